This is an optimization exercise on Yosys and OpenROAD, whose aim is small area and few clock cycles, not a production implementation. Where RTL was checked, it was by simulation tests only, not by an equivalence proof against the original. Order is by start time. A run may have started before the one above it ended, and the first run may already hold edits. Some runs may be left out. An edit can pass the tests and still lose a function that they never use. No functional check of the RTL was part of run 3.

**design.v**
```verilog
module  mcolrow  ( a1,a2,a3, y ) ; 
input   [4:0]  a1 ;   
input   [4:0]  a2 ;   
input   [4:0]  a3 ;   
output  [4:0]  y ;   
assign y=a1^a2^a3;
endmodule
module  mcol  ( a1, a2, a3, a4, y1, y2, y3, y4 ) ;
input   [4:0]  a1 ;   
input   [4:0]  a2 ;   
input   [4:0]  a3 ;   
input   [4:0]  a4 ;   
output  [4:0]  y1 ;   
output  [4:0]  y2 ;   
output  [4:0]  y3 ;   
output  [4:0]  y4 ;   
mcolrow m1(.a1(a2), .a2(a3), .a3(a4), .y(y1));
mcolrow m2(.a1(a1), .a2(a3), .a3(a4), .y(y2));
mcolrow m3(.a1(a1), .a2(a2), .a3(a4), .y(y3));
mcolrow m4(.a1(a1), .a2(a2), .a3(a3), .y(y4));
endmodule
module  mcol_state  ( a, y ) ;
input   [159:0]  a ;   
output  [159:0]  y ;   
wire [4:0] a00 = a[159:155];
wire [4:0] a01 = a[154:150];
wire [4:0] a02 = a[149:145];
wire [4:0] a03 = a[144:140];
wire [4:0] a10 = a[139:135];
wire [4:0] a11 = a[134:130];
wire [4:0] a12 = a[129:125];
wire [4:0] a13 = a[124:120];
wire [4:0] a20 = a[119:115];
wire [4:0] a21 = a[114:110];
wire [4:0] a22 = a[109:105];
wire [4:0] a23 = a[104:100];
wire [4:0] a30 = a[99:95];
wire [4:0] a31 = a[94:90];
wire [4:0] a32 = a[89:85];
wire [4:0] a33 = a[84:80];
wire [4:0] a40 = a[79:75];
wire [4:0] a41 = a[74:70];
wire [4:0] a42 = a[69:65];
wire [4:0] a43 = a[64:60];
wire [4:0] a50 = a[59:55];
wire [4:0] a51 = a[54:50];
wire [4:0] a52 = a[49:45];
wire [4:0] a53 = a[44:40];
wire [4:0] a60 = a[39:35];
wire [4:0] a61 = a[34:30];
wire [4:0] a62 = a[29:25];
wire [4:0] a63 = a[24:20];
wire [4:0] a70 = a[19:15];
wire [4:0] a71 = a[14:10];
wire [4:0] a72 = a[9:5];
wire [4:0] a73 = a[4:0];
mcol m1(.a1(a[159:155]), .a2(a[154:150]), .a3(a[149:145]), .a4(a[144:140]), .y1(y[159:155]), .y2(y[154:150]), .y3(y[149:145]), .y4(y[144:140]) );
mcol m2(.a1(a[139:135]), .a2(a[134:130]), .a3(a[129:125]), .a4(a[124:120]), .y1(y[139:135]), .y2(y[134:130]), .y3(y[129:125]), .y4(y[124:120]) );
mcol m3(.a1(a[119:115]), .a2(a[114:110]), .a3(a[109:105]), .a4(a[104:100]), .y1(y[119:115]), .y2(y[114:110]), .y3(y[109:105]), .y4(y[104:100]) );
mcol m4(.a1(a[99:95]), .a2(a[94:90]), .a3(a[89:85]), .a4(a[84:80]), .y1(y[99:95]), .y2(y[94:90]), .y3(y[89:85]), .y4(y[84:80]) );
mcol m5(.a1(a[79:75]), .a2(a[74:70]), .a3(a[69:65]), .a4(a[64:60]), .y1(y[79:75]), .y2(y[74:70]), .y3(y[69:65]), .y4(y[64:60]) );
mcol m6(.a1(a[59:55]), .a2(a[54:50]), .a3(a[49:45]), .a4(a[44:40]), .y1(y[59:55]), .y2(y[54:50]), .y3(y[49:45]), .y4(y[44:40]) );
mcol m7(.a1(a[39:35]), .a2(a[34:30]), .a3(a[29:25]), .a4(a[24:20]), .y1(y[39:35]), .y2(y[34:30]), .y3(y[29:25]), .y4(y[24:20]) );
mcol m8(.a1(a[19:15]), .a2(a[14:10]), .a3(a[9:5]), .a4(a[4:0]), .y1(y[19:15]), .y2(y[14:10]), .y3(y[9:5]), .y4(y[4:0]) );
endmodule
 module sbox_1 ( a2, a3, a4, y); 
input [0:4] a2; 
input [0:4] a3; 
input [0:4] a4; 
output [0:4] y; 
 assign y={a2[3]^a2[2]^((a2[3]^a3[3]^a4[3])&(a2[2]^a3[2]^a4[2]))^a2[1]^((a2[4]^a3[4]^a4[4])&(a2[1]^a3[1]^a4[1]))^((a2[3]^a3[3]^a4[3])&(a2[0]^a3[0]^a4[0]))^((a2[2]^a3[2]^a4[2])&(a2[0]^a3[0]^a4[0])),a2[3]^((a2[4]^a3[4]^a4[4])&(a2[2]^a3[2]^a4[2]))^((a2[3]^a3[3]^a4[3])&(a2[2]^a3[2]^a4[2]))^((a2[3]^a3[3]^a4[3])&(a2[1]^a3[1]^a4[1]))^((a2[2]^a3[2]^a4[2])&(a2[1]^a3[1]^a4[1]))^a2[0],((a2[4]^a3[4]^a4[4])&(a2[2]^a3[2]^a4[2]))^((a2[3]^a3[3]^a4[3])&(a2[2]^a3[2]^a4[2]))^a2[1]^a2[0]^((a2[4]^a3[4]^a4[4])&(a2[0]^a3[0]^a4[0]))^((a2[1]^a3[1]^a4[1])&(a2[0]^a3[0]^a4[0])),((a2[4]^a3[4]^a4[4])&(a2[3]^a3[3]^a4[3]))^((a2[2]^a3[2]^a4[2])&(a2[1]^a3[1]^a4[1]))^a2[0]^((a2[4]^a3[4]^a4[4])&(a2[0]^a3[0]^a4[0]))^((a2[2]^a3[2]^a4[2])&(a2[0]^a3[0]^a4[0])),1'b1^a2[4]^((a2[4]^a3[4]^a4[4])&(a2[2]^a3[2]^a4[2]))^a2[1]^((a2[3]^a3[3]^a4[3])&(a2[0]^a3[0]^a4[0]))}; 
 endmodule 
 module sbox_2 ( a1, a3, a4, y); 
input [0:4] a1; 
input [0:4] a3; 
input [0:4] a4; 
output [0:4] y; 
 assign y={a3[3]^a3[2]^((a1[3]&(a3[2]^a4[2]))^(a1[2]&(a3[3]^a4[3]))^(a1[3]&a1[2]))^a3[1]^((a1[4]&(a3[1]^a4[1]))^(a1[1]&(a3[4]^a4[4]))^(a1[4]&a1[1]))^((a1[3]&(a3[0]^a4[0]))^(a1[0]&(a3[3]^a4[3]))^(a1[3]&a1[0]))^((a1[2]&(a3[0]^a4[0]))^(a1[0]&(a3[2]^a4[2]))^(a1[2]&a1[0])),a3[3]^((a1[4]&(a3[2]^a4[2]))^(a1[2]&(a3[4]^a4[4]))^(a1[4]&a1[2]))^((a1[3]&(a3[2]^a4[2]))^(a1[2]&(a3[3]^a4[3]))^(a1[3]&a1[2]))^((a1[3]&(a3[1]^a4[1]))^(a1[1]&(a3[3]^a4[3]))^(a1[3]&a1[1]))^((a1[2]&(a3[1]^a4[1]))^(a1[1]&(a3[2]^a4[2]))^(a1[2]&a1[1]))^a3[0],((a1[4]&(a3[2]^a4[2]))^(a1[2]&(a3[4]^a4[4]))^(a1[4]&a1[2]))^((a1[3]&(a3[2]^a4[2]))^(a1[2]&(a3[3]^a4[3]))^(a1[3]&a1[2]))^a3[1]^a3[0]^((a1[4]&(a3[0]^a4[0]))^(a1[0]&(a3[4]^a4[4]))^(a1[4]&a1[0]))^((a1[1]&(a3[0]^a4[0]))^(a1[0]&(a3[1]^a4[1]))^(a1[1]&a1[0])),((a1[4]&(a3[3]^a4[3]))^(a1[3]&(a3[4]^a4[4]))^(a1[4]&a1[3]))^((a1[2]&(a3[1]^a4[1]))^(a1[1]&(a3[2]^a4[2]))^(a1[2]&a1[1]))^a3[0]^((a1[4]&(a3[0]^a4[0]))^(a1[0]&(a3[4]^a4[4]))^(a1[4]&a1[0]))^((a1[2]&(a3[0]^a4[0]))^(a1[0]&(a3[2]^a4[2]))^(a1[2]&a1[0])),a3[4]^((a1[4]&(a3[2]^a4[2]))^(a1[2]&(a3[4]^a4[4]))^(a1[4]&a1[2]))^a3[1]^((a1[3]&(a3[0]^a4[0]))^(a1[0]&(a3[3]^a4[3]))^(a1[3]&a1[0]))}; 
 endmodule 
 module sbox_3 ( a1, a2, a4, y); 
input [0:4] a1; 
input [0:4] a2; 
input [0:4] a4; 
output [0:4] y; 
 assign y={a4[3]^a4[2]^(a1[3]&a2[2])^(a2[3]&a1[2])^a4[1]^(a1[4]&a2[1])^(a2[4]&a1[1])^(a1[3]&a2[0])^(a2[3]&a1[0])^(a1[2]&a2[0])^(a2[2]&a1[0]),a4[3]^(a1[4]&a2[2])^(a2[4]&a1[2])^(a1[3]&a2[2])^(a2[3]&a1[2])^(a1[3]&a2[1])^(a2[3]&a1[1])^(a1[2]&a2[1])^(a2[2]&a1[1])^a4[0],(a1[4]&a2[2])^(a2[4]&a1[2])^(a1[3]&a2[2])^(a2[3]&a1[2])^a4[1]^a4[0]^(a1[4]&a2[0])^(a2[4]&a1[0])^(a1[1]&a2[0])^(a2[1]&a1[0]),(a1[4]&a2[3])^(a2[4]&a1[3])^(a1[2]&a2[1])^(a2[2]&a1[1])^a4[0]^(a1[4]&a2[0])^(a2[4]&a1[0])^(a1[2]&a2[0])^(a2[2]&a1[0]),a4[4]^(a1[4]&a2[2])^(a2[4]&a1[2])^a4[1]^(a1[3]&a2[0])^(a2[3]&a1[0])}; 
 endmodule 
 module sbox_4 ( a1, a2, a3, y); 
input [0:4] a1; 
input [0:4] a2; 
input [0:4] a3; 
output [0:4] y; 
 assign y={a1[3]^a1[2]^a1[1],a1[3]^a1[0],a1[1]^a1[0],a1[0],a1[4]^a1[1]}; 
 endmodule 
 module sbox_state (a1,a2,a3,a4,y1,y2,y3,y4) ;
 input [159:0] a1;
 input [159:0] a2;
 input [159:0] a3;
 input [159:0] a4;
 output [159:0] y1;
 output [159:0] y2;
 output [159:0] y3;
 output [159:0] y4;
	sbox_1 sb01(.a2(a2[4:0]), .a3(a3[4:0]), .a4(a4[4:0]), .y(y1[4:0]));
	sbox_2 sb02(.a1(a1[4:0]), .a3(a3[4:0]), .a4(a4[4:0]), .y(y2[4:0]));
	sbox_3 sb03(.a1(a1[4:0]), .a2(a2[4:0]), .a4(a4[4:0]), .y(y3[4:0]));
	sbox_4 sb04(.a1(a1[4:0]), .a2(a2[4:0]), .a3(a3[4:0]), .y(y4[4:0]));
	sbox_1 sb11(.a2(a2[9:5]), .a3(a3[9:5]), .a4(a4[9:5]), .y(y1[9:5]));
	sbox_2 sb12(.a1(a1[9:5]), .a3(a3[9:5]), .a4(a4[9:5]), .y(y2[9:5]));
	sbox_3 sb13(.a1(a1[9:5]), .a2(a2[9:5]), .a4(a4[9:5]), .y(y3[9:5]));
	sbox_4 sb14(.a1(a1[9:5]), .a2(a2[9:5]), .a3(a3[9:5]), .y(y4[9:5]));
	sbox_1 sb21(.a2(a2[14:10]), .a3(a3[14:10]), .a4(a4[14:10]), .y(y1[14:10]));
	sbox_2 sb22(.a1(a1[14:10]), .a3(a3[14:10]), .a4(a4[14:10]), .y(y2[14:10]));
	sbox_3 sb23(.a1(a1[14:10]), .a2(a2[14:10]), .a4(a4[14:10]), .y(y3[14:10]));
	sbox_4 sb24(.a1(a1[14:10]), .a2(a2[14:10]), .a3(a3[14:10]), .y(y4[14:10]));
	sbox_1 sb31(.a2(a2[19:15]), .a3(a3[19:15]), .a4(a4[19:15]), .y(y1[19:15]));
	sbox_2 sb32(.a1(a1[19:15]), .a3(a3[19:15]), .a4(a4[19:15]), .y(y2[19:15]));
	sbox_3 sb33(.a1(a1[19:15]), .a2(a2[19:15]), .a4(a4[19:15]), .y(y3[19:15]));
	sbox_4 sb34(.a1(a1[19:15]), .a2(a2[19:15]), .a3(a3[19:15]), .y(y4[19:15]));
	sbox_1 sb41(.a2(a2[24:20]), .a3(a3[24:20]), .a4(a4[24:20]), .y(y1[24:20]));
	sbox_2 sb42(.a1(a1[24:20]), .a3(a3[24:20]), .a4(a4[24:20]), .y(y2[24:20]));
	sbox_3 sb43(.a1(a1[24:20]), .a2(a2[24:20]), .a4(a4[24:20]), .y(y3[24:20]));
	sbox_4 sb44(.a1(a1[24:20]), .a2(a2[24:20]), .a3(a3[24:20]), .y(y4[24:20]));
	sbox_1 sb51(.a2(a2[29:25]), .a3(a3[29:25]), .a4(a4[29:25]), .y(y1[29:25]));
	sbox_2 sb52(.a1(a1[29:25]), .a3(a3[29:25]), .a4(a4[29:25]), .y(y2[29:25]));
	sbox_3 sb53(.a1(a1[29:25]), .a2(a2[29:25]), .a4(a4[29:25]), .y(y3[29:25]));
	sbox_4 sb54(.a1(a1[29:25]), .a2(a2[29:25]), .a3(a3[29:25]), .y(y4[29:25]));
	sbox_1 sb61(.a2(a2[34:30]), .a3(a3[34:30]), .a4(a4[34:30]), .y(y1[34:30]));
	sbox_2 sb62(.a1(a1[34:30]), .a3(a3[34:30]), .a4(a4[34:30]), .y(y2[34:30]));
	sbox_3 sb63(.a1(a1[34:30]), .a2(a2[34:30]), .a4(a4[34:30]), .y(y3[34:30]));
	sbox_4 sb64(.a1(a1[34:30]), .a2(a2[34:30]), .a3(a3[34:30]), .y(y4[34:30]));
	sbox_1 sb71(.a2(a2[39:35]), .a3(a3[39:35]), .a4(a4[39:35]), .y(y1[39:35]));
	sbox_2 sb72(.a1(a1[39:35]), .a3(a3[39:35]), .a4(a4[39:35]), .y(y2[39:35]));
	sbox_3 sb73(.a1(a1[39:35]), .a2(a2[39:35]), .a4(a4[39:35]), .y(y3[39:35]));
	sbox_4 sb74(.a1(a1[39:35]), .a2(a2[39:35]), .a3(a3[39:35]), .y(y4[39:35]));
	sbox_1 sb81(.a2(a2[44:40]), .a3(a3[44:40]), .a4(a4[44:40]), .y(y1[44:40]));
	sbox_2 sb82(.a1(a1[44:40]), .a3(a3[44:40]), .a4(a4[44:40]), .y(y2[44:40]));
	sbox_3 sb83(.a1(a1[44:40]), .a2(a2[44:40]), .a4(a4[44:40]), .y(y3[44:40]));
	sbox_4 sb84(.a1(a1[44:40]), .a2(a2[44:40]), .a3(a3[44:40]), .y(y4[44:40]));
	sbox_1 sb91(.a2(a2[49:45]), .a3(a3[49:45]), .a4(a4[49:45]), .y(y1[49:45]));
	sbox_2 sb92(.a1(a1[49:45]), .a3(a3[49:45]), .a4(a4[49:45]), .y(y2[49:45]));
	sbox_3 sb93(.a1(a1[49:45]), .a2(a2[49:45]), .a4(a4[49:45]), .y(y3[49:45]));
	sbox_4 sb94(.a1(a1[49:45]), .a2(a2[49:45]), .a3(a3[49:45]), .y(y4[49:45]));
	sbox_1 sb101(.a2(a2[54:50]), .a3(a3[54:50]), .a4(a4[54:50]), .y(y1[54:50]));
	sbox_2 sb102(.a1(a1[54:50]), .a3(a3[54:50]), .a4(a4[54:50]), .y(y2[54:50]));
	sbox_3 sb103(.a1(a1[54:50]), .a2(a2[54:50]), .a4(a4[54:50]), .y(y3[54:50]));
	sbox_4 sb104(.a1(a1[54:50]), .a2(a2[54:50]), .a3(a3[54:50]), .y(y4[54:50]));
	sbox_1 sb111(.a2(a2[59:55]), .a3(a3[59:55]), .a4(a4[59:55]), .y(y1[59:55]));
	sbox_2 sb112(.a1(a1[59:55]), .a3(a3[59:55]), .a4(a4[59:55]), .y(y2[59:55]));
	sbox_3 sb113(.a1(a1[59:55]), .a2(a2[59:55]), .a4(a4[59:55]), .y(y3[59:55]));
	sbox_4 sb114(.a1(a1[59:55]), .a2(a2[59:55]), .a3(a3[59:55]), .y(y4[59:55]));
	sbox_1 sb121(.a2(a2[64:60]), .a3(a3[64:60]), .a4(a4[64:60]), .y(y1[64:60]));
	sbox_2 sb122(.a1(a1[64:60]), .a3(a3[64:60]), .a4(a4[64:60]), .y(y2[64:60]));
	sbox_3 sb123(.a1(a1[64:60]), .a2(a2[64:60]), .a4(a4[64:60]), .y(y3[64:60]));
	sbox_4 sb124(.a1(a1[64:60]), .a2(a2[64:60]), .a3(a3[64:60]), .y(y4[64:60]));
	sbox_1 sb131(.a2(a2[69:65]), .a3(a3[69:65]), .a4(a4[69:65]), .y(y1[69:65]));
	sbox_2 sb132(.a1(a1[69:65]), .a3(a3[69:65]), .a4(a4[69:65]), .y(y2[69:65]));
	sbox_3 sb133(.a1(a1[69:65]), .a2(a2[69:65]), .a4(a4[69:65]), .y(y3[69:65]));
	sbox_4 sb134(.a1(a1[69:65]), .a2(a2[69:65]), .a3(a3[69:65]), .y(y4[69:65]));
	sbox_1 sb141(.a2(a2[74:70]), .a3(a3[74:70]), .a4(a4[74:70]), .y(y1[74:70]));
	sbox_2 sb142(.a1(a1[74:70]), .a3(a3[74:70]), .a4(a4[74:70]), .y(y2[74:70]));
	sbox_3 sb143(.a1(a1[74:70]), .a2(a2[74:70]), .a4(a4[74:70]), .y(y3[74:70]));
	sbox_4 sb144(.a1(a1[74:70]), .a2(a2[74:70]), .a3(a3[74:70]), .y(y4[74:70]));
	sbox_1 sb151(.a2(a2[79:75]), .a3(a3[79:75]), .a4(a4[79:75]), .y(y1[79:75]));
	sbox_2 sb152(.a1(a1[79:75]), .a3(a3[79:75]), .a4(a4[79:75]), .y(y2[79:75]));
	sbox_3 sb153(.a1(a1[79:75]), .a2(a2[79:75]), .a4(a4[79:75]), .y(y3[79:75]));
	sbox_4 sb154(.a1(a1[79:75]), .a2(a2[79:75]), .a3(a3[79:75]), .y(y4[79:75]));
	sbox_1 sb161(.a2(a2[84:80]), .a3(a3[84:80]), .a4(a4[84:80]), .y(y1[84:80]));
	sbox_2 sb162(.a1(a1[84:80]), .a3(a3[84:80]), .a4(a4[84:80]), .y(y2[84:80]));
	sbox_3 sb163(.a1(a1[84:80]), .a2(a2[84:80]), .a4(a4[84:80]), .y(y3[84:80]));
	sbox_4 sb164(.a1(a1[84:80]), .a2(a2[84:80]), .a3(a3[84:80]), .y(y4[84:80]));
	sbox_1 sb171(.a2(a2[89:85]), .a3(a3[89:85]), .a4(a4[89:85]), .y(y1[89:85]));
	sbox_2 sb172(.a1(a1[89:85]), .a3(a3[89:85]), .a4(a4[89:85]), .y(y2[89:85]));
	sbox_3 sb173(.a1(a1[89:85]), .a2(a2[89:85]), .a4(a4[89:85]), .y(y3[89:85]));
	sbox_4 sb174(.a1(a1[89:85]), .a2(a2[89:85]), .a3(a3[89:85]), .y(y4[89:85]));
	sbox_1 sb181(.a2(a2[94:90]), .a3(a3[94:90]), .a4(a4[94:90]), .y(y1[94:90]));
	sbox_2 sb182(.a1(a1[94:90]), .a3(a3[94:90]), .a4(a4[94:90]), .y(y2[94:90]));
	sbox_3 sb183(.a1(a1[94:90]), .a2(a2[94:90]), .a4(a4[94:90]), .y(y3[94:90]));
	sbox_4 sb184(.a1(a1[94:90]), .a2(a2[94:90]), .a3(a3[94:90]), .y(y4[94:90]));
	sbox_1 sb191(.a2(a2[99:95]), .a3(a3[99:95]), .a4(a4[99:95]), .y(y1[99:95]));
	sbox_2 sb192(.a1(a1[99:95]), .a3(a3[99:95]), .a4(a4[99:95]), .y(y2[99:95]));
	sbox_3 sb193(.a1(a1[99:95]), .a2(a2[99:95]), .a4(a4[99:95]), .y(y3[99:95]));
	sbox_4 sb194(.a1(a1[99:95]), .a2(a2[99:95]), .a3(a3[99:95]), .y(y4[99:95]));
	sbox_1 sb201(.a2(a2[104:100]), .a3(a3[104:100]), .a4(a4[104:100]), .y(y1[104:100]));
	sbox_2 sb202(.a1(a1[104:100]), .a3(a3[104:100]), .a4(a4[104:100]), .y(y2[104:100]));
	sbox_3 sb203(.a1(a1[104:100]), .a2(a2[104:100]), .a4(a4[104:100]), .y(y3[104:100]));
	sbox_4 sb204(.a1(a1[104:100]), .a2(a2[104:100]), .a3(a3[104:100]), .y(y4[104:100]));
	sbox_1 sb211(.a2(a2[109:105]), .a3(a3[109:105]), .a4(a4[109:105]), .y(y1[109:105]));
	sbox_2 sb212(.a1(a1[109:105]), .a3(a3[109:105]), .a4(a4[109:105]), .y(y2[109:105]));
	sbox_3 sb213(.a1(a1[109:105]), .a2(a2[109:105]), .a4(a4[109:105]), .y(y3[109:105]));
	sbox_4 sb214(.a1(a1[109:105]), .a2(a2[109:105]), .a3(a3[109:105]), .y(y4[109:105]));
	sbox_1 sb221(.a2(a2[114:110]), .a3(a3[114:110]), .a4(a4[114:110]), .y(y1[114:110]));
	sbox_2 sb222(.a1(a1[114:110]), .a3(a3[114:110]), .a4(a4[114:110]), .y(y2[114:110]));
	sbox_3 sb223(.a1(a1[114:110]), .a2(a2[114:110]), .a4(a4[114:110]), .y(y3[114:110]));
	sbox_4 sb224(.a1(a1[114:110]), .a2(a2[114:110]), .a3(a3[114:110]), .y(y4[114:110]));
	sbox_1 sb231(.a2(a2[119:115]), .a3(a3[119:115]), .a4(a4[119:115]), .y(y1[119:115]));
	sbox_2 sb232(.a1(a1[119:115]), .a3(a3[119:115]), .a4(a4[119:115]), .y(y2[119:115]));
	sbox_3 sb233(.a1(a1[119:115]), .a2(a2[119:115]), .a4(a4[119:115]), .y(y3[119:115]));
	sbox_4 sb234(.a1(a1[119:115]), .a2(a2[119:115]), .a3(a3[119:115]), .y(y4[119:115]));
	sbox_1 sb241(.a2(a2[124:120]), .a3(a3[124:120]), .a4(a4[124:120]), .y(y1[124:120]));
	sbox_2 sb242(.a1(a1[124:120]), .a3(a3[124:120]), .a4(a4[124:120]), .y(y2[124:120]));
	sbox_3 sb243(.a1(a1[124:120]), .a2(a2[124:120]), .a4(a4[124:120]), .y(y3[124:120]));
	sbox_4 sb244(.a1(a1[124:120]), .a2(a2[124:120]), .a3(a3[124:120]), .y(y4[124:120]));
	sbox_1 sb251(.a2(a2[129:125]), .a3(a3[129:125]), .a4(a4[129:125]), .y(y1[129:125]));
	sbox_2 sb252(.a1(a1[129:125]), .a3(a3[129:125]), .a4(a4[129:125]), .y(y2[129:125]));
	sbox_3 sb253(.a1(a1[129:125]), .a2(a2[129:125]), .a4(a4[129:125]), .y(y3[129:125]));
	sbox_4 sb254(.a1(a1[129:125]), .a2(a2[129:125]), .a3(a3[129:125]), .y(y4[129:125]));
	sbox_1 sb261(.a2(a2[134:130]), .a3(a3[134:130]), .a4(a4[134:130]), .y(y1[134:130]));
	sbox_2 sb262(.a1(a1[134:130]), .a3(a3[134:130]), .a4(a4[134:130]), .y(y2[134:130]));
	sbox_3 sb263(.a1(a1[134:130]), .a2(a2[134:130]), .a4(a4[134:130]), .y(y3[134:130]));
	sbox_4 sb264(.a1(a1[134:130]), .a2(a2[134:130]), .a3(a3[134:130]), .y(y4[134:130]));
	sbox_1 sb271(.a2(a2[139:135]), .a3(a3[139:135]), .a4(a4[139:135]), .y(y1[139:135]));
	sbox_2 sb272(.a1(a1[139:135]), .a3(a3[139:135]), .a4(a4[139:135]), .y(y2[139:135]));
	sbox_3 sb273(.a1(a1[139:135]), .a2(a2[139:135]), .a4(a4[139:135]), .y(y3[139:135]));
	sbox_4 sb274(.a1(a1[139:135]), .a2(a2[139:135]), .a3(a3[139:135]), .y(y4[139:135]));
	sbox_1 sb281(.a2(a2[144:140]), .a3(a3[144:140]), .a4(a4[144:140]), .y(y1[144:140]));
	sbox_2 sb282(.a1(a1[144:140]), .a3(a3[144:140]), .a4(a4[144:140]), .y(y2[144:140]));
	sbox_3 sb283(.a1(a1[144:140]), .a2(a2[144:140]), .a4(a4[144:140]), .y(y3[144:140]));
	sbox_4 sb284(.a1(a1[144:140]), .a2(a2[144:140]), .a3(a3[144:140]), .y(y4[144:140]));
	sbox_1 sb291(.a2(a2[149:145]), .a3(a3[149:145]), .a4(a4[149:145]), .y(y1[149:145]));
	sbox_2 sb292(.a1(a1[149:145]), .a3(a3[149:145]), .a4(a4[149:145]), .y(y2[149:145]));
	sbox_3 sb293(.a1(a1[149:145]), .a2(a2[149:145]), .a4(a4[149:145]), .y(y3[149:145]));
	sbox_4 sb294(.a1(a1[149:145]), .a2(a2[149:145]), .a3(a3[149:145]), .y(y4[149:145]));
	sbox_1 sb301(.a2(a2[154:150]), .a3(a3[154:150]), .a4(a4[154:150]), .y(y1[154:150]));
	sbox_2 sb302(.a1(a1[154:150]), .a3(a3[154:150]), .a4(a4[154:150]), .y(y2[154:150]));
	sbox_3 sb303(.a1(a1[154:150]), .a2(a2[154:150]), .a4(a4[154:150]), .y(y3[154:150]));
	sbox_4 sb304(.a1(a1[154:150]), .a2(a2[154:150]), .a3(a3[154:150]), .y(y4[154:150]));
	sbox_1 sb311(.a2(a2[159:155]), .a3(a3[159:155]), .a4(a4[159:155]), .y(y1[159:155]));
	sbox_2 sb312(.a1(a1[159:155]), .a3(a3[159:155]), .a4(a4[159:155]), .y(y2[159:155]));
	sbox_3 sb313(.a1(a1[159:155]), .a2(a2[159:155]), .a4(a4[159:155]), .y(y3[159:155]));
	sbox_4 sb314(.a1(a1[159:155]), .a2(a2[159:155]), .a3(a3[159:155]), .y(y4[159:155]));
 endmodule 
module  lae_control  ( start , ck , Ain, Min, last, init, getdata, getdata0, outc, final_o, rcon ) ;
input   start ;
input   Ain ;
input   Min ;
input   last ;
input   ck ;  
output    init;
output    getdata;
output    getdata0;
output    outc;
output    final_o;
output    [4:0] rcon;
reg     [3:0]  round_ps;
reg     first;
always  @ ( posedge ck  )  round_ps  <= start ? 0 : (first || last) ? round_ps+1 : round_ps;
always  @ ( posedge ck  )  first <= start ? 1 : (round_ps==15) ? 0 : first;
assign  init   =  (first&&round_ps==0) ;
assign getdata = (~first&& round_ps==0) ? 1 : 0;
assign getdata0= first && round_ps==0&&Ain;
assign rcon={1'b0, round_ps};
assign outc=Min;
assign final_o= (last&&round_ps==15);
endmodule
module  lae_comb  (ck, inp1, inp2, inp3, inp4, key1, key2, key3, key4, nonce, init, getdata, getdata0, outc, final_o, rcon, c1, c2, c3, c4, T1, T2, T3, T4 ) ;
input ck;
input    [9:0]  inp1;
input    [9:0]  inp2;
input    [9:0]  inp3;
input    [9:0]  inp4;
input    [79:0]  key1;
input    [79:0]  key2;
input    [79:0]  key3;
input    [79:0]  key4;
input    [39:0]  nonce;
input    init;
input    getdata;
input    getdata0;
input    outc;
input    final_o;
input    [4:0] rcon;
output  [9:0]   c1;
output  [9:0]   c2;
output  [9:0]   c3;
output  [9:0]   c4;
output  [79:0]  T1;
output  [79:0]  T2;
output  [79:0]  T3;
output  [79:0]  T4;
reg   [159:0] state1;
reg   [159:0] state2;
reg   [159:0] state3;
reg   [159:0] state4;
wire  [159:0] sbin1;
wire  [159:0] sbin2;
wire  [159:0] sbin3;
wire  [159:0] sbin4;
wire  [159:0] sbout1;
wire  [159:0] sbout2;
wire  [159:0] sbout3;
wire  [159:0] sbout4;
wire  [159:0] shrow1;
wire  [159:0] shrow2;
wire  [159:0] shrow3;
wire  [159:0] shrow4;
wire  [159:0] mcout1;
wire  [159:0] mcout2;
wire  [159:0] mcout3;
wire  [159:0] mcout4;
assign sbin1 = init ? {key1, nonce, 40'd0} : getdata0 ? state1^{inp1[9:5], key1[79:65], inp1[4:0], key1[64:0], 30'd0} : getdata ? state1^{inp1[9:5], 15'd0, inp1[4:0], 134'd0} : state1;
assign sbin2 = init ? {key2, 40'd0, 40'd0} : getdata0 ? state2^{inp2[9:5], key2[79:65], inp2[4:0], key2[64:0], 30'd0} : getdata ? state2^{inp2[9:5], 15'd0, inp2[4:0], 134'd0} : state2;
assign sbin3 = init ? {key3, 40'd0, 40'd0} : getdata0 ? state3^{inp3[9:5], key3[79:65], inp3[4:0], key3[64:0], 30'd0} : getdata ? state3^{inp3[9:5], 15'd0, inp3[4:0], 134'd0} : state3;
assign sbin4 = init ? {key4, 40'd0, 40'd0} : getdata0 ? state4^{inp4[9:5], key4[79:65], inp4[4:0], key4[64:0], 30'd0} : getdata ? state4^{inp4[9:5], 15'd0, inp4[4:0], 134'd0} : state4;
sbox_state sb(.a1(sbin1), .a2(sbin2), .a3(sbin3), .a4(sbin4), .y1(sbout1), .y2(sbout2), .y3(sbout3), .y4(sbout4));
assign shrow1={sbout1[159:155], sbout1[134:130], sbout1[109:105], sbout1[4:0], sbout1[139:135], sbout1[114:110], sbout1[89:85], sbout1[144:140], sbout1[119:115], sbout1[94:90], sbout1[69:65], sbout1[124:120], sbout1[99:95], sbout1[74:70], sbout1[49:45], sbout1[104:100], sbout1[79:75], sbout1[54:50], sbout1[29:25], sbout1[84:80], sbout1[59:55], sbout1[34:30], sbout1[9:5], sbout1[64:60], sbout1[39:35], sbout1[14:10], sbout1[149:145], sbout1[44:40], sbout1[19:15], sbout1[154:150], sbout1[129:125], sbout1[24:20]};
assign shrow2={sbout2[159:155], sbout2[134:130], sbout2[109:105], sbout2[4:0], sbout2[139:135], sbout2[114:110], sbout2[89:85], sbout2[144:140], sbout2[119:115], sbout2[94:90], sbout2[69:65], sbout2[124:120], sbout2[99:95], sbout2[74:70], sbout2[49:45], sbout2[104:100], sbout2[79:75], sbout2[54:50], sbout2[29:25], sbout2[84:80], sbout2[59:55], sbout2[34:30], sbout2[9:5], sbout2[64:60], sbout2[39:35], sbout2[14:10], sbout2[149:145], sbout2[44:40], sbout2[19:15], sbout2[154:150], sbout2[129:125], sbout2[24:20]};
assign shrow3={sbout3[159:155], sbout3[134:130], sbout3[109:105], sbout3[4:0], sbout3[139:135], sbout3[114:110], sbout3[89:85], sbout3[144:140], sbout3[119:115], sbout3[94:90], sbout3[69:65], sbout3[124:120], sbout3[99:95], sbout3[74:70], sbout3[49:45], sbout3[104:100], sbout3[79:75], sbout3[54:50], sbout3[29:25], sbout3[84:80], sbout3[59:55], sbout3[34:30], sbout3[9:5], sbout3[64:60], sbout3[39:35], sbout3[14:10], sbout3[149:145], sbout3[44:40], sbout3[19:15], sbout3[154:150], sbout3[129:125], sbout3[24:20]};
assign shrow4={sbout4[159:155], sbout4[134:130], sbout4[109:105], sbout4[4:0], sbout4[139:135], sbout4[114:110], sbout4[89:85], sbout4[144:140], sbout4[119:115], sbout4[94:90], sbout4[69:65], sbout4[124:120], sbout4[99:95], sbout4[74:70], sbout4[49:45], sbout4[104:100], sbout4[79:75], sbout4[54:50], sbout4[29:25], sbout4[84:80], sbout4[59:55], sbout4[34:30], sbout4[9:5], sbout4[64:60], sbout4[39:35], sbout4[14:10], sbout4[149:145], sbout4[44:40], sbout4[19:15], sbout4[154:150], sbout4[129:125], sbout4[24:20]};
mcol_state  mc1(.a(shrow1), .y(mcout1) );
mcol_state  mc2(.a(shrow2), .y(mcout2) );
mcol_state  mc3(.a(shrow3), .y(mcout3) );
mcol_state  mc4(.a(shrow4), .y(mcout4) );
always  @ ( posedge ck ) state1  <=  mcout1^{rcon, 155'd0} ;
always  @ ( posedge ck ) state2  <=  mcout2 ;
always  @ ( posedge ck ) state3  <=  mcout3 ;
always  @ ( posedge ck ) state4  <=  mcout4 ;
assign c1=outc ? state1[159:150]^inp1 : 10'd0;
assign c2=outc ? state2[159:150]^inp2 : 10'd0;
assign c3=outc ? state3[159:150]^inp3 : 10'd0;
assign c4=outc ? state4[159:150]^inp4 : 10'd0;
assign T1=final_o ? state1[159:80] : 80'd0;
assign T2=final_o ? state2[159:80] : 80'd0;
assign T3=final_o ? state3[159:80] : 80'd0;
assign T4=final_o ? state4[159:80] : 80'd0;
endmodule
module  lae  ( start , inp1, inp2, inp3, inp4, key1, key2, key3, key4, nonce, Ain, Min, last, ck , outc, cout1, cout2, cout3, cout4, final_o, Tout1, Tout2, Tout3, Tout4, getdata) ;
input   start ;
input    [9:0]  inp1;
input    [9:0]  inp2;
input    [9:0]  inp3;
input    [9:0]  inp4;
input    [79:0]  key1;
input    [79:0]  key2;
input    [79:0]  key3;
input    [79:0]  key4;
input    [39:0]  nonce;
input    ck ;  
input    Ain ;
input    Min ;
input    last ;
output    outc ;
output    final_o;
output    [9:0] cout1 ;
output    [9:0] cout2 ;
output    [9:0] cout3 ;
output    [9:0] cout4 ;
output    [79:0] Tout1 ;   
output    [79:0] Tout2 ;
output    [79:0] Tout3 ;
output    [79:0] Tout4 ;
output    getdata;
wire    init ;
wire    getdata ;
wire    getdata0 ;
wire    outc ;
wire    final_o ;
wire    [4:0]   rcon;
lae_control  u_control  (
  .start   ( start   ) ,
  .ck      ( ck      ) ,
  .Ain     ( Ain     ) ,
  .Min     ( Min     ) ,
  .last    ( last    ) ,
  .init    ( init    ) ,
  .getdata ( getdata ) ,
  .getdata0( getdata0) ,
  .outc    ( outc    ) ,
  .final_o   ( final_o   ) ,
  .rcon    (rcon     )
) ;
lae_comb  u_comb  (
  .ck      ( ck       ), 
  .inp1    ( inp1     ), 
  .inp2    ( inp2     ), 
  .inp3    ( inp3     ), 
  .inp4    ( inp4     ), 
  .key1    ( key1     ),
  .key2    ( key2     ),
  .key3    ( key3     ),
  .key4    ( key4     ),
  .nonce   ( nonce    ), 
  .init    ( init     ) ,
  .getdata ( getdata  ) ,
  .getdata0( getdata0 ) ,
  .outc    ( outc     ) ,
  .final_o   ( final_o    ) ,
  .rcon    (rcon      ),
  .c1      (cout1     ),
  .c2      (cout2     ),
  .c3      (cout3     ),
  .c4      (cout4     ),
  .T1      (Tout1     ),
  .T2      (Tout2     ),
  .T3      (Tout3     ),
  .T4      (Tout4     )
) ;
endmodule
```
**run.sh**
```bash
#!/bin/bash
# synth_recipe.tcl (not shown) runs the flow's synth.tcl, then flattens the netlist and writes it again
# the make line also repeats each setting of config.mk as NAME=value (left out here)
make -C /OpenROAD-flow-scripts/flow DESIGN_CONFIG=/design/flow/config.mk WORK_HOME=/design/flow/orfs CLKGATE_MAP_FILE= SYNTH_SCRIPT=/design/flow/synth_recipe.tcl finish
```
**constraint.sdc**
```tcl
create_clock -name core_clock -period 6.0 [get_ports {ck}]
set_input_delay 1.2000 -clock core_clock [delete_from_list [all_inputs] [get_ports {ck}]]
set_output_delay 1.2000 -clock core_clock [all_outputs]
set_load 0.01 [all_outputs]
```
**config.mk**
```make
export PLATFORM = sky130hd
export DESIGN_NAME = lae
export DESIGN_NICKNAME = lae
export VERILOG_FILES = /design/flow/design.v
export SDC_FILE = /design/flow/constraint.sdc
export NUM_CORES = 4
export LEC_CHECK = 0
export CAP_MARGIN = 20
export CORE_MARGIN = 2
export CORE_UTILIZATION = 40
export SLEW_MARGIN = 20
```
==> impl_metrics.env, run 1 <==
export IMPL_outcome="timing/DRC/antenna clean"
export IMPL_synth_compound_area_share_pct=7.95
export IMPL_drive_above_1_share_pct=5.92
export IMPL_htree_levels=3
export IMPL_clock_tree_buffer_depth=3
export IMPL_cp_required_ns=4.80
export IMPL_total_die_area_um2=193000
export IMPL_detail_route_wirelength_mm=330
export IMPL_via_per_inst=5.32
export IMPL_drv_cap=0
export IMPL_crit_path_top_delay_cell="dfxtp_1"
export IMPL_fin_worst_skew_ns=0.0422
export IMPL_postSynthCellCount=9456
export IMPL_rows=159
export IMPL_cpPeakStageDelay_ns=0.98
export IMPL_initial_core_util_pct=40.3
export IMPL_mappedNetlistNets=9987
export IMPL_post_route_min_period_ns=5.36
export IMPL_critPathCaptureType="output pin"
export IMPL_startpoint_class="flop"
export IMPL_clk_latency_ns=0.73
export IMPL_wl_per_cell_um=26.0
export IMPL_cts_hold_buf=0
export IMPL_finalMaxSlewViolations=0
export IMPL_postLayoutCellArea_um2=89400
export IMPL_setup_violations_final=0
export IMPL_critPathMaxFanout=63
export IMPL_fp_dieH_um=439
export IMPL_yosys_area_share_xor_xnor_pct=45.4
export IMPL_clkSlewWorstSetupHoldPaths_ns=0.06
export IMPL_grt_pass1_vias=65412
export IMPL_route_antenna_remaining_nets=0
export IMPL_drc=0
export IMPL_floorplan_io_pins=768
export IMPL_synth_seq_cells=645
export IMPL_tritoncts="yes"
export IMPL_die_x_um=439
export IMPL_synth_top_flop_cell="dfxtp_1"
export IMPL_synth_enable_flop_cells=0
export IMPL_postCtsSetupRepairBufs=0
export IMPL_routabilityCongestion=1.01
export IMPL_max_clock_freq_ghz=0.187
export IMPL_fillCellCount=18413
export IMPL_cts_root_buffer_cell="clkbuf_16"
export IMPL_drtIter0Drc=5526
export IMPL_grt_overflow=0
export IMPL_setup_total_negative_slack_ns=0
export IMPL_post_synth_instance_area_um2=75600
export IMPL_rsz0062_at_grt="false"
export IMPL_timing_final_crit_share_pct=89.4
export IMPL_placement_cell_area_um2=86500
export IMPL_layout_commonest_cell="xnor2_1"
export IMPL_synth_top_family_by_area="XOR/XNOR gates"
export IMPL_floorplan_core_area_um2=188000
export IMPL_portion_of_netlist_area_occupied_by_mux_cells_pct=8.15
export IMPL_crit_type="reg2out"
export IMPL_numCtsBuffers=79
export IMPL_grt_use_total_pct=32.9
export IMPL_antenna_found_initial=42
export IMPL_worstHoldPathType="reg2reg"
export IMPL_dp_hpwl_mm=273
export IMPL_max_slew_margin_rel_pct=24.1
export IMPL_synthArstFlopShare_pct=0
export IMPL_number_of_sinks_on_the_clock_net=645
export IMPL_synth_lib_cells_used_distinct=97
export IMPL_multi_input_gate_area_um2=60000
export IMPL_port_buffers=767
export IMPL_detailroute_via_count=67533
export IMPL_nNetsFinal=10640
export IMPL_worst_pin_slew_ns=1.14
export IMPL_hold_viol=0
export IMPL_worst_endpoint_arrival_ns=4.16
export IMPL_ctsResizeCount=0
export IMPL_first_pass_iters=17
export IMPL_layout_area_seq_um2=12900
export IMPL_worstPathCellList="nand3_1, nor2_4, buf_4, and2_1, clkdlybuf4s50_1"
export IMPL_areaGrowthSynthToFinish_pct=18.2
export IMPL_first_pass_grt_wire_length_mm=467
export IMPL_final_cell_mix="xnor2_1 (2,684), xor2_1 (1,136), nor2_1 (1,000), nand2_1 (856), clkdlybuf4s50_1 (767)"
export IMPL_yosysWarnings=2
export IMPL_synthSimpleGateAreaFrac_pct=15.6
export IMPL_ys_seq_area_share_pct=17.1
export IMPL_utilization_pct=47.6
export IMPL_average_cell_area_after_synthesis_um2=8.00
export IMPL_timing_hold_ws_ns=0.532
export IMPL_grt_max_degree=108
export IMPL_adder_cell_share_of_the_synthesized_area_pct=2.15
[layer usage]
layer  global-route usage, %  share of wire, %  vias to the layer above
met5                       0             0.035                        -
met4                    15.7               5.4                       18
met3                    5.37               6.5                      569
met2                    53.4                46                     2445
met1                    42.3                42                    32741
li1                        -                 -                    31760
[registers in the layout, summed over array words and instances (netlist names)]
register / count
u_control.first: 1
u_comb.state3: 160
u_control.round_ps: 4
u_comb.state2: 160
u_comb.state4: 160
u_comb.state1: 160
[stage by stage]
stage	cells	worst slack (ns)
final	12689	0.638
after global routing	12678	0.479
after CTS	12668	0.618
after detailed placement	12522	0.953
after global placement	12522	1.01
after floorplan	9456	1.38
[area by class of cell]
cell class | instances | share of cell area (%)
Sequential cell | 645 | 14.4
Antenna cell | 20 | 0.0560
Timing Repair Buffer | 1027 | 11.0
Inverter | 167 | 0.701
Clock buffer | 98 | 2.45
Multi-Input combinational cell | 8189 | 67.1
Tap cell | 2495 | 3.49
Clock inverter | 48 | 0.728
[cell families (layout without fill, tap and decap cells)]
group                    Yosys count  in the layout
AND/OR/NAND/NOR                 2639           2639
multiplexers                     570            570
AO/OA/AOI/OAI                    987            987
other                              0             20
flip-flops                       645            645
adder cells (fa/ha/maj)          131            131
buffers and inverters            622           1340
XOR/XNOR                        3862           3862
[Yosys cell counts (all sizes together), types with 35 or more instances]
master | instances | area (um^2)
xnor2 | 2693 | 23700
clkbuf | 271 | 1020
a21oi | 349 | 1780
o21ai | 260 | 1310
o22ai | 105 | 657
ha | 126 | 1580
dfxtp | 645 | 12900
a22oi | 35 | 263
nor2 | 1008 | 3800
inv | 158 | 593
buf | 184 | 1110
nor3 | 76 | 380
mux2i | 520 | 5530
nand2 | 856 | 3210
nand3 | 83 | 415
and2 | 437 | 2740
mux2 | 44 | 495
xor2 | 1141 | 10000
[final timing paths]
check	end	cells after the start	slack (ns)	startpoint
setup / recovery	Tout3[60]	5	0.64	u_control.round_ps[2]
hold / removal	u_control.round_ps[1]	2	0.53	u_control.round_ps[1]
setup reg to reg	u_comb.state2[46]	12	0.84	u_control.round_ps[2]
hold reg to reg	u_control.round_ps[1]	2	0.53	u_control.round_ps[1]
[critical path, delay by kind of cell, from the launching register on]
kind,cells,cell delay [ns]
simple gates,3,1.37
flops,1,0.98
buf+inv,2,1.07
Testbench counts, summed over its fixed seeds: cycles 15,573.
Power of run 1 is not shown: default switching activity piles up to over one toggle a cycle in this logic, so the estimate is an artifact.
==> inputs of run 2 (changes only) <==
--- a/design.v
+++ b/design.v
@@ -242,14 +242,28 @@
 output    final_o;
 output    [4:0] rcon;
-reg     [3:0]  round_ps;
-reg     first;
-always  @ ( posedge ck  )  round_ps  <= start ? 0 : (first || last) ? round_ps+1 : round_ps;
-always  @ ( posedge ck  )  first <= start ? 1 : (round_ps==15) ? 0 : first;
-assign  init   =  (first&&round_ps==0) ;
-assign getdata = (~first&& round_ps==0) ? 1 : 0;
-assign getdata0= first && round_ps==0&&Ain;
-assign rcon={1'b0, round_ps};
-assign outc=Min;
-assign final_o= (last&&round_ps==15);
+reg     [3:0]  cnt;
+reg     first;    
+reg     fin;      
+always  @ ( posedge ck  ) begin
+  if (start) begin
+    cnt   <= 4'd1;
+    first <= 1'b1;
+    fin   <= 1'b0;
+  end else if (first) begin
+    cnt   <= cnt + 4'd1;
+    if (cnt == 4'd15) first <= 1'b0;
+  end else if (fin) begin
+    if (cnt != 4'd15) cnt <= cnt + 4'd1;
+  end else if (last) begin
+    fin   <= 1'b1;
+    cnt   <= 4'd1;
+  end
+end
+assign  init    = start;
+assign  getdata = ~first & ~fin;
+assign  getdata0= 1'b0;
+assign  rcon    = {1'b0, cnt & {4{~start}}};
+assign  outc    = Min;
+assign  final_o = fin & (cnt == 4'd14);
 endmodule
 module  lae_comb  (ck, inp1, inp2, inp3, inp4, key1, key2, key3, key4, nonce, init, getdata, getdata0, outc, final_o, rcon, c1, c2, c3, c4, T1, T2, T3, T4 ) ;
@@ -298,8 +312,8 @@
 wire  [159:0] mcout3;
 wire  [159:0] mcout4;
-assign sbin1 = init ? {key1, nonce, 40'd0} : getdata0 ? state1^{inp1[9:5], key1[79:65], inp1[4:0], key1[64:0], 30'd0} : getdata ? state1^{inp1[9:5], 15'd0, inp1[4:0], 134'd0} : state1;
-assign sbin2 = init ? {key2, 40'd0, 40'd0} : getdata0 ? state2^{inp2[9:5], key2[79:65], inp2[4:0], key2[64:0], 30'd0} : getdata ? state2^{inp2[9:5], 15'd0, inp2[4:0], 134'd0} : state2;
-assign sbin3 = init ? {key3, 40'd0, 40'd0} : getdata0 ? state3^{inp3[9:5], key3[79:65], inp3[4:0], key3[64:0], 30'd0} : getdata ? state3^{inp3[9:5], 15'd0, inp3[4:0], 134'd0} : state3;
-assign sbin4 = init ? {key4, 40'd0, 40'd0} : getdata0 ? state4^{inp4[9:5], key4[79:65], inp4[4:0], key4[64:0], 30'd0} : getdata ? state4^{inp4[9:5], 15'd0, inp4[4:0], 134'd0} : state4;
+assign sbin1 = init ? {key1, nonce, 40'd0} : getdata ? state1^{inp1[9:5], 15'd0, inp1[4:0], 134'd0} : state1;
+assign sbin2 = init ? {key2, 40'd0, 40'd0} : getdata ? state2^{inp2[9:5], 15'd0, inp2[4:0], 134'd0} : state2;
+assign sbin3 = init ? {key3, 40'd0, 40'd0} : getdata ? state3^{inp3[9:5], 15'd0, inp3[4:0], 134'd0} : state3;
+assign sbin4 = init ? {key4, 40'd0, 40'd0} : getdata ? state4^{inp4[9:5], 15'd0, inp4[4:0], 134'd0} : state4;
 sbox_state sb(.a1(sbin1), .a2(sbin2), .a3(sbin3), .a4(sbin4), .y1(sbout1), .y2(sbout2), .y3(sbout3), .y4(sbout4));
 assign shrow1={sbout1[159:155], sbout1[134:130], sbout1[109:105], sbout1[4:0], sbout1[139:135], sbout1[114:110], sbout1[89:85], sbout1[144:140], sbout1[119:115], sbout1[94:90], sbout1[69:65], sbout1[124:120], sbout1[99:95], sbout1[74:70], sbout1[49:45], sbout1[104:100], sbout1[79:75], sbout1[54:50], sbout1[29:25], sbout1[84:80], sbout1[59:55], sbout1[34:30], sbout1[9:5], sbout1[64:60], sbout1[39:35], sbout1[14:10], sbout1[149:145], sbout1[44:40], sbout1[19:15], sbout1[154:150], sbout1[129:125], sbout1[24:20]};
@@ -311,5 +325,6 @@
 mcol_state  mc3(.a(shrow3), .y(mcout3) );
 mcol_state  mc4(.a(shrow4), .y(mcout4) );
-always  @ ( posedge ck ) state1  <=  mcout1^{rcon, 155'd0} ;
+wire  [159:0] next1 = mcout1^{rcon, 155'd0};
+always  @ ( posedge ck ) state1  <=  next1 ;
 always  @ ( posedge ck ) state2  <=  mcout2 ;
 always  @ ( posedge ck ) state3  <=  mcout3 ;
@@ -319,8 +334,8 @@
 assign c3=outc ? state3[159:150]^inp3 : 10'd0;
 assign c4=outc ? state4[159:150]^inp4 : 10'd0;
-assign T1=final_o ? state1[159:80] : 80'd0;
-assign T2=final_o ? state2[159:80] : 80'd0;
-assign T3=final_o ? state3[159:80] : 80'd0;
-assign T4=final_o ? state4[159:80] : 80'd0;
+assign T1=final_o ? next1[159:80] : 80'd0;
+assign T2=final_o ? mcout2[159:80] : 80'd0;
+assign T3=final_o ? mcout3[159:80] : 80'd0;
+assign T4=final_o ? mcout4[159:80] : 80'd0;
 endmodule
 module  lae  ( start , inp1, inp2, inp3, inp4, key1, key2, key3, key4, nonce, Ain, Min, last, ck , outc, cout1, cout2, cout3, cout4, final_o, Tout1, Tout2, Tout3, Tout4, getdata) ;
==> run 2 against run 1 <==
Against the previous run:
- now fails the layout checks on setup timing
- synthesized cell count is 3.6% higher
- register-to-register slack better by 0.74 ns
- cell count is 16% higher
- non-clock buffer count is 1552 higher
- critical path depth is 11 higher
- sequential cell count is 1 higher
- fmax is 13% lower
- synthesized area is 6.3% higher
- sequential share of layout area is 2.7 points lower
- largest cell class unchanged
==> impl_metrics.env, run 2 <==
export IMPL_outcome="failed layout checks"
export IMPL_so_faults="setup timing"
export IMPL_setup_violations_final=7
export IMPL_critical_path_top_delay_family="buffers and inverters"
export IMPL_placement_cell_area_um2=102000
export IMPL_worstPathCellList="buf_16, buf_16, inv_8, buf_4, mux2i_1, buf_4, o21ai_0, o22ai_1, xor2_2, xor3_1, buf_4, xnor2_2, xnor2_1, buf_4, and2_1, clkdlybuf4s50_1"
export IMPL_grt_use_total_pct=33.4
export IMPL_initial_core_util_pct=40.2
export IMPL_max_slew_margin_rel_pct=24.1
export IMPL_rsz0062_at_grt="true"
export IMPL_floorplan_core_area_um2=200000
export IMPL_worstHoldPathType="reg2reg"
export IMPL_timing_final_crit_share_pct=102
export IMPL_yosys_area_top_type_share_pct=29.3
export IMPL_numCtsBuffers=82
export IMPL_ys_seq_area_share_pct=16.1
export IMPL_worst_path_stages=16
export IMPL_die_x_um=452
export IMPL_port_buffers=766
export IMPL_cts_root_buffer_cell="clkbuf_16"
export IMPL_clkSlewWorstSetupHoldPaths_ns=0.05
export IMPL_synth_lib_cells_used_distinct=107
export IMPL_holdPathStages=2
export IMPL_route_antenna_remaining_nets=0
export IMPL_rr_worst_depth=11
export IMPL_cpPeakStageDelay_ns=0.54
export IMPL_drive_above_1_share_pct=22.6
export IMPL_max_clock_freq_ghz=0.163
export IMPL_wl_per_cell_um=24.3
export IMPL_drc=0
export IMPL_post_route_min_period_ns=6.14
export IMPL_crit_path_top_delay_cell="clkdlybuf4s50_1"
export IMPL_most_frequent_cell_after_synthesis="xnor2_1"
export IMPL_post_synth_instance_area_um2=80400
export IMPL_via_per_inst=5.29
export IMPL_synthArstFlopShare_pct=0
export IMPL_final_critical_path_setup_slack_ns=-0.142
export IMPL_synth_seq_cells=646
export IMPL_fp_dieH_um=452
export IMPL_grt_overflow=0
export IMPL_first_pass_iters=6
export IMPL_antenna_found_initial=81
export IMPL_nNetsFinal=12531
export IMPL_startpoint_class="input pin"
export IMPL_total_die_area_um2=204000
export IMPL_drtIter0Drc=6823
export IMPL_cp_required_ns=4.80
export IMPL_clock_tree_buffer_depth=3
export IMPL_finalNonFillerCells=14759
export IMPL_tritoncts="yes"
export IMPL_grt_pass1_vias=75727
export IMPL_grt_max_degree=125
export IMPL_cp_common_cell="buf_4"
export IMPL_floorplan_io_pins=768
export IMPL_postLayoutCellArea_um2=110000
export IMPL_final_cell_mix="xnor2_1 (2,508), buf_4 (1,723), xor2_1 (1,101), nor2_1 (909), nand2_1 (853)"
export IMPL_drv_cap=0
export IMPL_htree_levels=3
export IMPL_critical_path_buf_inv_count=8
export IMPL_place_detailed_instances=14390
export IMPL_first_pass_grt_wire_length_mm=509
export IMPL_detail_route_wirelength_mm=359
export IMPL_ys_top_cells_by_area="xnor2_1 (29%), dfxtp_1 (16%), xor2_1 (13%)"
export IMPL_critPathCaptureType="output pin"
export IMPL_synth_cells_most_frequent="xnor2_1 (2,692), xor2_1 (1,160), nor2_1 (920), nand2_1 (855), dfxtp_1 (646)"
export IMPL_finalMaxSlewViolations=0
export IMPL_critPathMaxFanout=10
export IMPL_utilization_pct=55.0
export IMPL_mappedNetlistNets=10332
export IMPL_detailroute_via_count=78015
export IMPL_routabilityCongestion=1.02
export IMPL_areaGrowthSynthToFinish_pct=36.7
export IMPL_synth_enable_flop_cells=0
export IMPL_worst_pin_slew_ns=1.13
export IMPL_crit_type="in2out"
export IMPL_clk_latency_ns=0.77
export IMPL_average_cell_area_after_synthesis_um2=8.20
export IMPL_synth_top_flop_cell="dfxtp_1"
export IMPL_worst_endpoint_arrival_ns=4.94
export IMPL_number_of_sinks_on_the_clock_net=646
export IMPL_rows=164
export IMPL_timing_hold_ws_ns=0.536
export IMPL_postSynthCellCount=9797
export IMPL_fin_worst_skew_ns=0.0693
export IMPL_hold_viol=0
export IMPL_synthDominantAreaCellType="xnor2_1"
export IMPL_layout_commonest_cell="xnor2_1"
export IMPL_dp_hpwl_mm=299
export IMPL_yosysWarnings=2
export IMPL_fillCellCount=18437
run 2: cell count changes in the layout (fill, tap and decap cells not counted), sizes merged, moves of 30 or more:
cell / before / now
clkdlybuf4s50: 767 / 610
xnor2: 2693 / 2726
dlymetal6s2s: 0 / 79
xnor3: 21 / 90
and2: 437 / 384
a32oi: 9 / 108
mux2i: 520 / 449
dlygate4sd2: 0 / 49
xor2: 1141 / 1171
buf: 259 / 1813
nor2b: 34 / 120
nor2: 1008 / 942
a21oi: 349 / 400
run 2: path summary, 6_finish.rpt:
check	start	end	slack (ns)
hold / removal	u_control.cnt[1]	u_control.cnt[1]	0.54
setup / recovery	start	Tout2[57]	-0.14
setup reg to reg	u_control.fin	u_comb.state1[2]	1.58
hold reg to reg	u_control.cnt[1]	u_control.cnt[1]	0.54
run 2: kinds of logic after synthesis:
| family | share of synthesized area (%) |
|---|---|
| AND/OR/NAND/NOR | 15.1 |
| flip-flops | 16.1 |
| multiplexers | 7.13 |
| XOR/XNOR | 45.7 |
| AO/OA/AOI/OAI | 9.70 |
| buffers and inverters | 3.93 |
| adder cells (fa/ha/maj) | 2.25 |
run 2: per-stage QoR:
stage               setup TNS (ns)  setup slack (ns)
CTS                          -1.04            -0.149
finish                      -0.299            -0.142
floorplan                        0             0.271
global route                 -1.67            -0.265
global placement            -25.55            -0.577
detailed placement          -28.08            -0.542
run 2: layer usage:
layer	wire length [um]	GRT usage [%]	up-vias
met3	26800	5.89	738
met2	162000	53.3	3198
li1	-	-	36444
met5	268	0	-
met4	20300	17.1	38
met1	149000	43.0	37597
run 2: area by class of cell:
type                            count  area [um^2]  share of cell area [%]
Antenna cell                       43          108                  0.0979
Clock buffer                      103         2270                    2.07
Clock inverter                     45          653                   0.594
Inverter                          176          684                   0.623
Multi-Input combinational cell   8510        67700                    61.6
Sequential cell                   646        12900                    11.8
Tap cell                         2656         3320                    3.02
Timing Repair Buffer             2579        22200                    20.2
Timing Repair inverter              1         11.3                  0.0102
run 2: what timing repair did:
| item | CTS | global route |
|---|---|---|
| gates cloned | 4 | 3 |
| resized for setup | 391 | 448 |
| setup endpoints to repair | 174 | 160 |
| hold buffers | 0 | 0 |
| pin swaps | 107 | 176 |
| setup buffers | 71 | 100 |
run 2: worst reg2reg max path, cell delays in order (launching register included):
cell     delay [ns]
dfxtp_4        0.45
buf_4          0.28
nor3b_1        0.26
xor2_1         0.67
mux2i_2        0.33
xnor3_1        0.47
or3b_2         0.46
and3_1         0.20
o22a_1         0.21
xnor2_2        0.28
xnor2_1        0.17
xnor2_1        0.47
Testbench counts for the RTL of run 2, summed over its fixed seeds: cycles 14,933.
Power of run 2 is left out for the same reason.
==> inputs of run 3 (changes only) <==
--- a/design.v
+++ b/design.v
@@ -7,16 +7,12 @@
 endmodule
 module  mcol  ( a1, a2, a3, a4, y1, y2, y3, y4 ) ;
-input   [4:0]  a1 ;   
-input   [4:0]  a2 ;   
-input   [4:0]  a3 ;   
-input   [4:0]  a4 ;   
-output  [4:0]  y1 ;   
-output  [4:0]  y2 ;   
-output  [4:0]  y3 ;   
-output  [4:0]  y4 ;   
-mcolrow m1(.a1(a2), .a2(a3), .a3(a4), .y(y1));
-mcolrow m2(.a1(a1), .a2(a3), .a3(a4), .y(y2));
-mcolrow m3(.a1(a1), .a2(a2), .a3(a4), .y(y3));
-mcolrow m4(.a1(a1), .a2(a2), .a3(a3), .y(y4));
+input   [4:0]  a1, a2, a3, a4;
+output  [4:0]  y1, y2, y3, y4;
+wire [4:0] s12 = a1 ^ a2;
+wire [4:0] s34 = a3 ^ a4;
+assign y1 = s34 ^ a2;
+assign y2 = s34 ^ a1;
+assign y3 = s12 ^ a4;
+assign y4 = s12 ^ a3;
 endmodule
 module  mcol_state  ( a, y ) ;
@@ -64,32 +60,117 @@
 mcol m8(.a1(a[19:15]), .a2(a[14:10]), .a3(a[9:5]), .a4(a[4:0]), .y1(y[19:15]), .y2(y[14:10]), .y3(y[9:5]), .y4(y[4:0]) );
 endmodule
- module sbox_1 ( a2, a3, a4, y); 
-input [0:4] a2; 
-input [0:4] a3; 
-input [0:4] a4; 
-output [0:4] y; 
- assign y={a2[3]^a2[2]^((a2[3]^a3[3]^a4[3])&(a2[2]^a3[2]^a4[2]))^a2[1]^((a2[4]^a3[4]^a4[4])&(a2[1]^a3[1]^a4[1]))^((a2[3]^a3[3]^a4[3])&(a2[0]^a3[0]^a4[0]))^((a2[2]^a3[2]^a4[2])&(a2[0]^a3[0]^a4[0])),a2[3]^((a2[4]^a3[4]^a4[4])&(a2[2]^a3[2]^a4[2]))^((a2[3]^a3[3]^a4[3])&(a2[2]^a3[2]^a4[2]))^((a2[3]^a3[3]^a4[3])&(a2[1]^a3[1]^a4[1]))^((a2[2]^a3[2]^a4[2])&(a2[1]^a3[1]^a4[1]))^a2[0],((a2[4]^a3[4]^a4[4])&(a2[2]^a3[2]^a4[2]))^((a2[3]^a3[3]^a4[3])&(a2[2]^a3[2]^a4[2]))^a2[1]^a2[0]^((a2[4]^a3[4]^a4[4])&(a2[0]^a3[0]^a4[0]))^((a2[1]^a3[1]^a4[1])&(a2[0]^a3[0]^a4[0])),((a2[4]^a3[4]^a4[4])&(a2[3]^a3[3]^a4[3]))^((a2[2]^a3[2]^a4[2])&(a2[1]^a3[1]^a4[1]))^a2[0]^((a2[4]^a3[4]^a4[4])&(a2[0]^a3[0]^a4[0]))^((a2[2]^a3[2]^a4[2])&(a2[0]^a3[0]^a4[0])),1'b1^a2[4]^((a2[4]^a3[4]^a4[4])&(a2[2]^a3[2]^a4[2]))^a2[1]^((a2[3]^a3[3]^a4[3])&(a2[0]^a3[0]^a4[0]))}; 
- endmodule 
- module sbox_2 ( a1, a3, a4, y); 
-input [0:4] a1; 
-input [0:4] a3; 
-input [0:4] a4; 
-output [0:4] y; 
- assign y={a3[3]^a3[2]^((a1[3]&(a3[2]^a4[2]))^(a1[2]&(a3[3]^a4[3]))^(a1[3]&a1[2]))^a3[1]^((a1[4]&(a3[1]^a4[1]))^(a1[1]&(a3[4]^a4[4]))^(a1[4]&a1[1]))^((a1[3]&(a3[0]^a4[0]))^(a1[0]&(a3[3]^a4[3]))^(a1[3]&a1[0]))^((a1[2]&(a3[0]^a4[0]))^(a1[0]&(a3[2]^a4[2]))^(a1[2]&a1[0])),a3[3]^((a1[4]&(a3[2]^a4[2]))^(a1[2]&(a3[4]^a4[4]))^(a1[4]&a1[2]))^((a1[3]&(a3[2]^a4[2]))^(a1[2]&(a3[3]^a4[3]))^(a1[3]&a1[2]))^((a1[3]&(a3[1]^a4[1]))^(a1[1]&(a3[3]^a4[3]))^(a1[3]&a1[1]))^((a1[2]&(a3[1]^a4[1]))^(a1[1]&(a3[2]^a4[2]))^(a1[2]&a1[1]))^a3[0],((a1[4]&(a3[2]^a4[2]))^(a1[2]&(a3[4]^a4[4]))^(a1[4]&a1[2]))^((a1[3]&(a3[2]^a4[2]))^(a1[2]&(a3[3]^a4[3]))^(a1[3]&a1[2]))^a3[1]^a3[0]^((a1[4]&(a3[0]^a4[0]))^(a1[0]&(a3[4]^a4[4]))^(a1[4]&a1[0]))^((a1[1]&(a3[0]^a4[0]))^(a1[0]&(a3[1]^a4[1]))^(a1[1]&a1[0])),((a1[4]&(a3[3]^a4[3]))^(a1[3]&(a3[4]^a4[4]))^(a1[4]&a1[3]))^((a1[2]&(a3[1]^a4[1]))^(a1[1]&(a3[2]^a4[2]))^(a1[2]&a1[1]))^a3[0]^((a1[4]&(a3[0]^a4[0]))^(a1[0]&(a3[4]^a4[4]))^(a1[4]&a1[0]))^((a1[2]&(a3[0]^a4[0]))^(a1[0]&(a3[2]^a4[2]))^(a1[2]&a1[0])),a3[4]^((a1[4]&(a3[2]^a4[2]))^(a1[2]&(a3[4]^a4[4]))^(a1[4]&a1[2]))^a3[1]^((a1[3]&(a3[0]^a4[0]))^(a1[0]&(a3[3]^a4[3]))^(a1[3]&a1[0]))}; 
- endmodule 
- module sbox_3 ( a1, a2, a4, y); 
-input [0:4] a1; 
-input [0:4] a2; 
-input [0:4] a4; 
-output [0:4] y; 
- assign y={a4[3]^a4[2]^(a1[3]&a2[2])^(a2[3]&a1[2])^a4[1]^(a1[4]&a2[1])^(a2[4]&a1[1])^(a1[3]&a2[0])^(a2[3]&a1[0])^(a1[2]&a2[0])^(a2[2]&a1[0]),a4[3]^(a1[4]&a2[2])^(a2[4]&a1[2])^(a1[3]&a2[2])^(a2[3]&a1[2])^(a1[3]&a2[1])^(a2[3]&a1[1])^(a1[2]&a2[1])^(a2[2]&a1[1])^a4[0],(a1[4]&a2[2])^(a2[4]&a1[2])^(a1[3]&a2[2])^(a2[3]&a1[2])^a4[1]^a4[0]^(a1[4]&a2[0])^(a2[4]&a1[0])^(a1[1]&a2[0])^(a2[1]&a1[0]),(a1[4]&a2[3])^(a2[4]&a1[3])^(a1[2]&a2[1])^(a2[2]&a1[1])^a4[0]^(a1[4]&a2[0])^(a2[4]&a1[0])^(a1[2]&a2[0])^(a2[2]&a1[0]),a4[4]^(a1[4]&a2[2])^(a2[4]&a1[2])^a4[1]^(a1[3]&a2[0])^(a2[3]&a1[0])}; 
- endmodule 
- module sbox_4 ( a1, a2, a3, y); 
-input [0:4] a1; 
-input [0:4] a2; 
-input [0:4] a3; 
-output [0:4] y; 
- assign y={a1[3]^a1[2]^a1[1],a1[3]^a1[0],a1[1]^a1[0],a1[0],a1[4]^a1[1]}; 
- endmodule 
+module sbox_1 ( a2, a3, a4, y);
+input [0:4] a2, a3, a4;
+output [0:4] y;
+wire [0:4] b = a2 ^ a3 ^ a4;
+wire q10 = b[1] & b[0];
+wire q20 = b[2] & b[0];
+wire q21 = b[2] & b[1];
+wire q30 = b[3] & b[0];
+wire q31 = b[3] & b[1];
+wire q32 = b[3] & b[2];
+wire q40 = b[4] & b[0];
+wire q41 = b[4] & b[1];
+wire q42 = b[4] & b[2];
+wire q43 = b[4] & b[3];
+wire s15 = q30 ^ a2[1];
+wire s16 = q41 ^ a2[2];
+wire s17 = q32 ^ q42;
+wire s18 = q21 ^ q43;
+wire s19 = a2[0] ^ s17;
+wire s20 = q20 ^ s18;
+wire s21 = a2[3] ^ s16;
+wire s22 = q10 ^ q40;
+wire s23 = q42 ^ a2[4];
+wire s24 = q20 ^ s15;
+wire s25 = a2[3] ^ s19;
+wire s26 = q32 ^ s21;
+wire s27 = q31 ^ s25;
+wire s28 = s24 ^ s26;
+wire s29 = a2[1] ^ s22;
+wire s30 = q40 ^ a2[0];
+wire s31 = s19 ^ s29;
+wire s32 = s15 ^ s23;
+wire s33 = q21 ^ s27;
+wire s34 = s20 ^ s30;
+assign y = {s28, s33, s31, s34, ~s32};
+endmodule
+module sbox_2 ( a1, a3, a4, y);
+input [0:4] a1, a3, a4;
+output [0:4] y;
+wire [0:4] c = a3 ^ a4;
+wire [0:4] d = a1 ^ c;
+wire t10 = (a1[1] & d[0]) ^ (a1[0] & c[1]);
+wire t20 = (a1[2] & d[0]) ^ (a1[0] & c[2]);
+wire t21 = (a1[2] & d[1]) ^ (a1[1] & c[2]);
+wire t30 = (a1[3] & d[0]) ^ (a1[0] & c[3]);
+wire t31 = (a1[3] & d[1]) ^ (a1[1] & c[3]);
+wire t32 = (a1[3] & d[2]) ^ (a1[2] & c[3]);
+wire t40 = (a1[4] & d[0]) ^ (a1[0] & c[4]);
+wire t41 = (a1[4] & d[1]) ^ (a1[1] & c[4]);
+wire t42 = (a1[4] & d[2]) ^ (a1[2] & c[4]);
+wire t43 = (a1[4] & d[3]) ^ (a1[3] & c[4]);
+wire s15 = t30 ^ a3[1];
+wire s16 = t41 ^ a3[2];
+wire s17 = t32 ^ t42;
+wire s18 = t21 ^ t43;
+wire s19 = a3[0] ^ s17;
+wire s20 = t20 ^ s18;
+wire s21 = a3[3] ^ s16;
+wire s22 = t10 ^ t40;
+wire s23 = t42 ^ a3[4];
+wire s24 = t20 ^ s15;
+wire s25 = a3[3] ^ s19;
+wire s26 = t32 ^ s21;
+wire s27 = t31 ^ s25;
+wire s28 = s24 ^ s26;
+wire s29 = a3[1] ^ s22;
+wire s30 = t40 ^ a3[0];
+wire s31 = s19 ^ s29;
+wire s32 = s15 ^ s23;
+wire s33 = t21 ^ s27;
+wire s34 = s20 ^ s30;
+assign y = {s28, s33, s31, s34, s32};
+endmodule
+module sbox_3 ( a1, a2, a4, y);
+input [0:4] a1, a2, a4;
+output [0:4] y;
+wire u10 = (a1[1] & a2[0]) ^ (a1[0] & a2[1]);
+wire u20 = (a1[2] & a2[0]) ^ (a1[0] & a2[2]);
+wire u21 = (a1[2] & a2[1]) ^ (a1[1] & a2[2]);
+wire u30 = (a1[3] & a2[0]) ^ (a1[0] & a2[3]);
+wire u31 = (a1[3] & a2[1]) ^ (a1[1] & a2[3]);
+wire u32 = (a1[3] & a2[2]) ^ (a1[2] & a2[3]);
+wire u40 = (a1[4] & a2[0]) ^ (a1[0] & a2[4]);
+wire u41 = (a1[4] & a2[1]) ^ (a1[1] & a2[4]);
+wire u42 = (a1[4] & a2[2]) ^ (a1[2] & a2[4]);
+wire u43 = (a1[4] & a2[3]) ^ (a1[3] & a2[4]);
+wire s15 = u30 ^ a4[1];
+wire s16 = u41 ^ a4[2];
+wire s17 = u32 ^ u42;
+wire s18 = u21 ^ u43;
+wire s19 = a4[0] ^ s17;
+wire s20 = u20 ^ s18;
+wire s21 = a4[3] ^ s16;
+wire s22 = u10 ^ u40;
+wire s23 = u42 ^ a4[4];
+wire s24 = u20 ^ s15;
+wire s25 = a4[3] ^ s19;
+wire s26 = u32 ^ s21;
+wire s27 = u31 ^ s25;
+wire s28 = s24 ^ s26;
+wire s29 = a4[1] ^ s22;
+wire s30 = u40 ^ a4[0];
+wire s31 = s19 ^ s29;
+wire s32 = s15 ^ s23;
+wire s33 = u21 ^ s27;
+wire s34 = s20 ^ s30;
+assign y = {s28, s33, s31, s34, s32};
+endmodule
+module sbox_4 ( a1, a2, a3, y);
+input [0:4] a1, a2, a3;
+output [0:4] y;
+assign y = {((a1[3]^a1[2])^a1[1]), (a1[3]^a1[0]), (a1[1]^a1[0]), a1[0], (a1[4]^a1[1])};
+endmodule
  module sbox_state (a1,a2,a3,a4,y1,y2,y3,y4) ;
  input [159:0] a1;
@@ -254,5 +335,6 @@
     if (cnt == 4'd15) first <= 1'b0;
   end else if (fin) begin
-    if (cnt != 4'd15) cnt <= cnt + 4'd1;
+    cnt <= cnt + 4'd1;
+    if (cnt == 4'd15) fin <= 1'b0;
   end else if (last) begin
     fin   <= 1'b1;
@@ -265,5 +347,5 @@
 assign  rcon    = {1'b0, cnt & {4{~start}}};
 assign  outc    = Min;
-assign  final_o = fin & (cnt == 4'd14);
+assign  final_o = fin & (cnt == 4'd15);
 endmodule
 module  lae_comb  (ck, inp1, inp2, inp3, inp4, key1, key2, key3, key4, nonce, init, getdata, getdata0, outc, final_o, rcon, c1, c2, c3, c4, T1, T2, T3, T4 ) ;
@@ -334,8 +416,8 @@
 assign c3=outc ? state3[159:150]^inp3 : 10'd0;
 assign c4=outc ? state4[159:150]^inp4 : 10'd0;
-assign T1=final_o ? next1[159:80] : 80'd0;
-assign T2=final_o ? mcout2[159:80] : 80'd0;
-assign T3=final_o ? mcout3[159:80] : 80'd0;
-assign T4=final_o ? mcout4[159:80] : 80'd0;
+assign T1=final_o ? state1[159:80] : 80'd0;
+assign T2=final_o ? state2[159:80] : 80'd0;
+assign T3=final_o ? state3[159:80] : 80'd0;
+assign T4=final_o ? state4[159:80] : 80'd0;
 endmodule
 module  lae  ( start , inp1, inp2, inp3, inp4, key1, key2, key3, key4, nonce, Ain, Min, last, ck , outc, cout1, cout2, cout3, cout4, final_o, Tout1, Tout2, Tout3, Tout4, getdata) ;
==> flow/run.sh (new file) <==
#!/bin/bash
# Own layout flow: the standard flow (standard.sh), with
#  - synthesis: the standard synthesis script, but with an area-oriented abc
#    script (flow/area.abc) for the technology mapping;
#  - port buffers: the smallest buffer (buf_1) instead of clkdlybuf4s50_1;
#  - CTS: no dummy loads.
# Each tool's log is under orfs/logs/; make's output goes to flow_make.log.
set -euo pipefail
W=$(pwd)
sed "s#@ABC@#$W/flow/area.abc#" flow/abc_proc.tcl > "$W/own_synth.tcl"
cat synth_recipe.tcl >> "$W/own_synth.tcl"
sed "s#SYNTH_SCRIPT=[^ ]*#SYNTH_SCRIPT=$W/own_synth.tcl#" standard.sh > "$W/own_standard.sh"
grep -q "SYNTH_SCRIPT=$W/own_synth.tcl" "$W/own_standard.sh"
export BUFFER_PORTS_ARGS="-buffer_cell sky130_fd_sc_hd__buf_1"
export CTS_ARGS="-sink_clustering_enable -repair_clock_nets -dont_use_dummy_load"
bash "$W/own_standard.sh" > "$W/flow_make.log" 2>&1
==> flow/abc_proc.tcl (new file) <==
# Area-oriented technology mapping: every abc call of the standard synthesis
# script runs flow/area.abc in place of the ORFS script it names.
proc abc {args} {
  set i [lsearch -exact $args -script]
  if { $i >= 0 } {
    set args [lreplace $args [expr { $i + 1 }] [expr { $i + 1 }] {@ABC@}]
  }
  puts "abc (area script): $args"
  yosys abc {*}$args
}
==> flow/area.abc (new file) <==
strash
balance; rewrite; refactor; balance; rewrite; rewrite -z; balance; refactor -z; rewrite -z; balance
balance; rewrite; refactor; balance; rewrite; rewrite -z; balance; refactor -z; rewrite -z; balance
dch
amap
==> standard.sh (new file) <==
#!/bin/bash
# synth_recipe.tcl (not shown) runs the flow's synth.tcl, then flattens the netlist and writes it again
# the make line also repeats each setting of config.mk as NAME=value (left out here)
make -C /OpenROAD-flow-scripts/flow DESIGN_CONFIG=/design/flow/config.mk WORK_HOME=/design/flow/orfs CLKGATE_MAP_FILE= SYNTH_SCRIPT=/design/flow/synth_recipe.tcl "${@:-finish}"
--- a/config.mk
+++ b/config.mk
@@ -9,3 +9,4 @@
 export CORE_MARGIN = 2
 export CORE_UTILIZATION = 40
+export GPL_TIMING_DRIVEN = 0
 export SLEW_MARGIN = 20
removed: run.sh
==> run 3 against run 2 <==
Against the previous run:
- still fails the layout checks on setup timing
- hold slack worse by 0.0071 ns
- sequential cell count unchanged
- register-to-register slack got worse by 1.2 ns
- critical path type is now in2reg
- largest cell class unchanged
- highest routed layer unchanged
==> impl_metrics.env, run 3 <==
export IMPL_initial_core_util_pct=40.3
export IMPL_worstHoldPathType="reg2reg"
export IMPL_hold_viol=0
export IMPL_rows=145
export IMPL_htree_levels=3
export IMPL_route_antenna_remaining_nets=0
export IMPL_grt_pass1_vias=68910
export IMPL_layout_area_seq_um2=12900
export IMPL_routabilityCongestion=1.04
export IMPL_drc=0
export IMPL_synthArstFlopShare_pct=0
export IMPL_worst_path_stages=21
export IMPL_tritoncts="yes"
export IMPL_antenna_found_initial=50
export IMPL_critical_path_buf_inv_count=9
export IMPL_yosysWarnings=2
export IMPL_worst_endpoint_arrival_ns=6.63
export IMPL_finalMaxSlewViolations=0
export IMPL_synth_cells_most_frequent="nor2_1 (2,582), o22ai_1 (2,052), clkinv_1 (1,965), a21oi_1 (1,274), nand2_1 (970)"
export IMPL_number_of_sinks_on_the_clock_net=646
export IMPL_holdPathStages=1
export IMPL_yosys_area_top_type_share_pct=20.5
export IMPL_drive_above_1_share_pct=4.19
export IMPL_grt_max_degree=127
export IMPL_most_frequent_cell_after_synthesis="nor2_1"
export IMPL_first_pass_grt_wire_length_mm=449
export IMPL_startpoint_class="input pin"
export IMPL_average_cell_area_after_synthesis_um2=5.64
export IMPL_areaGrowthSynthToFinish_pct=17.6
export IMPL_postLayoutCellArea_um2=74100
export IMPL_layout_commonest_cell="nor2_1"
export IMPL_detail_route_wirelength_mm=320
export IMPL_floorplan_core_area_um2=156000
export IMPL_crit_path_top_delay_cell="o22ai_2"
export IMPL_cts_root_buffer_cell="clkbuf_16"
export IMPL_fillCellCount=16691
export IMPL_timing_final_crit_share_pct=101
export IMPL_detailroute_via_count=83042
export IMPL_place_detailed_instances=14037
export IMPL_mappedNetlistNets=11567
export IMPL_grt_use_total_pct=37.0
export IMPL_clkSlewWorstSetupHoldPaths_ns=0.06
export IMPL_max_slew_margin_rel_pct=21.9
export IMPL_synth_enable_flop_cells=0
export IMPL_placement_cell_area_um2=69900
export IMPL_critPathMaxFanout=43
export IMPL_synthDominantAreaCellType="dfxtp_1"
export IMPL_synth_top_flop_cell="dfxtp_1"
export IMPL_critical_path_top_delay_family="compound AO/OA/AOI/OAI gates"
export IMPL_critPathCaptureType="flop"
export IMPL_final_critical_path_setup_slack_ns=-0.0565
export IMPL_so_faults="setup timing"
export IMPL_final_cell_mix="nor2_1 (2,581), clkinv_1 (1,961), o22ai_1 (1,787), a21oi_1 (1,231), nand2_1 (969)"
export IMPL_drv_cap=0
export IMPL_post_synth_instance_area_um2=63000
export IMPL_cp_required_ns=6.57
export IMPL_grt_overflow=0
export IMPL_multi_input_gate_area_um2=45000
export IMPL_wl_per_cell_um=22.6
export IMPL_worst_pin_slew_ns=1.17
export IMPL_numCtsBuffers=79
export IMPL_fin_worst_skew_ns=0.0622
export IMPL_total_die_area_um2=161000
export IMPL_max_clock_freq_ghz=0.165
export IMPL_port_buffers=766
export IMPL_post_route_min_period_ns=6.06
export IMPL_worstPathCellList="buf_8, buf_12, buf_16, clkinv_16, buf_16, buf_16, o22ai_2, nor2_1, a21oi_1, clkinv_1, o22ai_1, xnor2_1, nor2_1, a21oi_1, nor2_1, a21oi_1, xor2_1, clkinv_1, o22ai_1, clkinv_1, o22ai_1"
export IMPL_outcome="failed layout checks"
export IMPL_die_x_um=401
export IMPL_first_pass_iters=8
export IMPL_drtIter0Drc=9637
export IMPL_ys_seq_area_share_pct=20.5
export IMPL_floorplan_io_pins=768
export IMPL_nNetsFinal=12492
export IMPL_synth_lib_cells_used_distinct=25
export IMPL_postSynthCellCount=11161
export IMPL_crit_type="in2reg"
export IMPL_fp_dieH_um=401
export IMPL_dp_hpwl_mm=260
export IMPL_setup_violations_final=3
export IMPL_clock_tree_buffer_depth=3
export IMPL_cts_hold_buf=0
export IMPL_rsz0062_at_grt="true"
export IMPL_ys_top_cells_by_area="dfxtp_1 (21%), o22ai_1 (20%), nor2_1 (15%)"
export IMPL_synth_seq_cells=646
export IMPL_via_per_inst=5.86
export IMPL_finalNonFillerCells=14164
export IMPL_clk_latency_ns=0.70
export IMPL_cpPeakStageDelay_ns=0.77
export IMPL_rr_worst_depth=22
-- run 3: worst paths after layout --
check / start / end / slack (ns)
worst max-delay path: start / u_comb.state3[17] / -0.06
worst min-delay path: u_control.cnt[0] / u_control.cnt[0] / 0.53
worst max register to register: u_control.fin / u_comb.state1[126] / 0.34
worst min register to register: u_control.cnt[0] / u_control.cnt[0] / 0.53
-- run 3: area by class of cell --
type	instances	share of cell area (%)
clock buffers	79	2.67
well taps	2058	3.48
repair buffers	841	5.55
inverters	1965	10.0
multi-input cells	8550	60.7
repair inverters	2	0.0372
diodes	22	0.0743
plain buffers	1	0.0101
flip-flops and latches	646	17.5
-- run 3: repair_timing --
action / 4_1_cts / 5_1_grt
setup buffers: 2 / 10
setup endpoints to repair: 339 / 296
cloned: 5 / 6
pin swaps: 2 / 9
resized for setup: 93 / 265
-- run 3: cell families (layout without fill, tap and decap cells) --
kind of cell	after synthesis	count (layout)	share of synthesized area, %
other	0	22	0
DFF	646	646	20.5
buffers and inverters	1966	2888	11.7
adders and majority gates	1	1	0.0199
xor gates and xnor gates	153	153	2.13
and+or+nand+nor	3854	3855	24.1
AOI/OAI and AO/OA	4541	4541	41.5
-- run 3: layer usage --
layer  GRT usage [%]  wire length, um
met1            50.2           134000
met4            14.7            15900
met3            6.17            31800
met5               0              149
met2            58.0           139000
-- run 3: through the flow --
stage	hold WS (ns)	TNS (ns)	setup WS [ns]	util (%)
3_5_place_dp	0.503	-472.04	-2.35	44.7
4_1_cts	0.517	-0.170	-0.0533	46.3
3_3_place_gp	0.472	-	-24.62	43.8
5_1_grt	0.558	-2.79	-0.193	47.4
2_1_floorplan	0.458	0	0.247	-
6_report	0.529	-0.120	-0.0565	47.4
-- run 3: worst register-to-register path, stage by stage, from the launching register on --
cell	delay (ns)
dfxtp_1	0.42
nor2_4	0.40
buf_16	0.24
clkinv_4	0.36
nor3_1	0.32
o21ai_0	0.23
o21ai_1	0.31
nor2_1	0.11
a21oi_2	0.22
clkinv_1	0.20
o22ai_1	0.31
clkinv_1	0.23
nor2_1	0.17
nor2_1	0.06
a21oi_1	0.21
nor2_1	0.07
a21oi_1	0.23
nor2_1	0.09
a21oi_2	0.35
clkinv_1	0.18
o22ai_1	0.33
clkinv_1	0.14
o22ai_1	0.33
Power of run 3 is not shown: the default activity estimate is doubtful for this run.
==> inputs of run 4 (changes only) <==
--- a/design.v
+++ b/design.v
@@ -74,25 +74,5 @@
 wire q42 = b[4] & b[2];
 wire q43 = b[4] & b[3];
-wire s15 = q30 ^ a2[1];
-wire s16 = q41 ^ a2[2];
-wire s17 = q32 ^ q42;
-wire s18 = q21 ^ q43;
-wire s19 = a2[0] ^ s17;
-wire s20 = q20 ^ s18;
-wire s21 = a2[3] ^ s16;
-wire s22 = q10 ^ q40;
-wire s23 = q42 ^ a2[4];
-wire s24 = q20 ^ s15;
-wire s25 = a2[3] ^ s19;
-wire s26 = q32 ^ s21;
-wire s27 = q31 ^ s25;
-wire s28 = s24 ^ s26;
-wire s29 = a2[1] ^ s22;
-wire s30 = q40 ^ a2[0];
-wire s31 = s19 ^ s29;
-wire s32 = s15 ^ s23;
-wire s33 = q21 ^ s27;
-wire s34 = s20 ^ s30;
-assign y = {s28, s33, s31, s34, ~s32};
+assign y = {(((q32^q41)^(q30^q20))^((a2[3]^a2[2])^a2[1])), (((q42^q32)^(q31^q21))^(a2[3]^a2[0])), (((q42^q32)^(q40^q10))^(a2[1]^a2[0])), (((q43^q21)^(q40^q20))^a2[0]), ~(((q42^q30)^(a2[4]^a2[1])))};
 endmodule
 module sbox_2 ( a1, a3, a4, y);
@@ -111,25 +91,5 @@
 wire t42 = (a1[4] & d[2]) ^ (a1[2] & c[4]);
 wire t43 = (a1[4] & d[3]) ^ (a1[3] & c[4]);
-wire s15 = t30 ^ a3[1];
-wire s16 = t41 ^ a3[2];
-wire s17 = t32 ^ t42;
-wire s18 = t21 ^ t43;
-wire s19 = a3[0] ^ s17;
-wire s20 = t20 ^ s18;
-wire s21 = a3[3] ^ s16;
-wire s22 = t10 ^ t40;
-wire s23 = t42 ^ a3[4];
-wire s24 = t20 ^ s15;
-wire s25 = a3[3] ^ s19;
-wire s26 = t32 ^ s21;
-wire s27 = t31 ^ s25;
-wire s28 = s24 ^ s26;
-wire s29 = a3[1] ^ s22;
-wire s30 = t40 ^ a3[0];
-wire s31 = s19 ^ s29;
-wire s32 = s15 ^ s23;
-wire s33 = t21 ^ s27;
-wire s34 = s20 ^ s30;
-assign y = {s28, s33, s31, s34, s32};
+assign y = {(((t32^t41)^(t30^t20))^((a3[3]^a3[2])^a3[1])), (((t42^t32)^(t31^t21))^(a3[3]^a3[0])), (((t42^t32)^(t40^t10))^(a3[1]^a3[0])), (((t43^t21)^(t40^t20))^a3[0]), ((t42^t30)^(a3[4]^a3[1]))};
 endmodule
 module sbox_3 ( a1, a2, a4, y);
@@ -146,25 +106,5 @@
 wire u42 = (a1[4] & a2[2]) ^ (a1[2] & a2[4]);
 wire u43 = (a1[4] & a2[3]) ^ (a1[3] & a2[4]);
-wire s15 = u30 ^ a4[1];
-wire s16 = u41 ^ a4[2];
-wire s17 = u32 ^ u42;
-wire s18 = u21 ^ u43;
-wire s19 = a4[0] ^ s17;
-wire s20 = u20 ^ s18;
-wire s21 = a4[3] ^ s16;
-wire s22 = u10 ^ u40;
-wire s23 = u42 ^ a4[4];
-wire s24 = u20 ^ s15;
-wire s25 = a4[3] ^ s19;
-wire s26 = u32 ^ s21;
-wire s27 = u31 ^ s25;
-wire s28 = s24 ^ s26;
-wire s29 = a4[1] ^ s22;
-wire s30 = u40 ^ a4[0];
-wire s31 = s19 ^ s29;
-wire s32 = s15 ^ s23;
-wire s33 = u21 ^ s27;
-wire s34 = s20 ^ s30;
-assign y = {s28, s33, s31, s34, s32};
+assign y = {(((u32^u41)^(u30^u20))^((a4[3]^a4[2])^a4[1])), (((u42^u32)^(u31^u21))^(a4[3]^a4[0])), (((u42^u32)^(u40^u10))^(a4[1]^a4[0])), (((u43^u21)^(u40^u20))^a4[0]), ((u42^u30)^(a4[4]^a4[1]))};
 endmodule
 module sbox_4 ( a1, a2, a3, y);
--- a/config.mk
+++ b/config.mk
@@ -9,4 +9,3 @@
 export CORE_MARGIN = 2
 export CORE_UTILIZATION = 40
-export GPL_TIMING_DRIVEN = 0
 export SLEW_MARGIN = 20
==> run 4 against run 3 <==
Against the previous run:
- now clean on timing, DRC and antenna
- sequential cell count stayed put
- first-iteration DRC count is 7.7% lower
- critical endpoint is now u_comb.state2[2]
- cell count up 3.6%
- highest routed layer unchanged
- via count grew 3.1%
- synthesized area increased by 0.89%
- critical path type is now reg2reg
- design area rose by 1.7%
- sequential share of layout area shrank 0.30 points
==> impl_metrics.env, run 4 <==
export IMPL_outcome="timing/DRC/antenna clean"
export IMPL_numCtsBuffers=83
export IMPL_critPathLaunch="u_control.fin"
export IMPL_antenna_found_initial=42
export IMPL_drive_above_1_share_pct=4.90
export IMPL_ys_seq_area_share_pct=20.3
export IMPL_yosysWarnings=2
export IMPL_setup_violations_final=0
export IMPL_grt_overflow=0
export IMPL_synthArstFlopShare_pct=0
export IMPL_post_synth_instance_area_um2=63600
export IMPL_critPathCaptureType="flop"
export IMPL_wl_per_cell_um=22.5
export IMPL_crit_type="reg2reg"
export IMPL_clk_latency_ns=0.70
export IMPL_hold_viol=0
export IMPL_finalMaxSlewViolations=0
export IMPL_first_pass_iters=7
export IMPL_min_from="u_control.first"
export IMPL_synth_lib_cells_used_distinct=29
export IMPL_dp_hpwl_mm=278
export IMPL_detail_route_wirelength_mm=330
export IMPL_cts_hold_buf=0
export IMPL_synth_seq_cells=646
export IMPL_drv_cap=0
export IMPL_worst_pin_slew_ns=1.05
export IMPL_floorplan_core_area_um2=158000
export IMPL_total_die_area_um2=162000
export IMPL_drtIter0Drc=8899
export IMPL_via_per_inst=5.84
export IMPL_most_frequent_cell_after_synthesis="nor2_1"
export IMPL_synth_top_flop_cell="dfxtp_1"
export IMPL_ys_top_cells_by_area="o22ai_1 (21%), dfxtp_1 (20%), nor2_1 (15%)"
export IMPL_postCtsSetupRepairBufs=0
export IMPL_detailroute_via_count=85647
export IMPL_layout_commonest_cell="nor2_1"
export IMPL_synthDominantAreaCellType="o22ai_1"
export IMPL_finalNonFillerCells=14671
export IMPL_areaGrowthSynthToFinish_pct=18.6
export IMPL_grt_max_degree=97
export IMPL_startpoint_class="flop"
export IMPL_grt_use_total_pct=38.5
export IMPL_die_x_um=403
export IMPL_number_of_sinks_on_the_clock_net=646
export IMPL_rsz0062_at_grt="false"
export IMPL_route_antenna_remaining_nets=0
export IMPL_critPathMaxFanout=27
export IMPL_postLayoutCellArea_um2=75400
export IMPL_utilization_pct=47.7
export IMPL_max_clock_freq_ghz=0.175
export IMPL_initial_core_util_pct=40.2
export IMPL_mappedNetlistNets=11608
export IMPL_htree_levels=3
export IMPL_max_slew_margin_rel_pct=29.5
export IMPL_post_route_min_period_ns=5.71
export IMPL_fp_dieH_um=403
export IMPL_nNetsFinal=12982
export IMPL_average_cell_area_after_synthesis_um2=5.67
export IMPL_cts_root_buffer_cell="clkbuf_16"
export IMPL_tritoncts="yes"
export IMPL_worstHoldPathType="reg2reg"
export IMPL_port_buffers=766
export IMPL_first_pass_grt_wire_length_mm=471
export IMPL_timing_final_crit_share_pct=95.1
export IMPL_fin_worst_skew_ns=0.0558
export IMPL_reg2reg_from="u_control.fin"
export IMPL_fillCellCount=16915
export IMPL_synth_cells_most_frequent="nor2_1 (2,482), o22ai_1 (2,184), clkinv_1 (1,920), a21oi_1 (1,216), nand2_1 (1,028)"
export IMPL_grt_pass1_vias=73537
export IMPL_placement_cell_area_um2=73200
export IMPL_synth_enable_flop_cells=0
export IMPL_place_detailed_instances=14563
export IMPL_cp_required_ns=6.56
export IMPL_clock_tree_buffer_depth=3
export IMPL_final_cell_mix="nor2_1 (2,481), o22ai_1 (2,180), clkinv_1 (1,918), a21oi_1 (1,216), nand2_1 (1,027)"
export IMPL_drc=0
export IMPL_clkSlewWorstSetupHoldPaths_ns=0.06
export IMPL_yosys_area_top_type_share_pct=21.5
export IMPL_floorplan_io_pins=768
export IMPL_postSynthCellCount=11202
export IMPL_routabilityCongestion=1.07
export IMPL_rows=146
export IMPL_worst_endpoint_arrival_ns=6.26
==> run 4: changes by cell type after synthesis, sizes merged, moves of 32 or more <==
cell and delta:
o22ai +132, nor2 -100, a21oi -58, nand2 +58, o31ai +49, clkinv -45, o221ai -32
==> run 4: cell type report <==
class | count | area (um^2) | share of cell area, %
inverter | 1920 | 7240 | 9.60
clock buffer | 83 | 2080 | 2.76
tap | 2072 | 2590 | 3.44
timing repair buffer | 1290 | 7000 | 9.29
sequential | 646 | 12900 | 17.2
multi-input combinational | 8635 | 43500 | 57.7
antenna | 25 | 62.6 | 0.0830
==> run 4: worst paths after layout <==
kind                            slack, ns               end  cells past startpoint
worst min-delay path                 0.52     u_control.fin                      2
worst max register to register       0.29  u_comb.state2[2]                     20
worst min register to register       0.52     u_control.fin                      2
worst max-delay path                 0.29  u_comb.state2[2]                     20
==> run 4: timing repair <==
action / CTS / global route
endpoints found under the setup margin: 0 / 1
resized for setup: 0 / 1
endpoints found under the hold margin: 0 / 0
==> run 4: metal layers <==
metal	global-route usage, %	wire length (um)
met5	0	175
met4	19.1	18500
met3	6.19	29300
met2	61.6	145000
met1	50.2	137000
==> run 4: critical path: stages, from the launching register on <==
cell and delay [ns]:
dfxtp_1 0.40, nor2_4 0.44, clkinvlp_4 0.43, buf_4 0.36
nor3_1 0.20, o21ai_0 0.24, o21ai_0 0.37, clkinv_1 0.31
o22ai_1 0.30, clkinv_1 0.18, o22ai_1 0.33, nor2_1 0.11
o21ai_0 0.32, o21ai_0 0.15, o21ai_0 0.24, nor2_1 0.06
a21oi_1 0.30, clkinv_1 0.15, o22ai_1 0.28, clkinv_1 0.14
o22ai_1 0.25
==> run 4: logic make-up (layout without fill, tap and decap cells) <==
family,count (synthesis),count (layout),share of synthesized area [%]
AOI/OAI and AO/OA,4668,4668,42.5
other,0,25,0
DFF,646,646,20.3
xor gates and xnor gates,155,155,2.14
adders and majority gates,1,1,0.0197
buffers and inverters,1921,3293,11.4
and+or+nand+nor,3811,3811,23.6
==> run 4: stage by stage <==
step | setup slack (ns) | TNS, ns | hold slack [ns]
6_report | 0.294 | 0 | 0.521
2_1_floorplan | 0.00605 | 0 | 0.458
4_1_cts | 0.466 | 0 | 0.522
3_3_place_gp | 0.0452 | 0 | 0.494
3_5_place_dp | -0.0503 | -0.0705 | 0.510
5_1_grt | 0.0628 | 0 | 0.565
Testbench counts for the RTL of run 4, summed over its fixed seeds: cycles 15,253.
Power of run 4 is not shown: the default activity estimate is doubtful for this run.
==> inputs of run 5 (changes only) <==
--- a/design.v
+++ b/design.v
@@ -63,5 +63,5 @@
 input [0:4] a2, a3, a4;
 output [0:4] y;
-wire [0:4] b = a2 ^ a3 ^ a4;
+wire [0:4] b = a2 ^ (a3 ^ a4);
 wire q10 = b[1] & b[0];
 wire q20 = b[2] & b[0];
@@ -74,5 +74,25 @@
 wire q42 = b[4] & b[2];
 wire q43 = b[4] & b[3];
-assign y = {(((q32^q41)^(q30^q20))^((a2[3]^a2[2])^a2[1])), (((q42^q32)^(q31^q21))^(a2[3]^a2[0])), (((q42^q32)^(q40^q10))^(a2[1]^a2[0])), (((q43^q21)^(q40^q20))^a2[0]), ~(((q42^q30)^(a2[4]^a2[1])))};
+wire s15 = q30 ^ a2[1];
+wire s16 = q41 ^ a2[2];
+wire s17 = q32 ^ q42;
+wire s18 = q21 ^ q43;
+wire s19 = a2[0] ^ s17;
+wire s20 = q20 ^ s18;
+wire s21 = a2[3] ^ s16;
+wire s22 = q10 ^ q40;
+wire s23 = q42 ^ a2[4];
+wire s24 = q20 ^ s15;
+wire s25 = a2[3] ^ s19;
+wire s26 = q32 ^ s21;
+wire s27 = q31 ^ s25;
+wire s28 = s24 ^ s26;
+wire s29 = a2[1] ^ s22;
+wire s30 = q40 ^ a2[0];
+wire s31 = s19 ^ s29;
+wire s32 = s15 ^ s23;
+wire s33 = q21 ^ s27;
+wire s34 = s20 ^ s30;
+assign y = {s28, s33, s31, s34, ~s32};
 endmodule
 module sbox_2 ( a1, a3, a4, y);
@@ -91,5 +111,25 @@
 wire t42 = (a1[4] & d[2]) ^ (a1[2] & c[4]);
 wire t43 = (a1[4] & d[3]) ^ (a1[3] & c[4]);
-assign y = {(((t32^t41)^(t30^t20))^((a3[3]^a3[2])^a3[1])), (((t42^t32)^(t31^t21))^(a3[3]^a3[0])), (((t42^t32)^(t40^t10))^(a3[1]^a3[0])), (((t43^t21)^(t40^t20))^a3[0]), ((t42^t30)^(a3[4]^a3[1]))};
+wire s15 = t30 ^ a3[1];
+wire s16 = t41 ^ a3[2];
+wire s17 = t32 ^ t42;
+wire s18 = t21 ^ t43;
+wire s19 = a3[0] ^ s17;
+wire s20 = t20 ^ s18;
+wire s21 = a3[3] ^ s16;
+wire s22 = t10 ^ t40;
+wire s23 = t42 ^ a3[4];
+wire s24 = t20 ^ s15;
+wire s25 = a3[3] ^ s19;
+wire s26 = t32 ^ s21;
+wire s27 = t31 ^ s25;
+wire s28 = s24 ^ s26;
+wire s29 = a3[1] ^ s22;
+wire s30 = t40 ^ a3[0];
+wire s31 = s19 ^ s29;
+wire s32 = s15 ^ s23;
+wire s33 = t21 ^ s27;
+wire s34 = s20 ^ s30;
+assign y = {s28, s33, s31, s34, s32};
 endmodule
 module sbox_3 ( a1, a2, a4, y);
@@ -106,5 +146,25 @@
 wire u42 = (a1[4] & a2[2]) ^ (a1[2] & a2[4]);
 wire u43 = (a1[4] & a2[3]) ^ (a1[3] & a2[4]);
-assign y = {(((u32^u41)^(u30^u20))^((a4[3]^a4[2])^a4[1])), (((u42^u32)^(u31^u21))^(a4[3]^a4[0])), (((u42^u32)^(u40^u10))^(a4[1]^a4[0])), (((u43^u21)^(u40^u20))^a4[0]), ((u42^u30)^(a4[4]^a4[1]))};
+wire s15 = u30 ^ a4[1];
+wire s16 = u41 ^ a4[2];
+wire s17 = u32 ^ u42;
+wire s18 = u21 ^ u43;
+wire s19 = a4[0] ^ s17;
+wire s20 = u20 ^ s18;
+wire s21 = a4[3] ^ s16;
+wire s22 = u10 ^ u40;
+wire s23 = u42 ^ a4[4];
+wire s24 = u20 ^ s15;
+wire s25 = a4[3] ^ s19;
+wire s26 = u32 ^ s21;
+wire s27 = u31 ^ s25;
+wire s28 = s24 ^ s26;
+wire s29 = a4[1] ^ s22;
+wire s30 = u40 ^ a4[0];
+wire s31 = s19 ^ s29;
+wire s32 = s15 ^ s23;
+wire s33 = u21 ^ s27;
+wire s34 = s20 ^ s30;
+assign y = {s28, s33, s31, s34, s32};
 endmodule
 module sbox_4 ( a1, a2, a3, y);
--- a/flow/run.sh
+++ b/flow/run.sh
@@ -4,5 +4,5 @@
 #    script (flow/area.abc) for the technology mapping;
 #  - port buffers: the smallest buffer (buf_1) instead of clkdlybuf4s50_1;
-#  - CTS: no dummy loads.
+#  - CTS: no dummy loads, small clock buffers.
 # Each tool's log is under orfs/logs/; make's output goes to flow_make.log.
 set -euo pipefail
@@ -13,4 +13,4 @@
 grep -q "SYNTH_SCRIPT=$W/own_synth.tcl" "$W/own_standard.sh"
 export BUFFER_PORTS_ARGS="-buffer_cell sky130_fd_sc_hd__buf_1"
-export CTS_ARGS="-sink_clustering_enable -repair_clock_nets -dont_use_dummy_load"
+export CTS_ARGS="-sink_clustering_enable -repair_clock_nets -dont_use_dummy_load -buf_list {sky130_fd_sc_hd__clkbuf_4}"
 bash "$W/own_standard.sh" > "$W/flow_make.log" 2>&1
--- a/flow/area.abc
+++ b/flow/area.abc
@@ -3,3 +3,3 @@
 balance; rewrite; refactor; balance; rewrite; rewrite -z; balance; refactor -z; rewrite -z; balance
 dch
-amap
+amap -F 4 -A 8
--- a/config.mk
+++ b/config.mk
@@ -6,6 +6,6 @@
 export NUM_CORES = 4
 export LEC_CHECK = 0
-export CAP_MARGIN = 20
+export CAP_MARGIN = 10
 export CORE_MARGIN = 2
-export CORE_UTILIZATION = 40
-export SLEW_MARGIN = 20
+export CORE_UTILIZATION = 55
+export SLEW_MARGIN = 10
==> run 5 against run 4 <==
Against the previous run:
- still clean on timing, DRC and antenna
- setup slack gained 0.25 ns
- wire length decreased by 12%
- die area decreased by 29%
- design area shrank 6.9%
- clock skew increased by 0.043 ns
- synthesized area decreased by 3.4%
- cell count is 8.9% lower
- first-iteration DRC count is 33% higher
- via count down 1.3%
==> impl_metrics.env, run 5 <==
export IMPL_outcome="timing/DRC/antenna clean"
export IMPL_clkSlewWorstSetupHoldPaths_ns=0.06
export IMPL_finalNonFillerCells=13361
export IMPL_post_route_min_period_ns=5.46
export IMPL_min_from="u_control.first"
export IMPL_crit_path_top_delay_cell="a21oi_1"
export IMPL_areaGrowthSynthToFinish_pct=14.3
export IMPL_postLayoutCellArea_um2=70200
export IMPL_grt_max_degree=135
export IMPL_synth_seq_cells=646
export IMPL_detail_route_wirelength_mm=291
export IMPL_reg2reg_from="u_control.fin"
export IMPL_crit_reg2reg_capture="u_comb.state1[147]"
export IMPL_layout_area_seq_um2=12900
export IMPL_synth_compound_area_share_pct=44.7
export IMPL_reg2reg_setup_slack_ns=0.54
export IMPL_cpPeakStageDelay_ns=0.49
export IMPL_portion_of_netlist_area_occupied_by_mux_cells_pct=0
export IMPL_critical_path_top_delay_family="compound AO/OA/AOI/OAI gates"
export IMPL_mappedNetlistNets=10988
export IMPL_detailroute_via_count=84508
export IMPL_max_clock_freq_ghz=0.183
export IMPL_adder_cell_share_of_the_synthesized_area_pct=0.0204
export IMPL_final_cell_mix="nor2_1 (2,281), a21oi_1 (1,700), o22ai_1 (1,428), clkinv_1 (1,202), nand2_1 (1,120)"
export IMPL_grt_pass1_vias=70407
export IMPL_tritoncts="yes"
export IMPL_cts_root_buffer_cell="clkbuf_4"
export IMPL_synthSimpleGateAreaFrac_pct=23.8
export IMPL_via_per_inst=6.32
export IMPL_route_antenna_remaining_nets=0
export IMPL_finalMaxSlewViolations=0
export IMPL_synthArstFlopShare_pct=0
export IMPL_fin_worst_skew_ns=0.0987
export IMPL_number_of_sinks_on_the_clock_net=646
export IMPL_synth_cells_most_frequent="nor2_1 (2,281), a21oi_1 (1,700), o22ai_1 (1,428), clkinv_1 (1,203), nand2_1 (1,121)"
export IMPL_die_x_um=338
export IMPL_grt_overflow=0
export IMPL_average_cell_area_after_synthesis_um2=5.80
export IMPL_first_pass_iters=7
export IMPL_hold_viol=0
export IMPL_drtIter0Drc=11880
export IMPL_post_synth_instance_area_um2=61400
export IMPL_critPathCaptureType="flop"
export IMPL_grt_use_total_pct=47.7
export IMPL_worstPathCellList="nor2_1, buf_4, clkinv_1, buf_4, nor2_1, nor2_1, a21oi_1, o22ai_1, clkinv_1, o21ai_0, clkinv_1, o22ai_1, clkinv_1, o221ai_1, nand2_1, o21ai_0, nor2_1, a21oi_1, nor2_1, a21oi_1, nor2_1, a21oi_1"
export IMPL_postCtsSetupRepairBufs=0
export IMPL_worst_pin_slew_ns=1.36
export IMPL_place_detailed_instances=13148
export IMPL_ys_top_cells_by_area="dfxtp_1 (21%), o22ai_1 (15%), nor2_1 (14%)"
export IMPL_cts_hold_buf=0
export IMPL_worst_endpoint_arrival_ns=6.41
export IMPL_synth_lib_cells_used_distinct=28
export IMPL_ctsResizeCount=0
export IMPL_fillCellCount=11118
export IMPL_layout_commonest_cell="nor2_1"
export IMPL_first_pass_grt_wire_length_mm=423
export IMPL_yosys_area_top_type_share_pct=21.1
export IMPL_initial_core_util_pct=55.5
export IMPL_critPathMaxFanout=44
export IMPL_synth_top_family_by_area="compound AO/OA/AOI/OAI gates"
export IMPL_setup_violations_final=0
export IMPL_floorplan_core_area_um2=111000
export IMPL_ys_seq_area_share_pct=21.1
export IMPL_port_buffers=766
export IMPL_critical_path_buf_inv_count=6
export IMPL_htree_levels=4
export IMPL_fp_dieH_um=338
export IMPL_cp_required_ns=6.95
export IMPL_synthDominantAreaCellType="dfxtp_1"
export IMPL_numCtsBuffers=181
export IMPL_routabilityCongestion=1.22
export IMPL_rr_worst_depth=22
export IMPL_nNetsFinal=12249
export IMPL_clock_tree_buffer_depth=3
export IMPL_synth_enable_flop_cells=0
export IMPL_cp_common_cell="nor2_1"
export IMPL_placement_cell_area_um2=68700
export IMPL_floorplan_io_pins=768
export IMPL_yosys_area_share_xor_xnor_pct=3.04
export IMPL_crit_type="reg2reg"
export IMPL_timing_final_crit_share_pct=90.9
export IMPL_rsz0062_at_grt="false"
export IMPL_worst_hold_path_endpoint="u_control.fin"
export IMPL_drc=0
export IMPL_holdPathStages=2
export IMPL_synth_top_flop_cell="dfxtp_1"
export IMPL_drive_above_1_share_pct=4.20
export IMPL_most_frequent_cell_after_synthesis="nor2_1"
export IMPL_wl_per_cell_um=21.7
export IMPL_clk_latency_ns=1.19
export IMPL_setup_total_negative_slack_ns=0
export IMPL_antenna_found_initial=37
export IMPL_rows=122
export IMPL_multi_input_gate_area_um2=44000
export IMPL_drv_cap=0
export IMPL_worstHoldPathType="reg2reg"
export IMPL_startpoint_class="flop"
export IMPL_postSynthCellCount=10582
export IMPL_total_die_area_um2=114000
export IMPL_yosysWarnings=2
export IMPL_dp_hpwl_mm=237
export IMPL_max_slew_margin_rel_pct=8.30
## run 5: cell count changes after synthesis, moves of 49 or more
| cell | delta |
|---|---|
| clkinv_1 | -717 |
| a21oi_1 | +484 |
| nand2_1 | +93 |
| o22ai_1 | -756 |
| a31oi_1 | +304 |
| o21ai_0 | +49 |
| nor2_1 | -201 |
| o221ai_1 | +66 |
## run 5: per-layer routing
metal | GRT usage [%] | up-vias | wire (um)
li1 | - | 41004 | -
met1 | 61.1 | 36642 | 110000
met2 | 67.9 | 5745 | 115000
met3 | 15.0 | 1085 | 42000
met4 | 32.5 | 32 | 22800
met5 | 0 | - | 217
## run 5: layout make-up
type	instances	area share [%]
clock buffers	181	1.94
multi-input cells	8732	62.7
diodes	32	0.114
repair buffers	1079	7.72
inverters	1203	6.47
flip-flops and latches	646	18.4
well taps	1488	2.65
## run 5: cell families after synthesis
logic type / Yosys count
adders and majority gates: 1
AOI/OAI and AO/OA: 4817
buffers and inverters: 1204
xor gates and xnor gates: 213
DFF: 646
and+or+nand+nor: 3701
## run 5: per-stage QoR
step / setup slack (ns) / hold slack (ns) / util (%)
after floorplan: 0.0327 / 0.454 / -
after global placement: 0.184 / 0.476 / 62.1
after detailed placement: 0.0893 / 0.481 / 62.1
after CTS: 0.702 / 0.417 / 63.3
after global routing: 0.265 / 0.470 / 63.4
final: 0.545 / 0.496 / 63.4
## run 5: worst max-delay path by stage
stage / startpoint / endpoint / slack, ns / depth (start not counted)
2_1_floorplan: start / u_comb.state2[54] / 0.03 / 17
3_3_place_gp: start / u_comb.state2[74] / 0.18 / 18
3_5_place_dp: start / u_comb.state2[74] / 0.09 / 18
4_1_cts: u_control.cnt[0] / Tout4[60] / 0.70 / 7
5_1_grt: u_control.fin / u_comb.state1[147] / 0.26 / 22
6_report: u_control.fin / u_comb.state1[147] / 0.54 / 22
## run 5: worst min-delay path, delay by kind of cell, from the launching register on
kind	cells	cell delay (ns)
buf+inv	1	0.06
flops	1	0.31
compound gates	1	0.07
Testbench counts for the RTL of run 5, summed over its fixed seeds: cycles 15,253.
Power of run 5 is not shown: the default activity estimate is doubtful for this run.
==> inputs of run 6 (changes only) <==
--- a/config.mk
+++ b/config.mk
@@ -8,4 +8,5 @@
 export CAP_MARGIN = 10
 export CORE_MARGIN = 2
-export CORE_UTILIZATION = 55
+export CORE_UTILIZATION = 60
+export PLACE_DENSITY = 0.66
 export SLEW_MARGIN = 10
==> run 6 against run 5 <==
Against the previous run:
- first-iteration DRC count grew 12%
- sequential share of layout area up 0.099 points
- hold slack lost 0.11 ns
- via count up 1.2%
- wire length decreased by 2.4%
- sequential cell count is the same
- design area is 0.53% lower
- highest routed layer unchanged
- cell count shrank 0.99%
- count of clock-buffer cells in the layout down 5
- fmax is 0.16% higher
- setup slack gained 0.0088 ns
- still clean
- core utilization is 5.3 points higher
==> impl_metrics.env, run 6 <==
export IMPL_die_x_um=324
export IMPL_first_pass_iters=17
export IMPL_average_cell_area_after_synthesis_um2=5.80
export IMPL_grt_overflow=0
export IMPL_first_pass_grt_wire_length_mm=408
export IMPL_timing_final_crit_share_pct=90.8
export IMPL_cts_root_buffer_cell="clkbuf_4"
export IMPL_nNetsFinal=12210
export IMPL_mappedNetlistNets=10988
export IMPL_clk_latency_ns=1.21
export IMPL_floorplan_io_pins=768
export IMPL_synth_top_flop_cell="dfxtp_1"
export IMPL_detail_route_wirelength_mm=283
export IMPL_synth_seq_cells=646
export IMPL_hold_viol=0
export IMPL_globalRoute_busiestLayer="met2"
export IMPL_cp_required_ns=4.80
export IMPL_ctsResizeCount=0
export IMPL_rsz0062_at_grt="false"
export IMPL_routabilityCongestion=1.46
export IMPL_crit_type="reg2out"
export IMPL_portion_of_netlist_area_occupied_by_mux_cells_pct=0
export IMPL_holdPathStages=3
export IMPL_route_antenna_remaining_nets=0
export IMPL_most_frequent_cell_after_synthesis="nor2_1"
export IMPL_max_slew_margin_rel_pct=9.47
export IMPL_synth_compound_area_share_pct=44.7
export IMPL_via_per_inst=6.46
export IMPL_numCtsBuffers=176
export IMPL_worstHoldPathType="in2reg"
export IMPL_met2_usage_pct=70.7
export IMPL_reg2reg_setup_slack_ns=0.61
export IMPL_postCtsSetupRepairBufs=0
export IMPL_synthArstFlopShare_pct=0
export IMPL_critPathLaunch="u_control.cnt[0]"
export IMPL_place_detailed_instances=12994
export IMPL_initial_core_util_pct=60.5
export IMPL_placement_cell_area_um2=68300
export IMPL_synth_enable_flop_cells=0
export IMPL_grt_use_met3_pct=21.5
export IMPL_adder_cell_share_of_the_synthesized_area_pct=0.0204
export IMPL_outcome="timing/DRC/antenna clean"
export IMPL_number_of_sinks_on_the_clock_net=646
export IMPL_critPathCaptureType="output pin"
export IMPL_grt_max_degree=142
export IMPL_min_from="last"
export IMPL_finalMaxSlewViolations=0
export IMPL_yosys_area_top_type_share_pct=21.1
export IMPL_critPathMaxFanout=141
export IMPL_final_cell_mix="nor2_1 (2,281), a21oi_1 (1,700), o22ai_1 (1,428), clkinv_1 (1,202), nand2_1 (1,120)"
export IMPL_postLayoutCellArea_um2=69800
export IMPL_synthDominantAreaCellType="dfxtp_1"
export IMPL_wl_per_cell_um=21.4
export IMPL_layout_commonest_cell="nor2_1"
export IMPL_synthSimpleGateAreaFrac_pct=23.8
export IMPL_post_synth_instance_area_um2=61400
export IMPL_drtIter0Drc=13358
export IMPL_fp_dieH_um=324
export IMPL_grt_use_total_pct=50.8
export IMPL_cts_hold_buf=0
export IMPL_reg2reg_from="u_control.fin"
export IMPL_rr_worst_depth=22
export IMPL_clock_tree_buffer_depth=3
export IMPL_grtUsageMet1_pct=61.7
export IMPL_worst_endpoint_arrival_ns=4.25
export IMPL_fillCellCount=9515
export IMPL_ys_seq_area_share_pct=21.1
export IMPL_dp_hpwl_mm=228
export IMPL_port_buffers=766
export IMPL_yosys_area_share_xor_xnor_pct=3.04
export IMPL_utilization_pct=68.7
export IMPL_max_clock_freq_ghz=0.184
export IMPL_finalNonFillerCells=13229
export IMPL_synth_top_family_by_area="compound AO/OA/AOI/OAI gates"
export IMPL_floorplan_core_area_um2=102000
export IMPL_antenna_found_initial=50
export IMPL_startpoint_class="flop"
export IMPL_synth_lib_cells_used_distinct=28
export IMPL_crit_reg2reg_capture="u_comb.state2[4]"
export IMPL_postSynthCellCount=10582
export IMPL_drc=0
export IMPL_total_die_area_um2=105000
export IMPL_tritoncts="yes"
export IMPL_fin_worst_skew_ns=0.127
export IMPL_areaGrowthSynthToFinish_pct=13.6
export IMPL_yosysWarnings=2
export IMPL_setup_violations_final=0
export IMPL_grt_pass1_vias=69846
export IMPL_drive_above_1_share_pct=3.88
export IMPL_clkSlewWorstSetupHoldPaths_ns=0.07
export IMPL_synth_cells_most_frequent="nor2_1 (2,281), a21oi_1 (1,700), o22ai_1 (1,428), clkinv_1 (1,203), nand2_1 (1,121)"
export IMPL_rows=117
export IMPL_worst_pin_slew_ns=1.36
export IMPL_detailroute_via_count=85507
export IMPL_htree_levels=4
export IMPL_drv_cap=0
export IMPL_ys_top_cells_by_area="dfxtp_1 (21%), o22ai_1 (15%), nor2_1 (14%)"
export IMPL_post_route_min_period_ns=5.45
export IMPL_timing_hold_ws_ns=0.381
export IMPL_worst_hold_path_endpoint="u_control.fin"
[run 6: cell counts after synthesis]
Identical to the previous run, type by type.
[run 6: cell type report]
cell class,instances,area [um^2],area share [%]
Clock buffer,176,1320,1.89
Inverter,1203,4540,6.51
Sequential cell,646,12900,18.5
Multi-Input combinational cell,8732,44000,63.0
Timing Repair Buffer,1045,5160,7.39
Antenna cell,59,148,0.212
Tap cell,1368,1710,2.45
[run 6: kinds of logic (layout without fill, tap and decap cells)]
family                     Yosys count  after routing
AOI/OAI and AO/OA                 4817           4817
xor gates and xnor gates           213            213
adders and majority gates            1              1
buffers and inverters             1204           2424
DFF                                646            646
other                                0             59
and+or+nand+nor                   3701           3701
[run 6: critical path, cell delays in order (launching register included)]
cell	delay [ns]
dfxtp_1	0.39
ha_1	0.21
clkinv_1	0.08
nor3_1	0.55
nand2_8	0.51
buf_12	0.50
nor2b_1	0.56
buf_1	0.21
[run 6: per-layer routing]
metal / part of all wire [%] / routed length (um)
met1: 36 / 102000
met2: 39 / 109000
met3: 16 / 45800
met4: 9.1 / 25900
met5: 0.35 / 982
[run 6: worst max path at each step]
stage | slack (ns) | cells after the start | end
detailed placement | -0.13 | 20 | u_comb.state2[124]
CTS | 0.68 | 7 | Tout1[69]
finish | 0.55 | 7 | Tout3[39]
global placement | 0.009 | 20 | u_comb.state2[129]
global route | 0.29 | 18 | u_comb.state1[103]
floorplan | 0.03 | 17 | u_comb.state2[54]
[run 6: through the flow]
| stage | setup slack, ns | setup TNS [ns] |
|---|---|---|
| after detailed placement | -0.131 | -0.246 |
| after global placement | 0.00887 | 0 |
| after global routing | 0.286 | 0 |
| final | 0.554 | 0 |
| after floorplan | 0.0327 | 0 |
| after CTS | 0.676 | 0 |
Power of run 6 is not shown: the default activity estimate is doubtful for this run.

separate check: timing with driven ports:
How much do the figures lean on ideal ports? The routed layouts below were timed once more, with nothing changed but the port constraints. Step 1, drivers: a clkbuf_16 drives ck and a buf_2 each remaining input, both assumed. Step 2, shift: input delay + t, output delay - t, t = (earliest + latest rising clock arrival at the registers) / 2. This alone moves slack from input paths to output paths. Slacks: ideal / step 1 / step 2; pairs: ideal / step 1.
run | t, ns | setup WS [ns] | worst register clock-pin slew, ns | worst data-port slew with drivers (ns)
run 1 | 0.798 | 0.638 / 0.551 / 0.844 | 0.07 / 0.07 | 0.21
run 2 | 0.826 | -0.142 / -0.241 / -0.305 | 0.07 / 0.07 | 0.23
run 3 | 0.759 | -0.057 / -0.016 / -0.775 | 0.06 / 0.06 | 0.17
run 4 | 0.778 | 0.294 / 0.294 / -0.295 | 0.06 / 0.06 | 0.20
run 5 | 1.221 | 0.545 / 0.478 / -0.387 | 0.08 / 0.08 | 0.30
run 6 | 1.208 | 0.554 / 0.483 / -0.394 | 0.08 / 0.08 | 0.28
Met with ideal ports but missed after step 2: setup timing in run 4, run 5 and run 6. For run 6, which loses most, drivers alone change the setup slack by -0.071 ns; drivers and shift together by -0.948 ns.
